Context: an optimization exercise on an open-source flow, tuned for small area and a short achievable clock period. The choices shown serve that exercise and are no tape-out recipe. The RTL was checked by simulation tests, not by an equivalence proof against the original design. The runs stand in the order in which they began. Some may have run side by side, so a run need not build on the results above it, and the first need not be the original design. Some runs may be left out. An edit can pass the tests and still lose a function that they never use.

==> flow/design.v <==
module Master #(parameter DATA = 32, ADDR = 32)(
    input  wire             pclk,
    input  wire             presetn,
    input  wire             pready,     
    input  wire [DATA-1:0]  prdata,     
    input  wire             transfer,
    input  wire             rw,         
    input  wire [ADDR-1:0]  addr_in,
    input  wire [DATA-1:0]  data_in,
    output reg  [ADDR-1:0]  paddr,
    output reg              pwrite,
    output reg  [DATA-1:0]  pwdata,
    output reg              psel,
    output reg              penable
);
    parameter IDLE   = 2'b00,
              SETUP  = 2'b01, 
              ACCESS = 2'b10;
    reg [1:0] state, next_state;
    always @(*) begin
        case(state)
            IDLE   : next_state = (transfer) ? SETUP : IDLE;
            SETUP  : next_state = ACCESS;
            ACCESS : next_state = (pready&&!transfer)?IDLE:ACCESS;
            default: next_state = IDLE;
        endcase
    end
    always @(posedge pclk or negedge presetn) begin
        if(!presetn)
            state <= IDLE;
        else
            state <= next_state;
    end
    always @(*) begin
        case(state)
            IDLE  : begin 
                paddr   = 0;
                pwdata  = 0;
                pwrite  = 0;
                psel    = 0;
                penable = 0;    end
            SETUP : begin
                psel    = 1;
                penable = 0;
                paddr   = addr_in;
                pwdata  = data_in;
                pwrite  = rw;
            end
            ACCESS: begin
                psel    = 1;
                penable = 1;
                paddr   = addr_in;
                pwdata  = data_in;
                pwrite  = rw;
            end
            default: begin
                paddr   = 0;
                pwdata  = 0;
                pwrite  = 0;
                psel    = 0;
                penable = 0;
            end
        endcase
    end
endmodule
module Slave #(parameter DATA = 32, ADDR =32)(
    input wire             pclk,
    input wire             presetn,
    input wire [ADDR-1:0]  paddr,
    input wire             pwrite,
    input wire [DATA-1:0]  pwdata,
    input wire             psel,
    input wire             penable,
    output reg [DATA-1:0]  prdata,
    output reg             pready
);
    reg [DATA-1:0] mem [0:127];
  always @(posedge pclk or negedge presetn) begin
    if(!presetn) begin
        pready <= 0;
        prdata <= 0;
    end else begin
        if(psel && penable) begin
            pready <= 1;
            if(pwrite)
                mem[paddr[6:0]] <= pwdata;  
            else
                prdata <= mem[paddr[6:0]]; 
        end else begin
            pready <= 0;
        end
    end
end
endmodule
module Top #(parameter DATA = 32, ADDR = 32)(
    input  wire             pclk,
    input  wire             presetn,
    input  wire             transfer,
    input  wire             rw, 
    input  wire [ADDR-1:0]  addr_in,
    input  wire [DATA-1:0]  data_in,
    output wire [DATA-1:0]  prdata
);
    wire [ADDR-1:0] paddr;
    wire            pwrite;
    wire [DATA-1:0] pwdata;
    wire            psel;
    wire            penable;
    wire            pready;
    Master #(.DATA(DATA), .ADDR(ADDR)) master_inst (
        .pclk   (pclk),
        .presetn(presetn),
        .pready (pready),
        .prdata (prdata),
      .transfer(transfer),
        .rw     (rw),
        .addr_in(addr_in),
        .data_in(data_in),
        .paddr  (paddr),
        .pwrite (pwrite),
        .pwdata (pwdata),
        .psel   (psel),
        .penable(penable)
    );
    Slave #(.DATA(DATA), .ADDR(ADDR)) slave_inst (
        .pclk   (pclk),
        .presetn(presetn),
        .paddr  (paddr),
        .pwrite (pwrite),
        .pwdata (pwdata),
        .psel   (psel),
        .penable(penable),
        .prdata (prdata),
        .pready (pready)
    );
endmodule
==> flow/run.sh <==
#!/bin/bash
# synth_recipe.tcl (not shown) runs the flow's synth.tcl, then flattens the netlist and writes it again
# the make line also repeats each setting of config.mk as NAME=value (left out here)
make -C /OpenROAD-flow-scripts/flow DESIGN_CONFIG=/design/flow/config.mk WORK_HOME=/design/flow/orfs CLKGATE_MAP_FILE= SYNTH_SCRIPT=/design/flow/synth_recipe.tcl finish
==> flow/config.mk <==
export PLATFORM = sky130hd
export DESIGN_NAME = Top
export DESIGN_NICKNAME = Top
export VERILOG_FILES = /design/flow/design.v
export SDC_FILE = /design/flow/constraint.sdc
export NUM_CORES = 4
export LEC_CHECK = 0
export CAP_MARGIN = 20
export CELL_PAD_IN_SITES_DETAIL_PLACEMENT = 1
export CELL_PAD_IN_SITES_GLOBAL_PLACEMENT = 1
export CORE_MARGIN = 2
export CORE_UTILIZATION = 30
export PLACE_DENSITY = 0.4
export SLEW_MARGIN = 20
==> flow/constraint.sdc <==
create_clock -name core_clock -period 9.0 [get_ports {pclk}]
set_input_delay 1.8000 -clock core_clock [delete_from_list [all_inputs] [get_ports {pclk}]]
set_output_delay 1.8000 -clock core_clock [all_outputs]
set_load 0.01 [all_outputs]
==> summary.md, run 1 <==
| Metric | Value |
|---|---|
| Outcome | timing/DRC/antenna clean |
| Worst endpoint data arrival time | between 7 and 8 ns |
| Multi-input gate area | 27400 sq um |
| Clock H-tree levels | 5 |
| Ordered cell list for the critical path | buf_4 -> buf_4 -> or4b_2 -> nor2_4 -> a2111oi_1 -> o2111ai_1 -> or4_1 -> nor4_2 -> a31oi_1 |
| Main area contributors after synthesis | sky130_fd_sc_hd__edfxtp_1, sky130_fd_sc_hd__a22oi_1, sky130_fd_sc_hd__a22o_1 |
| Height of the chip | between 700 and 800 microns |
| GP Congestion | 0.891 |
| Area of the core | 505000 sq um |
| Pre-CTS setup slack | 1.93 ns |
| Count of final hold-check violations | 0 |
| Largest net degree at the start of global routing | 90 |
| Initial core utilization | 30.1% |
| Worst path setup slack after routing | around 2.6 ns |
| Layout Area Growth over Synthesis | 18.4% |
| Total of flip-flops plus latches after synthesis | about 4100 |
| Kind of start point of the critical path | input pin |
| Die X | 715 microns |
| Dominant synthesized flop cell | sky130_fd_sc_hd__edfxtp_1 |
| Worst-case hold slack | 0.518 ns |
| CTS Buffer Depth | 4 |
| Clock Skews | ~0.096 ns |
| Post-CTS Setup Repair Bufs | 0 |
| Post-synth net total | between 8000 and 9000 |
| Leading cell types by count after synthesis | sky130_fd_sc_hd__edfxtp_1, sky130_fd_sc_hd__a22oi_1, sky130_fd_sc_hd__clkbuf_1 |
| Total overflow reported by the global router | 0 |
| I/O pins | 100 |
| Tot GR Track Use | 29.5% |
| Post-layout min period | between 6 and 7 ns |
| Number of gates resized after CTS | 0 |
| Critical path required time | 9.90 ns |
| Area share of the largest cell type after synthesis | 81.0% |
| Final routed wirelength across all metal layers | 773000 microns |
| Cell chosen for the clock root | sky130_fd_sc_hd__clkbuf_16 |
| Highest clock frequency the design can meet | 157 MHz |
| Cell Area, Synth | 152000 sq um |
| RSZ-0062 raised after global routing | no |
| Clock tree from TritonCTS | built |
| Net count of the finished layout | 8995 |
| Tightest Hold Check Type | reg -> reg |
| Most common cell on crit path | sky130_fd_sc_hd__buf_4 |
| Number of slew-limit violations in the final report | 0 |
| Area of the die | 512000 sq um |
| Post-synth ARST share | 0.847% |
| Transition time at the pin with the least slew margin | 1.37 ns |
| Post-synth EDFFs | 4096 |
| Cell with the most instances after synthesis | sky130_fd_sc_hd__edfxtp_1 |
| Buffers on Ports | between 70 and 80 |
| Largest driver fanout on the critical path | 32 |
| Skew-Pair Late Insertion Delay | 1.12 ns |
| Total number of placement rows | between 200 and 300 |
| Filler cell count in the final layout | 49634 |
| Detailed placement HPWL | 492000 microns |
| Cell type with the largest total area after synthesis | sky130_fd_sc_hd__edfxtp_1 |
| Residual antenna-violating net count after detailed routing | 0 |
| Clock transition at the register clock pins on the worst setup and hold paths after CTS | roughly 0.06 ns |
| # setup viols final | 0 |
| Seq/Total Area, Yosys | roughly four fifths |
| # Max-Cap Violations | 0 |
| Number of antenna violations at the first check in global routing | 118 |
| DRC violation total after the first TritonRoute iteration | between 15000 and 20000 |
| Final-layout setup total negative slack | 0 ns |
| Mean instance size in the synthesized netlist | 18.1 sq um |
| Total CTS buffers | 467 |
| Average detailed-routed wire length per instance | 48.0 microns |
| First drt pass iteration count | 9 |
| Part of the cycle the worst path needs | 70.9% |
| DR DRC count | 0 |
| Number of library cell types mapped by synthesis | 71 |
| Synth warn | 3 |
| Synthesized instance count | ~8400 |
| Worst path slowest cell | sky130_fd_sc_hd__a2111oi_1 |
| Headroom to the max-slew limit | 8.97% |
| Sink Count | 4131 |
| CTS hold repair buffers | 0 |
| Number of global-route vias before repair | 94205 |
| Fraction of final layout cells sized beyond drive strength 1 | 16.7% |
| Critical path start-end classification | in -> reg |
| Via Count | 96882 |
| Crit path largest cell delay | roughly 1.2 ns |
| Wire length of the first global-routing pass | 986000 microns |
| Post-detailed-route via-to-cell ratio | roughly 6 |
| Area taken by flip-flops and latches | 124000 sq um |
| Kind of capture point of the worst setup path | register |
area by class of cell:
class                           count  share of cell area [%]
Clock buffer                      610                    6.90
Sequential cell                  4131                    68.9
Tap cell                         6706                    4.67
Clock inverter                    252                    1.05
Multi-Input combinational cell   3657                    15.3
Timing Repair Buffer              662                    3.08
Antenna cell                       75                   0.104
Inverter                            5                  0.0104
cell families after synthesis:
group | count (synthesis) | synth area share, %
adders and majority gates | 3 | 0.0247
buffers and inverters | 578 | 1.63
DFF | 4131 | 81.6
muxes | 48 | 0.327
AOI/OAI and AO/OA | 2440 | 12.2
and+or+nand+nor | 1166 | 4.24
path summary, 6_finish.rpt:
| check | start | to | slack [ns] | depth (start not counted) |
|---|---|---|---|---|
| max | addr_in[4] | slave_inst.prdata[22]$_DFFE_PN0P_ | 2.61 | 9 |
| min | slave_inst.mem[0][29]$_DFFE_PP_ | slave_inst.prdata[29]$_DFFE_PN0P_ | 0.52 | 2 |
| max reg2reg | master_inst.state[0]$_DFF_PN0_ | slave_inst.prdata[9]$_DFFE_PN0P_ | 2.98 | 13 |
| min reg2reg | slave_inst.mem[0][29]$_DFFE_PP_ | slave_inst.prdata[29]$_DFFE_PN0P_ | 0.52 | 2 |
| max in group asynchronous | presetn | slave_inst.prdata[5]$_DFFE_PN0P_ | 7.00 | 3 |
| min in group asynchronous | presetn | slave_inst.pready$_DFF_PN0_ | 0.77 | 1 |
per-stage QoR:
stage	area, sq um	std cells	utilization [%]
floorplan	152000	8366	-
detailed placement	165000	15161	32.7
finish	180000	16098	35.6
global placement	165000	15155	32.7
global route	180000	16039	35.6
CTS	179000	16023	35.6
state kept, by name (all words and copies together) (netlist names):
| signal | cells |
|---|---|
| slave_inst.mem | 4096 |
| slave_inst.prdata | 32 |
| master_inst.state | 2 |
| slave_inst.pready | 1 |
worst max-delay path, delay by kind of cell:
family                 cells  cell delay (ns)
AND/OR/NAND/NOR            4             2.81
buffers and inverters      2             0.84
AO/OA/AOI/OAI              3             1.60
metal layers:
| metal | global-route usage, % | routed length (microns) | vias up |
|---|---|---|---|
| met5 | 0 | 182 | - |
| met4 | 12.8 | 39400 | 20 |
| met3 | 5.73 | 65800 | 1208 |
| met2 | 46.5 | 352000 | 5446 |
| met1 | 39.7 | 316000 | 53421 |
| li1 | - | - | 36787 |
cells in the final DEF (no fill, tap or decap), drive strengths merged, types with 75 or more instances in the layout:
| master | instances |
|---|---|
| a221oi | 128 |
| nor2 | 161 |
| nor3 | 165 |
| and3 | 93 |
| nand4 | 139 |
| clkinv | 221 |
| clkbuf | 610 |
| buf | 595 |
| nand2 | 191 |
| a22oi | 1231 |
| a222oi | 101 |
| nand3 | 137 |
| o22ai | 212 |
| a22o | 300 |
| edfxtp | 4096 |
| diode | 75 |
| a21oi | 164 |
Power of run 1 is not shown: the default activity estimate is doubtful for this run.
==> run 2, diff against run 1 <==
==> flow/design.v (replaced) <==
module Master (
    input  wire pclk,
    input  wire presetn,
    input  wire transfer,
    output wire acc
);
    reg [1:0] st;
    always @(posedge pclk or negedge presetn) begin
        if (!presetn)
            st <= 2'b00;
        else case (st)
            2'b00:   st <= {1'b0, transfer};           
            2'b01:   st <= 2'b10;                      
            2'b10:   st <= 2'b11;                      
            default: st <= transfer ? 2'b11 : 2'b00;   
        endcase
    end
    assign acc = st[1];
endmodule
module Slave (
    input  wire        pclk,
    input  wire        presetn,
    input  wire        acc,
    input  wire        rw,
    input  wire [6:0]  addr,
    input  wire [31:0] wdata,
    output reg  [31:0] prdata
);
    reg [31:0] mem [0:127];
    wire [7:0]  plo = 8'b1 << addr[2:0];
    wire [15:0] phi = 16'b1 << addr[6:3];
    wire        wr  = acc & rw;
    wire [127:0] sel;
    genvar i, b, g;
    generate
        for (i = 0; i < 128; i = i + 1) begin : g_word
            assign sel[i] = plo[i % 8] & phi[i / 8];
            always @(posedge pclk)
                if (wr && sel[i])
                    mem[i] <= wdata;
        end
    endgenerate
    wire [31:0] rd;
    generate
        for (b = 0; b < 32; b = b + 1) begin : g_bit
            wire [42:0] y;
            for (g = 0; g < 42; g = g + 1) begin : g_aoi
                AOI222 u (.a0(mem[3*g][b]), .s0(sel[3*g]),
                          .a1(mem[3*g+1][b]), .s1(sel[3*g+1]),
                          .a2(mem[3*g+2][b]), .s2(sel[3*g+2]), .y(y[g]));
            end
            AOI22 u_last (.a0(mem[126][b]), .s0(sel[126]),
                          .a1(mem[127][b]), .s1(sel[127]), .y(y[42]));
            wire [10:0] z;
            for (g = 0; g < 10; g = g + 1) begin : g_nand
                NAND4 u (.a(y[4*g]), .b(y[4*g+1]), .c(y[4*g+2]), .d(y[4*g+3]), .y(z[g]));
            end
            NAND3 u_n3 (.a(y[40]), .b(y[41]), .c(y[42]), .y(z[10]));
            wire [2:0] w;
            NOR4 u_o0 (.a(z[0]), .b(z[1]), .c(z[2]),  .d(z[3]), .y(w[0]));
            NOR4 u_o1 (.a(z[4]), .b(z[5]), .c(z[6]),  .d(z[7]), .y(w[1]));
            NOR3 u_o2 (.a(z[8]), .b(z[9]), .c(z[10]), .y(w[2]));
            NAND3 u_f (.a(w[0]), .b(w[1]), .c(w[2]), .y(rd[b]));
        end
    endgenerate
    always @(posedge pclk or negedge presetn) begin
        if (!presetn)
            prdata <= 32'b0;
        else if (acc && !rw)
            prdata <= rd;
    end
endmodule
module AOI222 (input wire a0, s0, a1, s1, a2, s2, output wire y);
    assign y = ~((a0 & s0) | (a1 & s1) | (a2 & s2));
endmodule
module AOI22 (input wire a0, s0, a1, s1, output wire y);
    assign y = ~((a0 & s0) | (a1 & s1));
endmodule
module NAND4 (input wire a, b, c, d, output wire y);
    assign y = ~(a & b & c & d);
endmodule
module NAND3 (input wire a, b, c, output wire y);
    assign y = ~(a & b & c);
endmodule
module NOR4 (input wire a, b, c, d, output wire y);
    assign y = ~(a | b | c | d);
endmodule
module NOR3 (input wire a, b, c, output wire y);
    assign y = ~(a | b | c);
endmodule
module Top #(parameter DATA = 32, ADDR = 32)(
    input  wire             pclk,
    input  wire             presetn,
    input  wire             transfer,
    input  wire             rw,
    input  wire [ADDR-1:0]  addr_in,
    input  wire [DATA-1:0]  data_in,
    output wire [DATA-1:0]  prdata
);
    wire acc;
    Master master_inst (
        .pclk    (pclk),
        .presetn (presetn),
        .transfer(transfer),
        .acc     (acc)
    );
    Slave slave_inst (
        .pclk   (pclk),
        .presetn(presetn),
        .acc    (acc),
        .rw     (rw),
        .addr   (addr_in[6:0]),
        .wdata  (data_in),
        .prdata (prdata)
    );
endmodule
--- a/flow/config.mk
+++ b/flow/config.mk
@@ -9,6 +9,9 @@
 export CELL_PAD_IN_SITES_DETAIL_PLACEMENT = 1
 export CELL_PAD_IN_SITES_GLOBAL_PLACEMENT = 1
 export CORE_MARGIN = 2
-export CORE_UTILIZATION = 30
-export PLACE_DENSITY = 0.4
+export CORE_UTILIZATION = 50
+export PLACE_DENSITY = 0.6
+export SETUP_SLACK_MARGIN = 5
 export SLEW_MARGIN = 20
+export SYNTH_HIERARCHICAL = 1
+export SYNTH_MINIMUM_KEEP_SIZE = 0
==> run 2 against run 1 <==
Against the previous run: synthesized cell count is 24% lower; flip-flop and latch count is 1 lower; first-iteration DRC count is 8.1% higher; largest cell class unchanged; highest routed layer is now met4.
==> summary.md, run 2 <==
| Metric | Value |
|---|---|
| Ordered cell list for the critical path | clkbuf_16 -> nand3b_1 -> buf_4 -> buf_12 -> nor2_4 -> buf_6 -> a222oi_1 -> nand4_1 -> nor4_4 -> nand3_2 -> mux2_4 |
| Mean instance size in the synthesized netlist | 22.4 sq um |
| Number of library cell types mapped by synthesis | 31 |
| Detailed placement HPWL | 259000 microns |
| Net count of the finished layout | 7568 |
| Area of the die | 291000 sq um |
| Highest clock frequency the design can meet | 225 MHz |
| # setup viols final | 0 |
| Clock tree from TritonCTS | built |
| Cell chosen for the clock root | sky130_fd_sc_hd__clkbuf_16 |
| First drt pass iteration count | 13 |
| Clock H-tree levels | 5 |
| Sink Count | approximately 4100 |
| Post-synth EDFFs | just over 4000 |
| Kind of capture point of the worst setup path | register |
| Cell with the most instances after synthesis | sky130_fd_sc_hd__edfxtp_1 |
| Post-Place Cell Area | approximately 150000 sq um |
| Post-synth net total | 6460 |
| Total overflow reported by the global router | 0 |
| Area share of the largest cell type after synthesis | 85.8% |
| CTS Buffer Depth | 4 |
| Buffers on Ports | between 70 and 80 |
| Area of the core | around 290000 sq um |
| Leading cell types in the layout, fill and taps excluded | sky130_fd_sc_hd__edfxtp_1, sky130_fd_sc_hd__a222oi_1, sky130_fd_sc_hd__buf_4 |
| GP Congestion | 0.815 |
| Part of the cycle the worst path needs | 49.5% |
| Height of the chip | 539 microns |
| Cell Area, Synth | 143000 sq um |
| Worst-case hold slack | 0.507 ns |
| RSZ-0062 raised after global routing | yes |
| Total CTS buffers | 419 |
| Headroom to the max-slew limit | 18.7% |
| Average detailed-routed wire length per instance | 42.0 microns |
| Post-layout min period | 4.45 ns |
| Worst endpoint data arrival time | 5.31 ns |
| Number of global-route vias before repair | between 80000 and 90000 |
| Crit path largest cell delay | 1.01 ns |
| Core utilization of the finished layout | 60.5% |
| Synth warn | 10 |
| Via Count | 82768 |
| Die X | between 500 and 600 microns |
| Layout Area Growth over Synthesis | 20.4% |
| Wire length of the first global-routing pass | 658000 microns |
| I/O pins | 100 |
| Largest driver fanout on the critical path | 18 |
| Number of antenna violations at the first check in global routing | 19 |
| Tot GR Track Use | about a third |
| Initial core utilization | about half |
| Seq/Total Area, Yosys | 86.4% |
| Skew-Pair Late Insertion Delay | 1.01 ns |
| Tightest Hold Check Type | reg -> reg |
| Post-detailed-route via-to-cell ratio | 7.12 |
| Final-layout setup total negative slack | 0 ns |
| Leading cell types by count after synthesis | sky130_fd_sc_hd__edfxtp_1, sky130_fd_sc_hd__a222oi_1, sky130_fd_sc_hd__nand4_1 |
| Clock Skews | 0.0569 ns |
| Main area contributors after synthesis | sky130_fd_sc_hd__edfxtp_1, sky130_fd_sc_hd__a222oi_1, sky130_fd_sc_hd__nand4_1 |
| Clock transition at the register clock pins on the worst setup and hold paths after CTS | 0.06 ns |
| Number of slew-limit violations in the final report | 0 |
| DRC violation total after the first TritonRoute iteration | roughly 17000 |
| Fraction of final layout cells sized beyond drive strength 1 | 22.7% |
| Residual antenna-violating net count after detailed routing | 0 |
| Kind of start point of the critical path | input pin |
| # Max-Cap Violations | 0 |
| Final design area excluding fillers | 173000 sq um |
| Transition time at the pin with the least slew margin | 1.22 ns |
| Dominant synthesized flop cell | sky130_fd_sc_hd__edfxtp_1 |
| DR DRC count | 0 |
| Count of final hold-check violations | 0 |
| Outcome | timing/DRC/antenna clean |
| Worst path slowest cell | sky130_fd_sc_hd__nor4_4 |
| Flip-flop count of the largest register, all copies and words added | ~4100 |
| Cell type with the largest total area after synthesis | sky130_fd_sc_hd__edfxtp_1 |
| Commonest non-fill, non-tap cell in the layout | sky130_fd_sc_hd__edfxtp_1 |
| Final routed wirelength across all metal layers | 488000 microns |
| Critical path required time | 9.86 ns |
| Total number of placement rows | approximately 200 |
| Largest net degree at the start of global routing | 87 |
| Critical path start-end classification | in -> reg |
| Total of flip-flops plus latches after synthesis | approximately 4100 |
| Synthesized instance count | approximately 6400 |
| Post-synth ARST share | 0.823% |
[run 2: cells by family (layout without fill, tap and decap cells)]
| kind of cell | count (synthesis) | after routing | synth area share, % |
|---|---|---|---|
| compound gates | 1378 | 1378 | 9.68 |
| fa+ha+maj | 2 | 2 | 0.0175 |
| buf+inv | 79 | 1519 | 0.242 |
| flops | 4130 | 4130 | 86.4 |
| mux | 32 | 32 | 0.251 |
| other cells | 0 | 13 | 0 |
| simple gates | 769 | 784 | 3.39 |
[run 2: timing repair]
item,4_1_cts,5_1_grt
pin swaps,193,147
hold buffers,0,0
setup endpoints to repair,1985,366
cloned,24,16
buffers inserted,170,120
gates resized for setup,344,79
[run 2: layout make-up]
cell class              count  area (sq um)
diodes                     13          32.5
clock buffers             524         11100
clock inverters           244          2550
fillers                 23315        113000
inverters                   3          11.3
multi-input cells        2196         22400
flip-flops and latches   4130        124000
well taps                3762          4710
repair buffers            748          7870
[run 2: critical path, delay by kind of cell]
family	cells	cell delay [ns]
simple gates	5	2.07
buf+inv	4	0.70
mux	1	0.32
compound gates	1	0.37
[run 2: path summary, 6_finish.rpt]
path | startpoint | end | slack, ns | depth (start not counted)
worst min register to register | slave_inst.prdata[7]$_DFFE_PN0P_ | slave_inst.prdata[7]$_DFFE_PN0P_ | 0.51 | 1
worst min-delay path | slave_inst.prdata[7]$_DFFE_PN0P_ | slave_inst.prdata[7]$_DFFE_PN0P_ | 0.51 | 1
min in group asynchronous | presetn | slave_inst.prdata[10]$_DFFE_PN0P_ | 1.00 | 1
max in group asynchronous | presetn | slave_inst.prdata[30]$_DFFE_PN0P_ | 7.31 | 1
worst max register to register | slave_inst.mem[30][16]$_DFFE_PP_ | slave_inst.prdata[16]$_DFFE_PN0P_ | 5.93 | 5
worst max-delay path | addr_in[0] | slave_inst.prdata[14]$_DFFE_PN0P_ | 4.55 | 11
[run 2: routing by layer]
| layer | routed length (microns) | global-route usage, % | vias to the layer above |
|---|---|---|---|
| met1 | 185000 | 45.8 | 44338 |
| met5 | 0 | 0 | - |
| met3 | 51600 | 5.46 | 646 |
| li1 | - | - | 32592 |
| met2 | 229000 | 50.7 | 5192 |
| met4 | 22300 | 13.6 | 0 |
[run 2: per-module statistics from Yosys (local to each module, per instance), a selection]
| module | flip-flops and latches | cells inside | cell area (sq um) | times used |
|---|---|---|---|---|
| AOI22 | 0 | 1 | 12.5 | 32 |
| AOI222 | 0 | 1 | 10.0 | 1344 |
| Master | 2 | 11 | 115 | 1 |
| NAND3 | 0 | 1 | 5.00 | 64 |
| NAND4 | 0 | 1 | 6.26 | 320 |
| NOR3 | 0 | 1 | 10.0 | 32 |
| NOR4 | 0 | 1 | 12.5 | 64 |
| Slave | 4128 | 4523 | 126000 | 1 |
[run 2: per-stage QoR]
step	worst slack, ns	std cells
2_1_floorplan	4.04	6390
3_3_place_gp	1.70	10507
3_5_place_dp	1.67	10508
4_1_cts	4.73	11470
5_1_grt	4.60	11609
6_report	4.55	11620
Power of run 2 is not shown: the default activity estimate is doubtful for this run.
==> run 3, diff against run 2 <==
--- a/flow/design.v
+++ b/flow/design.v
@@ -27,30 +27,34 @@
     output reg  [31:0] prdata
 );
     reg [31:0] mem [0:127];
+    wire wr = acc & rw;
+    wire rd = acc & ~rw;
     wire [7:0]  plo = 8'b1 << addr[2:0];
     wire [15:0] phi = 16'b1 << addr[6:3];
-    wire        wr  = acc & rw;
-    wire [127:0] sel;
+    wire [15:0] phw = phi & {16{wr}};
+    wire [15:0] phr = phi & {16{rd}};
+    wire [127:0] rsel;
     genvar i, b, g;
     generate
         for (i = 0; i < 128; i = i + 1) begin : g_word
-            assign sel[i] = plo[i % 8] & phi[i / 8];
+            assign rsel[i] = plo[i % 8] & phr[i / 8];
             always @(posedge pclk)
-                if (wr && sel[i])
+                if (plo[i % 8] && phw[i / 8])
                     mem[i] <= wdata;
         end
     endgenerate
-    wire [31:0] rd;
+    wire [31:0] nxt;
     generate
         for (b = 0; b < 32; b = b + 1) begin : g_bit
             wire [42:0] y;
             for (g = 0; g < 42; g = g + 1) begin : g_aoi
-                AOI222 u (.a0(mem[3*g][b]), .s0(sel[3*g]),
-                          .a1(mem[3*g+1][b]), .s1(sel[3*g+1]),
-                          .a2(mem[3*g+2][b]), .s2(sel[3*g+2]), .y(y[g]));
+                AOI222 u (.a0(mem[3*g][b]), .s0(rsel[3*g]),
+                          .a1(mem[3*g+1][b]), .s1(rsel[3*g+1]),
+                          .a2(mem[3*g+2][b]), .s2(rsel[3*g+2]), .y(y[g]));
             end
-            AOI22 u_last (.a0(mem[126][b]), .s0(sel[126]),
-                          .a1(mem[127][b]), .s1(sel[127]), .y(y[42]));
+            AOI222 u_last (.a0(mem[126][b]), .s0(rsel[126]),
+                           .a1(mem[127][b]), .s1(rsel[127]),
+                           .a2(prdata[b]), .s2(~rd), .y(y[42]));
             wire [10:0] z;
             for (g = 0; g < 10; g = g + 1) begin : g_nand
                 NAND4 u (.a(y[4*g]), .b(y[4*g+1]), .c(y[4*g+2]), .d(y[4*g+3]), .y(z[g]));
@@ -60,21 +64,18 @@
             NOR4 u_o0 (.a(z[0]), .b(z[1]), .c(z[2]),  .d(z[3]), .y(w[0]));
             NOR4 u_o1 (.a(z[4]), .b(z[5]), .c(z[6]),  .d(z[7]), .y(w[1]));
             NOR3 u_o2 (.a(z[8]), .b(z[9]), .c(z[10]), .y(w[2]));
-            NAND3 u_f (.a(w[0]), .b(w[1]), .c(w[2]), .y(rd[b]));
+            NAND3 u_f (.a(w[0]), .b(w[1]), .c(w[2]), .y(nxt[b]));
         end
     endgenerate
     always @(posedge pclk or negedge presetn) begin
         if (!presetn)
             prdata <= 32'b0;
-        else if (acc && !rw)
-            prdata <= rd;
+        else
+            prdata <= nxt;
     end
 endmodule
 module AOI222 (input wire a0, s0, a1, s1, a2, s2, output wire y);
     assign y = ~((a0 & s0) | (a1 & s1) | (a2 & s2));
-endmodule
-module AOI22 (input wire a0, s0, a1, s1, output wire y);
-    assign y = ~((a0 & s0) | (a1 & s1));
 endmodule
 module NAND4 (input wire a, b, c, d, output wire y);
     assign y = ~(a & b & c & d);
--- a/flow/config.mk
+++ b/flow/config.mk
@@ -10,6 +10,8 @@
 export CELL_PAD_IN_SITES_GLOBAL_PLACEMENT = 1
 export CORE_MARGIN = 2
 export CORE_UTILIZATION = 50
+export CTS_CLUSTER_DIAMETER = 100
+export CTS_CLUSTER_SIZE = 25
 export PLACE_DENSITY = 0.6
 export SETUP_SLACK_MARGIN = 5
 export SLEW_MARGIN = 20
==> run 3 against run 2 <==
Against the previous run: critical path type unchanged; largest cell class unchanged; non-clock buffer count fell by 186; fmax up 6.9%; synthesized area decreased by 0.14%; count of clock-buffer cells in the layout fell by 285; register-to-register slack got worse by 0.74 ns; still clean on timing, DRC and antenna; synthesized cell count decreased by 0.55%.
==> summary.md, run 3 <==
| Metric | Value |
|---|---|
| Outcome | timing/DRC/antenna clean |
| Number of library cell types mapped by synthesis | 27 |
| Total overflow reported by the global router | 0 |
| Fraction of final layout cells sized beyond drive strength 1 | 15.6% |
| Cell chosen for the clock root | sky130_fd_sc_hd__clkbuf_16 |
| Buffers on Ports | 74 |
| Count of final hold-check violations | 0 |
| Area of the die | 291000 sq um |
| R2r startpoint | master_inst.st[1]$_DFF_PN0_ |
| Layout Area Growth over Synthesis | 12.4% |
| I/O pins | 100 |
| Cell Area, Synth | 143000 sq um |
| Filler cell count in the final layout | 23768 |
| Average detailed-routed wire length per instance | roughly 43 microns |
| Critical path required time | just under 10 ns |
| Largest driver fanout on the critical path | 32 |
| Die X | 539 microns |
| Post-synth net total | 6425 |
| Sink Count | just over 4000 |
| Worst path slowest cell | sky130_fd_sc_hd__nor4_4 |
| GP Congestion | 0.814 |
| CTS Buffer Depth | 4 |
| Seq/Total Area, Yosys | roughly 87% |
| Clock H-tree levels | 4 |
| Detailed placement HPWL | ~250000 microns |
| First drt pass iteration count | 14 |
| Clock Skews | approximately 0.062 ns |
| Final design area excluding fillers | 161000 sq um |
| # setup viols final | 0 |
| Clock transition at the register clock pins on the worst setup and hold paths after CTS | 0.11 ns |
| Net count of the finished layout | between 7000 and 8000 |
| Cell with the most instances after synthesis | sky130_fd_sc_hd__edfxtp_1 |
| Area share of the largest cell type after synthesis | 85.9% |
| # Max-Cap Violations | 0 |
| Total of flip-flops plus latches after synthesis | 4130 |
| Initial core utilization | roughly half |
| Post-detailed-route via-to-cell ratio | between 7 and 8 |
| Crit path largest cell delay | 0.79 ns |
| Cell type with the largest total area after synthesis | sky130_fd_sc_hd__edfxtp_1 |
| Dominant synthesized flop cell | sky130_fd_sc_hd__edfxtp_1 |
| Via Count | 79528 |
| Skew-Pair Late Insertion Delay | slightly above 0.9 ns |
| Residual antenna-violating net count after detailed routing | 0 |
| Total number of placement rows | roughly 200 |
| Start point of the worst hold path | master_inst.st[0]$_DFF_PN0_ |
| Clock tree from TritonCTS | built |
| Number of global-route vias before repair | between 70000 and 80000 |
| Multi-input gate area | 21500 sq um |
| Commonest non-fill, non-tap cell in the layout | sky130_fd_sc_hd__edfxtp_1 |
| Worst endpoint data arrival time | 4.93 ns |
| Kind of start point of the critical path | input pin |
| Ordered cell list for the critical path | buf_6 -> nand4bb_4 -> buf_12 -> buf_12 -> buf_4 -> nor3_2 -> buf_6 -> a222oi_1 -> nand4_1 -> nor4_4 -> nand3_1 |
| Total CTS buffers | 187 |
| Number of antenna violations at the first check in global routing | 25 |
| Post-synth EDFFs | 4096 |
| Headroom to the max-slew limit | 22.3% |
| Main area contributors after synthesis | sky130_fd_sc_hd__edfxtp_1, sky130_fd_sc_hd__a222oi_1, sky130_fd_sc_hd__nand4_1 |
| Critical path start-end classification | in -> reg |
| DR DRC count | 0 |
| Leading cell types by count after synthesis | sky130_fd_sc_hd__edfxtp_1, sky130_fd_sc_hd__a222oi_1, sky130_fd_sc_hd__nand4_1 |
| Area of the core | ~280000 sq um |
| Part of the cycle the worst path needs | between 40% and 50% |
| Largest net degree at the start of global routing | 90 |
| Tightest Hold Check Type | reg -> reg |
| Crit. Startpoint | rw |
| Tot GR Track Use | 31.1% |
| Flip-flop count of the largest register, all copies and words added | around 4100 |
| Number of slew-limit violations in the final report | 0 |
| Post-synth ARST share | 0.823% |
| Height of the chip | 539 microns |
| Final-layout setup total negative slack | 0 ns |
| Post-layout min period | 4.16 ns |
| Post-Place Cell Area | around 150000 sq um |
| Highest clock frequency the design can meet | 240 MHz |
| Kind of capture point of the worst setup path | register |
| Mean instance size in the synthesized netlist | 22.5 sq um |
| Leading cell types in the layout, fill and taps excluded | sky130_fd_sc_hd__edfxtp_1, sky130_fd_sc_hd__a222oi_1, sky130_fd_sc_hd__buf_4 |
| Transition time at the pin with the least slew margin | between 1 and 1.5 ns |
| Synthesized instance count | approximately 6400 |
| Synth warn | 10 |
| Final routed wirelength across all metal layers | around 460000 microns |
| RSZ-0062 raised after global routing | yes |
| Wire length of the first global-routing pass | ~630000 microns |
| Area taken by flip-flops and latches | between 100000 and 150000 sq um |
| DRC violation total after the first TritonRoute iteration | about 17000 |
run 3: cell types whose count changed after synthesis, sizes merged, moves of 3 or more:
cell,previous run,this run
nor2,128,0
nor3,160,288
a222oi,1344,1376
a22oi,32,0
mux2,32,0
clkbuf,45,53
nand4bb,6,3
or4b,4,1
run 3: final timing paths:
check,cells after the start,endpoint,slack (ns)
setup / recovery,11,slave_inst.prdata[19]$_DFF_PN0_,4.84
hold / removal,1,master_inst.st[0]$_DFF_PN0_,0.53
setup reg to reg,10,slave_inst.prdata[19]$_DFF_PN0_,5.19
hold reg to reg,1,master_inst.st[0]$_DFF_PN0_,0.53
max in group asynchronous,2,slave_inst.prdata[0]$_DFF_PN0_,7.46
min in group asynchronous,2,slave_inst.prdata[31]$_DFF_PN0_,1.00
run 3: Yosys stat by module (local to each module, per instance), excerpt:
module | cells inside | flops+latches | area (sq um) | times used
AOI222 | 1 | 0 | 10.0 | 1376
NAND3 | 1 | 0 | 5.00 | 64
Master | 11 | 2 | 115 | 1
Slave | 4488 | 4128 | 126000 | 1
NOR4 | 1 | 0 | 12.5 | 64
NAND4 | 1 | 0 | 6.26 | 320
run 3: layer usage:
layer | up-vias | part of all wire, % | GRT usage, % | wire [microns]
li1 | 31379 | - | - | -
met1 | 43026 | 39 | 44.1 | 180000
met2 | 4611 | 47 | 49.1 | 218000
met3 | 508 | 10 | 5.40 | 47100
met4 | 4 | 3.9 | 10.9 | 18200
met5 | - | 0.054 | 0 | 249
run 3: logic make-up (layout without fill, tap and decap cells):
group	after synthesis	after routing	share of synthesized area (%)
AO/OA/AOI/OAI	1378	1378	9.64
adder cells (fa/ha/maj)	2	2	0.0175
buffers and inverters	86	812	0.275
flip-flops	4130	4130	86.5
other	0	18	0
AND/OR/NAND/NOR	759	764	3.53
run 3: worst max-delay path, delay by kind of cell:
family / cells / cell delay [ns]
buffers and inverters: 5 / 0.84
and+or+nand+nor: 5 / 1.70
AOI/OAI and AO/OA: 1 / 0.52
run 3: timing repair:
item	4_1_cts	5_1_grt
gates cloned	13	8
hold buffers	0	0
endpoints found under the hold margin	0	0
resized for setup	225	87
pin swaps	69	48
setup buffers	75	47
setup endpoints to repair	329	28
run 3: layout make-up:
| cell class | count | area share (%) |
|---|---|---|
| well taps | 3762 | 2.93 |
| clock buffers | 239 | 3.06 |
| multi-input cells | 2144 | 13.4 |
| diodes | 18 | 0.0280 |
| inverters | 3 | 0.00700 |
| clock inverters | 8 | 0.0591 |
| repair buffers | 562 | 3.53 |
| flip-flops and latches | 4130 | 77.0 |
run 3: per-stage QoR:
step / worst slack, ns / cells / util (%) / hold slack (ns)
after CTS: 4.92 / 10790 / 56.1 / 0.533
after global placement: 2.48 / 10454 / 53.6 / 0.502
after floorplan: 4.03 / 6355 / - / 0.487
after global routing: 4.93 / 10851 / 56.4 / 0.546
final: 4.84 / 10866 / 56.4 / 0.525
after detailed placement: 2.33 / 10455 / 53.7 / 0.517
Power of run 3 is not shown: the default activity estimate is doubtful for this run.
==> run 4, diff against run 3 <==
--- a/flow/config.mk
+++ b/flow/config.mk
@@ -9,10 +9,10 @@
 export CELL_PAD_IN_SITES_DETAIL_PLACEMENT = 1
 export CELL_PAD_IN_SITES_GLOBAL_PLACEMENT = 1
 export CORE_MARGIN = 2
-export CORE_UTILIZATION = 50
+export CORE_UTILIZATION = 60
 export CTS_CLUSTER_DIAMETER = 100
 export CTS_CLUSTER_SIZE = 25
-export PLACE_DENSITY = 0.6
+export PLACE_DENSITY = 0.7
 export SETUP_SLACK_MARGIN = 5
 export SLEW_MARGIN = 20
 export SYNTH_HIERARCHICAL = 1
==> run 4 against run 3 <==
Against the previous run: still clean; via count increased by 2.7%; wire length fell by 1.1%; non-clock buffer count up 26; synthesized cell count stayed put; register-to-register slack worse by 0.15 ns; fmax shrank 0.29%; die area shrank 17%; design area is 0.35% lower; critical path depth decreased by 1; utilization up 11 points; count of clock-buffer cells in the layout decreased by 17; critical path type unchanged; critical endpoint is now slave_inst.prdata[3]$_DFF_PN0_; highest routed layer unchanged.
==> summary.md, run 4 <==
| Metric | Value |
|---|---|
| Sink Count | 4130 |
| Synth warn | 10 |
| Area taken by flip-flops and latches | ~120000 sq um |
| Transition time at the pin with the least slew margin | 1.16 ns |
| Internal reg-to-reg setup slack | 5.04 ns |
| Buffers on Ports | 74 |
| Largest driver fanout on the critical path | 15 |
| Total CTS buffers | between 150 and 200 |
| Post-detailed-route via-to-cell ratio | ~8.0 |
| Number of global-route vias before repair | 79599 |
| Critical path required time | 9.73 ns |
| Die X | 492 microns |
| Total overflow reported by the global router | 0 |
| CTS Buffer Depth | 3 |
| Leading cell types by count after synthesis | sky130_fd_sc_hd__edfxtp_1, sky130_fd_sc_hd__a222oi_1, sky130_fd_sc_hd__nand4_1 |
| Highest clock frequency the design can meet | roughly 240 MHz |
| Headroom to the max-slew limit | 22.5% |
| I/O pins | 100 |
| Cell with the most instances after synthesis | sky130_fd_sc_hd__edfxtp_1 |
| Dominant synthesized flop cell | sky130_fd_sc_hd__edfxtp_1 |
| Kind of capture point of the worst setup path | register |
| Post-synth ARST share | 0.823% |
| Average detailed-routed wire length per instance | 44.7 microns |
| Clock H-tree levels | 4 |
| Clock transition at the register clock pins on the worst setup and hold paths after CTS | 0.10 ns |
| Clock Skews | about 0.047 ns |
| Area share of the largest cell type after synthesis | between 80 and 90% |
| Total of flip-flops plus latches after synthesis | approximately 4100 |
| Height of the chip | 492 microns |
| Critical path start-end classification | in -> reg |
| Multi-input gate area | 21600 sq um |
| Mean instance size in the synthesized netlist | about 23 sq um |
| Skew-Pair Late Insertion Delay | 0.91 ns |
| Flip-flop count of the largest register, all copies and words added | 4096 |
| Outcome | timing/DRC/antenna clean |
| Area of the die | 242000 sq um |
| Total number of placement rows | 179 |
| Net count of the finished layout | 7118 |
| Cell chosen for the clock root | sky130_fd_sc_hd__clkbuf_16 |
| Residual antenna-violating net count after detailed routing | 0 |
| Tot GR Track Use | between 30% and 40% |
| Cell Area, Synth | 143000 sq um |
| Via Count | 81664 |
| Largest net degree at the start of global routing | 101 |
| Post-synth EDFFs | 4096 |
| GP Congestion | 0.820 |
| Worst path setup slack after routing | 4.82 ns |
| Number of slew-limit violations in the final report | 0 |
| Synthesized instance count | 6355 |
| Layout Area Growth over Synthesis | 12.0% |
| Initial core utilization | 60.2% |
| CTS hold repair buffers | 0 |
| Post-synth net total | about 6400 |
| DR DRC count | 0 |
| Detailed placement HPWL | 246000 microns |
| Part of the cycle the worst path needs | 46.4% |
| Area of the core | 238000 sq um |
| Leading cell types in the layout, fill and taps excluded | sky130_fd_sc_hd__edfxtp_1, sky130_fd_sc_hd__a222oi_1, sky130_fd_sc_hd__buf_4 |
| Cell type with the largest total area after synthesis | sky130_fd_sc_hd__edfxtp_1 |
| Kind of start point of the critical path | input pin |
| Commonest non-fill, non-tap cell in the layout | sky130_fd_sc_hd__edfxtp_1 |
| # Max-Cap Violations | 0 |
| Seq/Total Area, Yosys | between 80% and 90% |
| Fraction of final layout cells sized beyond drive strength 1 | 15.7% |
| Final-layout setup total negative slack | 0 ns |
| Final design area excluding fillers | between 150000 and 200000 sq um |
| RSZ-0062 raised after global routing | yes |
| Post-Place Cell Area | 152000 sq um |
| Post-layout min period | 4.18 ns |
| Worst endpoint data arrival time | 4.90 ns |
| Clock tree from TritonCTS | built |
| Worst-case hold slack | 0.596 ns |
| Main area contributors after synthesis | sky130_fd_sc_hd__edfxtp_1, sky130_fd_sc_hd__a222oi_1, sky130_fd_sc_hd__nand4_1 |
| First drt pass iteration count | 15 |
| Tightest Hold Check Type | reg -> reg |
| Wire length of the first global-routing pass | 619000 microns |
| # setup viols final | 0 |
| Pre-CTS setup slack | 2.39 ns |
| DRC violation total after the first TritonRoute iteration | ~19000 |
| Number of antenna violations at the first check in global routing | 18 |
| Number of library cell types mapped by synthesis | 27 |
| Filler cell count in the final layout | 18265 |
| Count of final hold-check violations | 0 |
| Final routed wirelength across all metal layers | 459000 microns |
[run 4: cell count changes in the layout (fill, tap and decap cells not counted), sizes merged]
cell      previous run  this run
clkinv               4         1
inv                  4         5
nand3               66        65
bufbuf               5         3
nand2b               3         2
buf                515       538
clkbuf             248       236
bufinv               1         0
clkinvlp             2         1
diode               18        14
[run 4: layer usage]
metal | up-vias | wire length [microns] | track usage (%)
met3 | 798 | 58800 | 7.35
met2 | 6430 | 219000 | 57.8
li1 | 31355 | - | -
met1 | 43073 | 160000 | 51.0
met4 | 8 | 20900 | 14.8
met5 | - | 40 | 0
[run 4: area by class of cell]
| class | count | area share (%) |
|---|---|---|
| antenna | 14 | 0.0219 |
| clock buffer | 222 | 3.01 |
| clock inverter | 4 | 0.0304 |
| inverter | 3 | 0.00703 |
| multi-input combinational | 2142 | 13.5 |
| sequential | 4130 | 77.3 |
| tap | 3167 | 2.47 |
| timing repair buffer | 588 | 3.71 |
[run 4: stage by stage]
stage / utilization [%] / instances
final: 67.4 / 10270
after global routing: 67.4 / 10257
after CTS: 66.7 / 10149
after floorplan: - / 6355
after global placement: 64.0 / 9847
after detailed placement: 64.0 / 9848
[run 4: worst max-delay path, cell delays in order]
cell                        delay, ns
sky130_fd_sc_hd__buf_6           0.16
sky130_fd_sc_hd__nand2b_4        0.26
sky130_fd_sc_hd__buf_12          0.21
sky130_fd_sc_hd__nor3_4          0.10
sky130_fd_sc_hd__clkbuf_16       0.19
sky130_fd_sc_hd__buf_6           0.16
sky130_fd_sc_hd__a222oi_1        0.43
sky130_fd_sc_hd__nand4_1         0.62
sky130_fd_sc_hd__nor4_4          0.79
sky130_fd_sc_hd__nand3_1         0.14
[run 4: final timing paths]
path	startpoint	endpoint	cells after the start
min in group asynchronous	presetn	slave_inst.prdata[28]$_DFF_PN0_	1
min	master_inst.st[0]$_DFF_PN0_	master_inst.st[0]$_DFF_PN0_	1
max	addr_in[4]	slave_inst.prdata[3]$_DFF_PN0_	10
max reg2reg	master_inst.st[1]$_DFF_PN0_	slave_inst.prdata[25]$_DFF_PN0_	11
min reg2reg	master_inst.st[0]$_DFF_PN0_	master_inst.st[0]$_DFF_PN0_	1
max in group asynchronous	presetn	slave_inst.prdata[17]$_DFF_PN0_	1
[run 4: what timing repair did]
action,CTS,global route
gates resized for setup,189,129
gates cloned,8,14
pin swaps,55,73
endpoints found under the setup margin,315,28
setup buffers,67,92
[run 4: cells by family after synthesis]
group | synth area share [%]
flops | 86.5
fa+ha+maj | 0.0175
buf+inv | 0.275
simple gates | 3.53
compound gates | 9.64
[run 4: modules after synthesis (local to each module, per instance), excerpt]
module / area, sq um / times used
NOR3: 10.0 / 32
Master: 115 / 1
Slave: 126000 / 1
NAND3: 5.00 / 64
NAND4: 6.26 / 320
AOI222: 10.0 / 1376
NOR4: 12.5 / 64
Power of run 4 is not shown: the default activity estimate is doubtful for this run.
==> run 5, diff against run 4 <==
--- a/flow/design.v
+++ b/flow/design.v
@@ -56,15 +56,15 @@
                            .a1(mem[127][b]), .s1(rsel[127]),
                            .a2(prdata[b]), .s2(~rd), .y(y[42]));
             wire [10:0] z;
-            for (g = 0; g < 10; g = g + 1) begin : g_nand
-                NAND4 u (.a(y[4*g]), .b(y[4*g+1]), .c(y[4*g+2]), .d(y[4*g+3]), .y(z[g]));
+            for (g = 0; g < 10; g = g + 1) begin : g_and
+                AND4 u (.a(y[4*g]), .b(y[4*g+1]), .c(y[4*g+2]), .d(y[4*g+3]), .y(z[g]));
             end
-            NAND3 u_n3 (.a(y[40]), .b(y[41]), .c(y[42]), .y(z[10]));
+            AND3 u_a3 (.a(y[40]), .b(y[41]), .c(y[42]), .y(z[10]));
             wire [2:0] w;
-            NOR4 u_o0 (.a(z[0]), .b(z[1]), .c(z[2]),  .d(z[3]), .y(w[0]));
-            NOR4 u_o1 (.a(z[4]), .b(z[5]), .c(z[6]),  .d(z[7]), .y(w[1]));
-            NOR3 u_o2 (.a(z[8]), .b(z[9]), .c(z[10]), .y(w[2]));
-            NAND3 u_f (.a(w[0]), .b(w[1]), .c(w[2]), .y(nxt[b]));
+            NAND4 u_n0 (.a(z[0]), .b(z[1]), .c(z[2]),  .d(z[3]), .y(w[0]));
+            NAND4 u_n1 (.a(z[4]), .b(z[5]), .c(z[6]),  .d(z[7]), .y(w[1]));
+            NAND3 u_n2 (.a(z[8]), .b(z[9]), .c(z[10]), .y(w[2]));
+            OR3 u_f (.a(w[0]), .b(w[1]), .c(w[2]), .y(nxt[b]));
         end
     endgenerate
     always @(posedge pclk or negedge presetn) begin
@@ -77,17 +77,20 @@
 module AOI222 (input wire a0, s0, a1, s1, a2, s2, output wire y);
     assign y = ~((a0 & s0) | (a1 & s1) | (a2 & s2));
 endmodule
+module AND4 (input wire a, b, c, d, output wire y);
+    assign y = a & b & c & d;
+endmodule
+module AND3 (input wire a, b, c, output wire y);
+    assign y = a & b & c;
+endmodule
 module NAND4 (input wire a, b, c, d, output wire y);
     assign y = ~(a & b & c & d);
 endmodule
 module NAND3 (input wire a, b, c, output wire y);
     assign y = ~(a & b & c);
 endmodule
-module NOR4 (input wire a, b, c, d, output wire y);
-    assign y = ~(a | b | c | d);
-endmodule
-module NOR3 (input wire a, b, c, output wire y);
-    assign y = ~(a | b | c);
+module OR3 (input wire a, b, c, output wire y);
+    assign y = a | b | c;
 endmodule
 module Top #(parameter DATA = 32, ADDR = 32)(
     input  wire             pclk,
==> flow/flow/run.sh (new file) <==
#!/bin/bash
set -euo pipefail
bash standard.sh \
  SETUP_SLACK_MARGIN=6 \
  "BUFFER_PORTS_ARGS=-buffer_cell sky130_fd_sc_hd__buf_4" \
  finish > flow_make.log 2>&1
==> flow/standard.sh (new file) <==
#!/bin/bash
# synth_recipe.tcl (not shown) runs the flow's synth.tcl, then flattens the netlist and writes it again
# the make line also repeats each setting of config.mk as NAME=value (left out here)
make -C /OpenROAD-flow-scripts/flow DESIGN_CONFIG=/design/flow/config.mk WORK_HOME=/design/flow/orfs CLKGATE_MAP_FILE= SYNTH_SCRIPT=/design/flow/synth_recipe.tcl "${@:-finish}"
--- a/flow/config.mk
+++ b/flow/config.mk
@@ -13,7 +13,6 @@
 export CTS_CLUSTER_DIAMETER = 100
 export CTS_CLUSTER_SIZE = 25
 export PLACE_DENSITY = 0.7
-export SETUP_SLACK_MARGIN = 5
 export SLEW_MARGIN = 20
 export SYNTH_HIERARCHICAL = 1
 export SYNTH_MINIMUM_KEEP_SIZE = 0
removed: flow/run.sh
==> run 5 against run 4 <==
Against the previous run: synthesized area increased by 0.22%; flip-flop and latch count unchanged; register-to-register slack got worse by 0.07 ns; wire length increased by 6.4%; synthesized cell count unchanged; setup slack got worse by 0.29 ns; utilization increased by 1.7 points.
==> summary.md, run 5 <==
| Metric | Value |
|---|---|
| Outcome | timing/DRC/antenna clean |
| Area of the die | 243000 sq um |
| Net count of the finished layout | 7227 |
| Seq/Total Area, Yosys | between 80% and 90% |
| Area of the core | between 200000 and 250000 sq um |
| Main area contributors after synthesis | sky130_fd_sc_hd__edfxtp_1, sky130_fd_sc_hd__a222oi_1, sky130_fd_sc_hd__and4_1 |
| DRC violation total after the first TritonRoute iteration | 21009 |
| R2r startpoint | master_inst.st[1]$_DFF_PN0_ |
| Largest net degree at the start of global routing | 101 |
| Buffers on Ports | 74 |
| Die X | 493 microns |
| I/O pins | 100 |
| Fraction of final layout cells sized beyond drive strength 1 | 18.7% |
| Number of slew-limit violations in the final report | 0 |
| Total overflow reported by the global router | 0 |
| Post-Place Cell Area | 153000 sq um |
| Worst-case hold path end point | master_inst.st[0]$_DFF_PN0_ |
| Post-detailed-route via-to-cell ratio | 8.03 |
| Average detailed-routed wire length per instance | 46.8 microns |
| Post-synth ARST share | 0.823% |
| Number of library cell types mapped by synthesis | 28 |
| Cell type with the largest total area after synthesis | sky130_fd_sc_hd__edfxtp_1 |
| Tightest Hold Check Type | reg -> reg |
| Kind of start point of the critical path | input pin |
| Crit path largest cell delay | approximately 0.8 ns |
| Sink Count | between 4000 and 5000 |
| Number of antenna violations at the first check in global routing | 50 |
| Post-layout min period | around 4.5 ns |
| DR DRC count | 0 |
| Post-synth EDFFs | 4096 |
| Critical path start-end classification | in -> reg |
| Transition time at the pin with the least slew margin | 1.22 ns |
| Clock tree from TritonCTS | built |
| # Max-Cap Violations | 0 |
| Total CTS buffers | 183 |
| Final-layout setup total negative slack | 0 ns |
| Synth warn | 10 |
| GP Congestion | 0.817 |
| Highest clock frequency the design can meet | 224 MHz |
| Cell Area, Synth | between 100000 and 150000 sq um |
| Detailed placement HPWL | 245000 microns |
| Cell depth of the worst hold path | 1 |
| Layout Area Growth over Synthesis | 14.6% |
| Tot GR Track Use | 39.1% |
| Synthesized instance count | 6355 |
| Post-synth net total | 6425 |
| Start point of the worst hold path | master_inst.st[0]$_DFF_PN0_ |
| Critical path required time | 9.80 ns |
| Clock Skews | 0.0506 ns |
| Total number of placement rows | approximately 180 |
| Number of global-route vias before repair | 81078 |
| Endpoint of the worst register-to-register path | slave_inst.prdata[11]$_DFF_PN0_ |
| Pre-CTS setup slack | 3.06 ns |
| Worst path setup slack after routing | between 4 and 5 ns |
| Initial core utilization | 60.3% |
| Cell chosen for the clock root | sky130_fd_sc_hd__clkbuf_16 |
| Clock transition at the register clock pins on the worst setup and hold paths after CTS | approximately 0.12 ns |
| Dominant synthesized flop cell | sky130_fd_sc_hd__edfxtp_1 |
| Internal reg-to-reg setup slack | 4.97 ns |
| Ordered cell list for the critical path | buf_12 -> or3b_4 -> buf_12 -> buf_16 -> buf_6 -> buf_12 -> nor3_4 -> clkbuf_16 -> a222oi_1 -> and4_1 -> nand4_1 -> or3_1 |
| Clock H-tree levels | 4 |
| Residual antenna-violating net count after detailed routing | 0 |
| Filler cell count in the final layout | about 18000 |
| Part of the cycle the worst path needs | 49.6% |
| Commonest non-fill, non-tap cell in the layout | sky130_fd_sc_hd__edfxtp_1 |
| Kind of capture point of the worst setup path | register |
| Mean instance size in the synthesized netlist | 22.6 sq um |
| Worst path slowest cell | sky130_fd_sc_hd__nand4_1 |
| Skew-Pair Late Insertion Delay | approximately 0.91 ns |
| Via Count | 83868 |
| Count of final hold-check violations | 0 |
| DP Cell Count | 9832 |
| Cell with the most instances after synthesis | sky130_fd_sc_hd__edfxtp_1 |
| Final design area excluding fillers | 164000 sq um |
| Most common cell on crit path | sky130_fd_sc_hd__buf_12 |
| Area share of the largest cell type after synthesis | a little under nine tenths |
| Final routed wirelength across all metal layers | 489000 microns |
| Leading cell types by count after synthesis | sky130_fd_sc_hd__edfxtp_1, sky130_fd_sc_hd__a222oi_1, sky130_fd_sc_hd__and4_1 |
| Number of standard cells in the final layout excluding fillers | 10438 |
| Largest driver fanout on the critical path | 8 |
| RSZ-0062 raised after global routing | yes |
| Total of flip-flops plus latches after synthesis | 4130 |
| Count of cells along the worst register-to-register path | 14 |
| CTS Buffer Depth | 3 |
| Wire length of the first global-routing pass | 655000 microns |
| # setup viols final | 0 |
| Leading cell types in the layout, fill and taps excluded | sky130_fd_sc_hd__edfxtp_1, sky130_fd_sc_hd__a222oi_1, sky130_fd_sc_hd__buf_4 |
| Headroom to the max-slew limit | 18.5% |
| First drt pass iteration count | 13 |
| Flip-flop count of the largest register, all copies and words added | 4096 |
| Height of the chip | between 400 and 500 microns |
| Worst endpoint data arrival time | 5.26 ns |
==> run 5: changes by cell type after synthesis, sizes merged <==
| cell | before | now |
|---|---|---|
| nand3 | 65 | 33 |
| nor3 | 288 | 256 |
| and4 | 0 | 320 |
| nand4 | 321 | 65 |
| or3 | 1 | 33 |
| and3 | 0 | 32 |
| nor4 | 64 | 0 |
==> run 5: modules after synthesis, one instance, submodules excluded, excerpt <==
module	copies in the design	cell area, sq um
Master	1	115
OR3	32	6.26
NAND3	32	5.00
NAND4	64	6.26
AOI222	1376	10.0
AND4	320	8.76
Slave	1	126000
AND3	32	6.26
==> run 5: area by class of cell <==
class | instances | area [sq um] | share of cell area [%]
well taps | 3167 | 3960 | 2.41
diodes | 59 | 148 | 0.0898
clock buffers | 230 | 4900 | 2.98
flip-flops and latches | 4130 | 124000 | 75.3
repair buffers | 696 | 8990 | 5.47
multi-input cells | 2143 | 22400 | 13.6
inverters | 3 | 11.3 | 0.00685
clock inverters | 10 | 118 | 0.0715
==> run 5: kinds of logic (layout without fill, tap and decap cells) <==
family / after synthesis / after routing / synth area share [%]
flops: 4130 / 4130 / 86.3
compound gates: 1378 / 1378 / 9.61
simple gates: 759 / 763 / 3.75
buf+inv: 86 / 939 / 0.274
fa+ha+maj: 2 / 2 / 0.0174
other cells: 0 / 59 / 0
==> run 5: metal layers <==
layer  share of wire, %  global-route usage, %  up-vias
met5              0.039                      0        -
met4                5.8                   19.8       28
met3                 14                   8.55     1001
met2                 46                   60.1     7347
met1                 34                   53.7    43771
li1                   -                      -    31721
==> run 5: timing repair <==
| action | 4_1_cts | 5_1_grt |
|---|---|---|
| hold endpoints to repair | 0 | 0 |
| hold buffers | 0 | 0 |
| setup buffers | 181 | 67 |
| gates resized for setup | 600 | 201 |
| cloned | 51 | 8 |
| pin swaps | 222 | 124 |
| setup endpoints to repair | 3001 | 1889 |
==> run 5: how the worst max path moves through the flow <==
stage	end	slack, ns	depth (start not counted)	from
finish	slave_inst.prdata[11]$_DFF_PN0_	4.53	12	addr_in[0]
global route	slave_inst.prdata[5]$_DFF_PN0_	4.70	10	addr_in[1]
CTS	slave_inst.prdata[27]$_DFF_PN0_	5.18	11	addr_in[2]
detailed placement	slave_inst.prdata[22]$_DFF_PN0_	3.06	9	addr_in[4]
global placement	slave_inst.prdata[19]$_DFF_PN0_	3.16	9	addr_in[1]
floorplan	slave_inst.prdata[0]$_DFF_PN0_	5.05	8	addr_in[5]
==> run 5: critical path: cells and delay by family <==
kind | cells | cell delay, ns
AND/OR/NAND/NOR | 5 | 2.17
buffers and inverters | 6 | 0.84
AO/OA/AOI/OAI | 1 | 0.40
==> run 5: metrics by stage <==
step	util, %	hold WS (ns)
finish	69.1	0.551
CTS	68.5	0.554
global placement	64.3	0.501
detailed placement	64.3	0.534
global route	69.1	0.579
floorplan	-	0.487
Power of run 5 is not shown: the default activity estimate is doubtful for this run.
==> run 6, diff against run 5 <==
--- a/flow/design.v
+++ b/flow/design.v
@@ -61,10 +61,10 @@
             end
             AND3 u_a3 (.a(y[40]), .b(y[41]), .c(y[42]), .y(z[10]));
             wire [2:0] w;
-            NAND4 u_n0 (.a(z[0]), .b(z[1]), .c(z[2]),  .d(z[3]), .y(w[0]));
-            NAND4 u_n1 (.a(z[4]), .b(z[5]), .c(z[6]),  .d(z[7]), .y(w[1]));
-            NAND3 u_n2 (.a(z[8]), .b(z[9]), .c(z[10]), .y(w[2]));
-            OR3 u_f (.a(w[0]), .b(w[1]), .c(w[2]), .y(nxt[b]));
+            AND4 u_w0 (.a(z[0]), .b(z[1]), .c(z[2]),  .d(z[3]), .y(w[0]));
+            AND4 u_w1 (.a(z[4]), .b(z[5]), .c(z[6]),  .d(z[7]), .y(w[1]));
+            AND3 u_w2 (.a(z[8]), .b(z[9]), .c(z[10]), .y(w[2]));
+            NAND3 u_f (.a(w[0]), .b(w[1]), .c(w[2]), .y(nxt[b]));
         end
     endgenerate
     always @(posedge pclk or negedge presetn) begin
@@ -83,14 +83,8 @@
 module AND3 (input wire a, b, c, output wire y);
     assign y = a & b & c;
 endmodule
-module NAND4 (input wire a, b, c, d, output wire y);
-    assign y = ~(a & b & c & d);
-endmodule
 module NAND3 (input wire a, b, c, output wire y);
     assign y = ~(a & b & c);
-endmodule
-module OR3 (input wire a, b, c, output wire y);
-    assign y = a | b | c;
 endmodule
 module Top #(parameter DATA = 32, ADDR = 32)(
     input  wire             pclk,
==> run 6 against run 5 <==
Against the previous run: global-route usage increased by 0.93 points; flip-flop and latch count stayed put; cell count is 0.31% higher; die area increased by 0.11%; synthesized area up 0.11%; synthesized cell count is the same; highest routed layer unchanged.
==> summary.md, run 6 <==
| Metric | Value |
|---|---|
| Final-layout setup total negative slack | 0 ns |
| Post-synth ARST share | 0.823% |
| Worst path setup slack after routing | 5.28 ns |
| Flip-flop count of the largest register, all copies and words added | 4096 |
| Tightest Hold Check Type | reg -> reg |
| Area share of the largest cell type after synthesis | 85.7% |
| Pre-CTS setup slack | 3.17 ns |
| Headroom to the max-slew limit | between 20% and 30% |
| Post-synth net total | 6425 |
| Clock H-tree levels | 4 |
| Post-synth EDFFs | 4096 |
| Main area contributors after synthesis | sky130_fd_sc_hd__edfxtp_1, sky130_fd_sc_hd__a222oi_1, sky130_fd_sc_hd__and4_1 |
| Cell type with the largest total area after synthesis | sky130_fd_sc_hd__edfxtp_1 |
| Total overflow reported by the global router | 0 |
| Outcome | timing/DRC/antenna clean |
| Critical path start-end classification | in -> reg |
| Detail Route met2 WL | about 230000 microns |
| CTS Buffer Depth | 3 |
| Layout Area Growth over Synthesis | 15.8% |
| Area of the core | 238000 sq um |
| Mean instance size in the synthesized netlist | 22.6 sq um |
| Die X | 493 microns |
| Total number of placement rows | about 180 |
| Clock Skews | 0.0342 ns |
| Number of global-route vias before repair | between 80000 and 90000 |
| Leading cell types in the layout, fill and taps excluded | sky130_fd_sc_hd__edfxtp_1, sky130_fd_sc_hd__a222oi_1, sky130_fd_sc_hd__buf_4 |
| Part of the cycle the worst path needs | around two fifths |
| Post-Place Cell Area | approximately 150000 sq um |
| Leading cell types by count after synthesis | sky130_fd_sc_hd__edfxtp_1, sky130_fd_sc_hd__a222oi_1, sky130_fd_sc_hd__and4_1 |
| Highest clock frequency the design can meet | 269 MHz |
| Via Count | 84702 |
| Area of the die | 243000 sq um |
| Clock transition at the register clock pins on the worst setup and hold paths after CTS | roughly 0.090 ns |
| Final routed wirelength across all metal layers | 500000 microns |
| Skew-Pair Late Insertion Delay | 0.88 ns |
| Number of antenna violations at the first check in global routing | 31 |
| CTS hold repair buffers | 0 |
| Kind of capture point of the worst setup path | register |
| Fraction of final layout cells sized beyond drive strength 1 | 20.7% |
| First drt pass iteration count | 22 |
| Critical path required time | 9.75 ns |
| Post-layout min period | 3.72 ns |
| Number of slew-limit violations in the final report | 0 |
| Cell with the most instances after synthesis | sky130_fd_sc_hd__edfxtp_1 |
| GP Congestion | slightly above 0.8 |
| Total of flip-flops plus latches after synthesis | 4130 |
| Detailed placement HPWL | 246000 microns |
| Count of final hold-check violations | 0 |
| Cell Area, Synth | 144000 sq um |
| # Max-Cap Violations | 0 |
| Synthesized instance count | 6355 |
| Net count of the finished layout | 7296 |
| DR DRC count | 0 |
| Initial core utilization | 60.4% |
| Cell depth of the worst hold path | 1 |
| Largest net degree at the start of global routing | 87 |
| Height of the chip | 493 microns |
| Post-detailed-route via-to-cell ratio | 8.09 |
| Cell chosen for the clock root | sky130_fd_sc_hd__clkbuf_16 |
| Final design area excluding fillers | around 170000 sq um |
| Largest driver fanout on the critical path | 10 |
| Dominant synthesized flop cell | sky130_fd_sc_hd__edfxtp_1 |
| Number of library cell types mapped by synthesis | 28 |
| Total CTS buffers | 183 |
| Buffers on Ports | 74 |
| Wl on met1 | 165000 microns |
| Average detailed-routed wire length per instance | 47.7 microns |
| # setup viols final | 0 |
| Transition time at the pin with the least slew margin | between 1 and 1.5 ns |
| Seq/Total Area, Yosys | 86.3% |
| Filler cell count in the final layout | 17938 |
| RSZ-0062 raised after global routing | yes |
| I/O pins | 100 |
| Count of cells along the worst register-to-register path | 13 |
| Met3 routed wirelength | ~67000 microns |
| Commonest non-fill, non-tap cell in the layout | sky130_fd_sc_hd__edfxtp_1 |
| Sink Count | between 4000 and 5000 |
| Residual antenna-violating net count after detailed routing | 0 |
| Kind of start point of the critical path | input pin |
| Wire length of the first global-routing pass | 669000 microns |
| Worst endpoint data arrival time | 4.47 ns |
| Tot GR Track Use | about two fifths |
| Clock tree from TritonCTS | built |
| Top Layer Used | met5 |
| Synth warn | 10 |
| DRC violation total after the first TritonRoute iteration | 21266 |
==> run 6: kinds of logic after synthesis <==
group	after synthesis	synth area share (%)
adder cells (fa/ha/maj)	2	0.0174
buffers and inverters	86	0.274
AND/OR/NAND/NOR	759	3.85
flip-flops	4130	86.3
AO/OA/AOI/OAI	1378	9.60
==> run 6: area by class of cell <==
type / instances / area [sq um] / area share [%]
flip-flops and latches: 4130 / 124000 / 74.5
multi-input cells: 2144 / 22900 / 13.8
repair buffers: 764 / 10500 / 6.29
clock buffers: 238 / 4960 / 2.98
well taps: 3167 / 3960 / 2.38
clock inverters: 8 / 108 / 0.0647
diodes: 16 / 40.0 / 0.0241
inverters: 3 / 11.3 / 0.00677
==> run 6: metrics by stage <==
stage,std cells,hold WS (ns),utilization (%)
global placement,9826,0.502,64.3
CTS,10370,0.563,69.3
global route,10456,0.578,69.9
floorplan,6355,0.487,-
detailed placement,9826,0.547,64.3
finish,10470,0.561,69.9
==> run 6: worst paths after layout <==
path	start	slack, ns	to
setup / recovery	addr_in[0]	5.28	slave_inst.prdata[7]$_DFF_PN0_
hold / removal	master_inst.st[0]$_DFF_PN0_	0.56	master_inst.st[0]$_DFF_PN0_
setup reg to reg	master_inst.st[1]$_DFF_PN0_	5.68	slave_inst.prdata[7]$_DFF_PN0_
hold reg to reg	master_inst.st[0]$_DFF_PN0_	0.56	master_inst.st[0]$_DFF_PN0_
max in group asynchronous	presetn	7.55	slave_inst.prdata[7]$_DFF_PN0_
min in group asynchronous	presetn	0.92	slave_inst.prdata[20]$_DFF_PN0_
==> run 6: per-module statistics from Yosys, one instance, submodules excluded, excerpt <==
module	copies in the design	cells inside	area [sq um]	flops+latches
NAND3	32	1	5.00	0
AND4	384	1	8.76	0
AND3	64	1	6.26	0
AOI222	1376	1	10.0	0
Master	1	11	115	2
Slave	1	4488	126000	4128
==> run 6: what timing repair did <==
item | 4_1_cts | 5_1_grt
buffers inserted | 232 | 64
resized for setup | 847 | 149
pin swaps | 178 | 104
cloned | 66 | 20
endpoints found under the setup margin | 3335 | 2200
==> run 6: per-layer routing <==
metal	up-vias	global-route usage, %
li1	31811	-
met1	44114	53.9
met2	7595	62.8
met3	1162	7.98
met4	20	21.1
met5	-	0
==> run 6: worst max-delay path: stages <==
cell	delay, ns
sky130_fd_sc_hd__buf_12	0.13
sky130_fd_sc_hd__or3b_4	0.37
sky130_fd_sc_hd__buf_12	0.28
sky130_fd_sc_hd__nor3_4	0.10
sky130_fd_sc_hd__buf_12	0.16
sky130_fd_sc_hd__buf_8	0.12
sky130_fd_sc_hd__buf_16	0.15
sky130_fd_sc_hd__a222oi_1	0.49
sky130_fd_sc_hd__and4_4	0.37
sky130_fd_sc_hd__and4_4	0.35
sky130_fd_sc_hd__nand3_2	0.12
Power of run 6 is not shown: the default activity estimate is doubtful for this run.
==> run 7, diff against run 6 <==
--- a/flow/design.v
+++ b/flow/design.v
@@ -31,15 +31,14 @@
     wire rd = acc & ~rw;
     wire [7:0]  plo = 8'b1 << addr[2:0];
     wire [15:0] phi = 16'b1 << addr[6:3];
-    wire [15:0] phw = phi & {16{wr}};
-    wire [15:0] phr = phi & {16{rd}};
-    wire [127:0] rsel;
+    wire [127:0] rsel, wsel;
     genvar i, b, g;
     generate
         for (i = 0; i < 128; i = i + 1) begin : g_word
-            assign rsel[i] = plo[i % 8] & phr[i / 8];
+            AND3 u_r (.a(plo[i % 8]), .b(phi[i / 8]), .c(rd), .y(rsel[i]));
+            AND3 u_w (.a(plo[i % 8]), .b(phi[i / 8]), .c(wr), .y(wsel[i]));
             always @(posedge pclk)
-                if (plo[i % 8] && phw[i / 8])
+                if (wsel[i])
                     mem[i] <= wdata;
         end
     endgenerate
==> flow/config.mk (replaced) <==
export PLATFORM = sky130hd
export DESIGN_NAME = Top
export DESIGN_NICKNAME = Top
export VERILOG_FILES = /design/flow/design.v
export SDC_FILE = /design/flow/constraint.sdc
export NUM_CORES = 4
export LEC_CHECK = 0
export CAP_MARGIN = 20
export CELL_PAD_IN_SITES_DETAIL_PLACEMENT = 0
export CELL_PAD_IN_SITES_GLOBAL_PLACEMENT = 0
export CORE_MARGIN = 2
export CORE_UTILIZATION = 66
export CTS_CLUSTER_DIAMETER = 100
export CTS_CLUSTER_SIZE = 25
export PLACE_DENSITY = 0.75
export SLEW_MARGIN = 20
export SYNTH_HIERARCHICAL = 1
export SYNTH_MINIMUM_KEEP_SIZE = 0
==> run 7 against run 6 <==
Against the previous run: register-to-register slack about the same; fmax decreased by 0.91%; cell count decreased by 8.2%; non-clock buffer count decreased by 621; synthesized cell count decreased by 1.1%; sequential share of layout area increased by 5.0 points.
==> summary.md, run 7 <==
| Metric | Value |
|---|---|
| Tot GR Track Use | approximately 37% |
| I/O pins | 100 |
| Filler cell count in the final layout | about 12000 |
| Residual antenna-violating net count after detailed routing | 0 |
| Sink Count | 4130 |
| Cell chosen for the clock root | sky130_fd_sc_hd__clkbuf_16 |
| Wire length of the first global-routing pass | 568000 microns |
| Post-synth EDFFs | slightly above 4000 |
| RSZ-0062 raised after global routing | yes |
| First drt pass iteration count | 14 |
| Commonest non-fill, non-tap cell in the layout | sky130_fd_sc_hd__edfxtp_1 |
| Fraction of final layout cells sized beyond drive strength 1 | 12.3% |
| Dominant synthesized flop cell | sky130_fd_sc_hd__edfxtp_1 |
| Proportion of synthesized area in mux cells | 0% |
| Critical path start-end classification | in -> reg |
| Clock transition at the register clock pins on the worst setup and hold paths after CTS | 0.10 ns |
| Tightest Hold Check Type | reg -> reg |
| Die X | 470 microns |
| Worst path setup slack after routing | 5.25 ns |
| Seq/Total Area, Yosys | around 86% |
| # Max-Cap Violations | 0 |
| DR DRC count | 0 |
| Clock tree from TritonCTS | built |
| Synth warn | 10 |
| Net count of the finished layout | 6762 |
| Detailed placement HPWL | 211000 microns |
| Cell with the most instances after synthesis | sky130_fd_sc_hd__edfxtp_1 |
| Mean instance size in the synthesized netlist | 22.9 sq um |
| Clock H-tree levels | 4 |
| Leading cell types by count after synthesis | sky130_fd_sc_hd__edfxtp_1, sky130_fd_sc_hd__a222oi_1, sky130_fd_sc_hd__and4_1 |
| Worst path slowest cell | sky130_fd_sc_hd__and3_2 |
| CTS Buffer Depth | 3 |
| Post-layout min period | ~3.8 ns |
| Average detailed-routed wire length per instance | 44.0 microns |
| Worst-case hold slack | ~0.56 ns |
| Final-layout setup total negative slack | 0 ns |
| Cell depth of the worst hold path | 1 |
| Number of library cell types mapped by synthesis | 24 |
| Total overflow reported by the global router | 0 |
| Count of cells along the worst register-to-register path | 7 |
| Height of the chip | ~470 microns |
| Post-synth ARST share | 0.823% |
| Number of slew-limit violations in the final report | 0 |
| Post-synth net total | ~6400 |
| GP Congestion | about 0.85 |
| Transition time at the pin with the least slew margin | 1.18 ns |
| Crit path largest cell delay | 0.52 ns |
| Most common cell on crit path | sky130_fd_sc_hd__and4_1 |
| DRC violation total after the first TritonRoute iteration | around 22000 |
| Area of the core | ~220000 sq um |
| Total of flip-flops plus latches after synthesis | slightly above 4000 |
| Number of antenna violations at the first check in global routing | 44 |
| Area share of the largest cell type after synthesis | 85.7% |
| Number of global-route vias before repair | 74651 |
| Synthesized instance count | 6282 |
| Outcome | timing/DRC/antenna clean |
| Kind of start point of the critical path | input pin |
| Headroom to the max-slew limit | 21.4% |
| Cell type with the largest total area after synthesis | sky130_fd_sc_hd__edfxtp_1 |
| Largest driver fanout on the critical path | 40 |
| Xor-xnor portion of the synthesized cell area | 0% |
| Ordered cell list for the critical path | buf_4 -> and3b_2 -> buf_6 -> and3_2 -> a222oi_1 -> and4_1 -> and4_1 -> nand3_1 |
| CTS hold repair buffers | 0 |
| Main area contributors after synthesis | sky130_fd_sc_hd__edfxtp_1, sky130_fd_sc_hd__a222oi_1, sky130_fd_sc_hd__and4_1 |
| Basic-gate share of the synthesized area counting and, or, nand and nor cells | 4.07% |
| Flip-flop count of the largest register, all copies and words added | 4096 |
| Highest clock frequency the design can meet | 266 MHz |
| Cell Area, Synth | approximately 140000 sq um |
| Initial core utilization | between 60% and 70% |
| Total CTS buffers | 183 |
| Post-detailed-route via-to-cell ratio | 8.44 |
| Combinational family with the most area after synthesis | compound AO/OA/AOI/OAI gates |
| Skew-Pair Late Insertion Delay | just over 0.9 ns |
| Part of the cycle the worst path needs | 41.7% |
| Buffers on Ports | 74 |
| Multi-input gate area | 22000 sq um |
| Count of final hold-check violations | 0 |
| Kind of capture point of the worst setup path | register |
| Largest net degree at the start of global routing | 110 |
| Internal reg-to-reg setup slack | 5.68 ns |
| Area of the die | between 200000 and 250000 sq um |
| Final routed wirelength across all metal layers | 423000 microns |
| Worst endpoint data arrival time | 4.52 ns |
| Critical path required time | 9.77 ns |
| Via Count | approximately 80000 |
| Layout Area Growth over Synthesis | 8.52% |
| Compound-cell area share of the yosys netlist | 9.61% |
| Adder-cell share of the synthesized area | 0.0174% |
| Leading cell types in the layout, fill and taps excluded | sky130_fd_sc_hd__edfxtp_1, sky130_fd_sc_hd__a222oi_1, sky130_fd_sc_hd__and3_4 |
| Clock Skews | slightly below 0.04 ns |
| Total number of placement rows | roughly 170 |
| # setup viols final | 0 |
| Pre-CTS setup slack | about 3.7 ns |
| Area taken by flip-flops and latches | roughly 120000 sq um |
-- run 7: stage by stage --
step                utilization (%)  cells  cell area (sq um)
finish                         71.9   9613             156000
global route                   71.9   9589             156000
CTS                            71.7   9552             155000
detailed placement             68.7   9252             149000
global placement               68.7   9252             149000
floorplan                         -   6282             144000
-- run 7: logic make-up (layout without fill, tap and decap cells) --
kind of cell,after synthesis,count (layout)
compound gates,1378,1378
flops,4130,4130
simple gates,765,851
buf+inv,7,369
fa+ha+maj,2,2
other cells,0,29
-- run 7: final timing paths --
kind,startpoint,to
max in group asynchronous,presetn,slave_inst.prdata[22]$_DFF_PN0_
max,addr_in[2],slave_inst.prdata[1]$_DFF_PN0_
min in group asynchronous,presetn,master_inst.st[0]$_DFF_PN0_
min reg2reg,master_inst.st[0]$_DFF_PN0_,master_inst.st[0]$_DFF_PN0_
min,master_inst.st[0]$_DFF_PN0_,master_inst.st[0]$_DFF_PN0_
max reg2reg,master_inst.st[1]$_DFF_PN0_,slave_inst.prdata[5]$_DFF_PN0_
-- run 7: area by class of cell --
| cell class | count | area share, % |
|---|---|---|
| Antenna cell | 29 | 0.0466 |
| Tap cell | 2854 | 2.29 |
| Clock buffer | 214 | 3.08 |
| Inverter | 3 | 0.00723 |
| Timing Repair Buffer | 143 | 0.854 |
| Sequential cell | 4130 | 79.5 |
| Multi-Input combinational cell | 2231 | 14.1 |
| Clock inverter | 9 | 0.0795 |
-- run 7: per-module statistics from Yosys, one instance, submodules excluded, a selection --
module	times used	flip-flops and latches
AOI222	1376	0
Slave	1	4128
NAND3	32	0
AND3	320	0
AND4	384	0
Master	1	2
-- run 7: routing by layer --
layer | up-vias | GRT usage (%) | routed length [microns]
li1 | 30853 | - | -
met1 | 40824 | 51.1 | 136000
met2 | 8308 | 54.9 | 191000
met3 | 1115 | 10.9 | 72500
met4 | 36 | 17.0 | 23100
met5 | - | 0 | 262
-- run 7: critical path: cells and delay by family --
| family | cells | cell delay, ns |
|---|---|---|
| buffers and inverters | 2 | 0.46 |
| AO/OA/AOI/OAI | 1 | 0.48 |
| AND/OR/NAND/NOR | 5 | 1.71 |
-- run 7: repair_timing --
item                        CTS  global route
resized for setup           330            45
cloned                       55            32
buffers inserted             22             0
pin swaps                    53            30
setup endpoints to repair  3488          3233
Power of run 7 is not shown: the default activity estimate is doubtful for this run.
==> run 8, diff against run 7 <==
--- a/flow/design.v
+++ b/flow/design.v
@@ -31,11 +31,12 @@
     wire rd = acc & ~rw;
     wire [7:0]  plo = 8'b1 << addr[2:0];
     wire [15:0] phi = 16'b1 << addr[6:3];
-    wire [127:0] rsel, wsel;
+    wire [127:0] rsel, rsel_h, wsel;
     genvar i, b, g;
     generate
         for (i = 0; i < 128; i = i + 1) begin : g_word
             AND3 u_r (.a(plo[i % 8]), .b(phi[i / 8]), .c(rd), .y(rsel[i]));
+            AND3 u_rh (.a(plo[i % 8]), .b(phi[i / 8]), .c(rd), .y(rsel_h[i]));
             AND3 u_w (.a(plo[i % 8]), .b(phi[i / 8]), .c(wr), .y(wsel[i]));
             always @(posedge pclk)
                 if (wsel[i])
@@ -46,13 +47,14 @@
     generate
         for (b = 0; b < 32; b = b + 1) begin : g_bit
             wire [42:0] y;
+            wire [127:0] rs = (b < 16) ? rsel : rsel_h;
             for (g = 0; g < 42; g = g + 1) begin : g_aoi
-                AOI222 u (.a0(mem[3*g][b]), .s0(rsel[3*g]),
-                          .a1(mem[3*g+1][b]), .s1(rsel[3*g+1]),
-                          .a2(mem[3*g+2][b]), .s2(rsel[3*g+2]), .y(y[g]));
+                AOI222 u (.a0(mem[3*g][b]), .s0(rs[3*g]),
+                          .a1(mem[3*g+1][b]), .s1(rs[3*g+1]),
+                          .a2(mem[3*g+2][b]), .s2(rs[3*g+2]), .y(y[g]));
             end
-            AOI222 u_last (.a0(mem[126][b]), .s0(rsel[126]),
-                           .a1(mem[127][b]), .s1(rsel[127]),
+            AOI222 u_last (.a0(mem[126][b]), .s0(rs[126]),
+                           .a1(mem[127][b]), .s1(rs[127]),
                            .a2(prdata[b]), .s2(~rd), .y(y[42]));
             wire [10:0] z;
             for (g = 0; g < 10; g = g + 1) begin : g_and
==> run 8 against run 7 <==
Against the previous run: still clean on timing, DRC and antenna; via count is 5.3% higher; worst hold slack worse by 0.027 ns; critical path depth is 2 higher; synthesized area is 0.56% higher; critical path type unchanged; critical endpoint is now slave_inst.prdata[10]$_DFF_PN0_.
==> summary.md, run 8 <==
| Metric | Value |
|---|---|
| Cell type with the largest total area after synthesis | sky130_fd_sc_hd__edfxtp_1 |
| Die X | between 400 and 500 microns |
| Net count of the finished layout | 7211 |
| Clock transition at the register clock pins on the worst setup and hold paths after CTS | 0.09 ns |
| Number of antenna violations at the first check in global routing | 43 |
| Average detailed-routed wire length per instance | 44.6 microns |
| Via Count | 85443 |
| Part of the cycle the worst path needs | approximately two fifths |
| Tightest Hold Check Type | reg -> reg |
| Post-synth EDFFs | 4096 |
| Critical path required time | 9.77 ns |
| First drt pass iteration count | 20 |
| Post-synth ARST share | 0.823% |
| RSZ-0062 raised after global routing | yes |
| Multi-input gate area | 24300 sq um |
| Synthesized instance count | 6410 |
| Height of the chip | 472 microns |
| Commonest non-fill, non-tap cell in the layout | sky130_fd_sc_hd__edfxtp_1 |
| Area taken by flip-flops and latches | about 120000 sq um |
| Total CTS buffers | 183 |
| Buffers on Ports | between 70 and 80 |
| Cell chosen for the clock root | sky130_fd_sc_hd__clkbuf_16 |
| Final routed wirelength across all metal layers | around 450000 microns |
| Sink Count | 4130 |
| Initial core utilization | 66.4% |
| Area of the core | between 200000 and 250000 sq um |
| Largest net degree at the start of global routing | approximately 120 |
| Skew-Pair Late Insertion Delay | 0.89 ns |
| Number of library cell types mapped by synthesis | 24 |
| Cell Area, Synth | 144000 sq um |
| Leading cell types by count after synthesis | sky130_fd_sc_hd__edfxtp_1, sky130_fd_sc_hd__a222oi_1, sky130_fd_sc_hd__and3_1 |
| Post-layout min period | 3.54 ns |
| Residual antenna-violating net count after detailed routing | 0 |
| Total overflow reported by the global router | 0 |
| Post-synth net total | approximately 6500 |
| GP Congestion | 0.848 |
| Wire length of the first global-routing pass | 602000 microns |
| Leading cell types in the layout, fill and taps excluded | sky130_fd_sc_hd__edfxtp_1, sky130_fd_sc_hd__a222oi_1, sky130_fd_sc_hd__and3_4 |
| Area share of the largest cell type after synthesis | 85.2% |
| Total of flip-flops plus latches after synthesis | 4130 |
| Clock tree from TritonCTS | built |
| # setup viols final | 0 |
| Seq/Total Area, Yosys | 85.8% |
| Synth warn | 10 |
| Tot GR Track Use | 39.1% |
| I/O pins | 100 |
| CTS Buffer Depth | 3 |
| Cell with the most instances after synthesis | sky130_fd_sc_hd__edfxtp_1 |
| Kind of start point of the critical path | input pin |
| Headroom to the max-slew limit | 23.1% |
| Kind of capture point of the worst setup path | register |
| Fraction of final layout cells sized beyond drive strength 1 | 19.9% |
| DR DRC count | 0 |
| Count of final hold-check violations | 0 |
| Transition time at the pin with the least slew margin | roughly 1.2 ns |
| Total number of placement rows | 171 |
| Dominant synthesized flop cell | sky130_fd_sc_hd__edfxtp_1 |
| Filler cell count in the final layout | 11417 |
| CTS hold repair buffers | 0 |
| Detailed placement HPWL | 222000 microns |
| Outcome | timing/DRC/antenna clean |
| # Max-Cap Violations | 0 |
| Final-layout setup total negative slack | 0 ns |
| Layout Area Growth over Synthesis | 12.3% |
| DRC violation total after the first TritonRoute iteration | about 24000 |
| Mean instance size in the synthesized netlist | 22.5 sq um |
| Area of the die | 222000 sq um |
| Highest clock frequency the design can meet | approximately 280 MHz |
| Flip-flop count of the largest register, all copies and words added | 4096 |
| Post-detailed-route via-to-cell ratio | ~8.5 |
| Critical path start-end classification | in -> reg |
| Number of global-route vias before repair | a little under 80000 |
| Clock Skews | around 0.064 ns |
| Number of slew-limit violations in the final report | 0 |
| Worst endpoint data arrival time | 4.31 ns |
| Largest driver fanout on the critical path | 8 |
| Clock H-tree levels | 4 |
| Main area contributors after synthesis | sky130_fd_sc_hd__edfxtp_1, sky130_fd_sc_hd__a222oi_1, sky130_fd_sc_hd__and4_1 |
## run 8: area by class of cell
type / count / share of cell area (%)
multi-input combinational: 2400 / 15.0
inverter: 3 / 0.00694
clock buffer: 240 / 3.06
tap: 2854 / 2.20
sequential: 4130 / 76.4
clock inverter: 10 / 0.0725
timing repair buffer: 423 / 3.26
antenna: 38 / 0.0586
## run 8: final timing paths
path | endpoint | start | cells past startpoint | slack, ns
worst max-delay path | slave_inst.prdata[10]$_DFF_PN0_ | rw | 10 | 5.46
worst min-delay path | master_inst.st[0]$_DFF_PN0_ | master_inst.st[0]$_DFF_PN0_ | 1 | 0.53
worst max register to register | slave_inst.prdata[10]$_DFF_PN0_ | master_inst.st[1]$_DFF_PN0_ | 9 | 5.72
worst min register to register | master_inst.st[0]$_DFF_PN0_ | master_inst.st[0]$_DFF_PN0_ | 1 | 0.53
max in group asynchronous | slave_inst.prdata[2]$_DFF_PN0_ | presetn | 1 | 7.53
min in group asynchronous | slave_inst.prdata[27]$_DFF_PN0_ | presetn | 1 | 0.93
## run 8: logic make-up (layout without fill, tap and decap cells)
group / Yosys count / in the layout / share of synthesized area [%]
buffers and inverters: 7 / 676 / 0.0390
other: 0 / 38 / 0
DFF: 4130 / 4130 / 85.8
and+or+nand+nor: 893 / 1020 / 4.60
adders and majority gates: 2 / 2 / 0.0173
AOI/OAI and AO/OA: 1378 / 1378 / 9.55
## run 8: critical path, cell delays in order
cell and delay [ns]:
sky130_fd_sc_hd__buf_12 0.09, sky130_fd_sc_hd__nor2b_4 0.05, sky130_fd_sc_hd__buf_12 0.16, sky130_fd_sc_hd__buf_16 0.18, sky130_fd_sc_hd__buf_16 0.18, sky130_fd_sc_hd__and3_4 0.21
sky130_fd_sc_hd__a222oi_1 0.84, sky130_fd_sc_hd__and4_1 0.40, sky130_fd_sc_hd__and4_4 0.28, sky130_fd_sc_hd__nand3_2 0.09
## run 8: per-layer routing
metal  share of wire, %  vias up  global-route usage [%]
met1                 31    42721                    52.6
met5              0.062        -                  0.0433
met2                 44     9042                    56.8
li1                   -    32194                       -
met3                 18     1458                    14.5
met4                6.6       28                    19.8
## run 8: what timing repair did
item	in CTS	in global routing
gates resized for setup	910	106
gates cloned	149	21
setup buffers	191	64
endpoints found under the setup margin	4000	2375
pin swaps	310	135
## run 8: per-stage QoR
step	instances	worst slack [ns]	utilization, %	cell area, sq um	hold WS (ns)
floorplan	6410	4.23	-	145000	0.486
global placement	9384	3.80	68.9	150000	0.504
detailed placement	9384	3.75	68.9	150000	0.510
CTS	9974	5.61	74.0	161000	0.528
global route	10062	5.55	74.6	162000	0.564
finish	10098	5.46	74.6	162000	0.531
## run 8: per-module statistics from Yosys, one instance, submodules excluded, a selection
module,cells inside,flops+latches,copies in the design
Master,11,2,1
Slave,4159,4128,1
NAND3,1,0,32
AOI222,1,0,1376
AND3,1,0,448
AND4,1,0,384
Power of run 8 is not shown: the default activity estimate is doubtful for this run.
==> run 9, diff against run 8 <==
--- a/flow/design.v
+++ b/flow/design.v
@@ -29,15 +29,17 @@
     reg [31:0] mem [0:127];
     wire wr = acc & rw;
     wire rd = acc & ~rw;
-    wire [7:0]  plo = 8'b1 << addr[2:0];
-    wire [15:0] phi = 16'b1 << addr[6:3];
+    wire [7:0]  plo, plo_w;
+    wire [15:0] phi, phi_w;
+    PREDEC u_pr (.addr(addr), .lo(plo),   .hi(phi));
+    PREDEC u_pw (.addr(addr), .lo(plo_w), .hi(phi_w));
     wire [127:0] rsel, rsel_h, wsel;
     genvar i, b, g;
     generate
         for (i = 0; i < 128; i = i + 1) begin : g_word
             AND3 u_r (.a(plo[i % 8]), .b(phi[i / 8]), .c(rd), .y(rsel[i]));
             AND3 u_rh (.a(plo[i % 8]), .b(phi[i / 8]), .c(rd), .y(rsel_h[i]));
-            AND3 u_w (.a(plo[i % 8]), .b(phi[i / 8]), .c(wr), .y(wsel[i]));
+            AND3 u_w (.a(plo_w[i % 8]), .b(phi_w[i / 8]), .c(wr), .y(wsel[i]));
             always @(posedge pclk)
                 if (wsel[i])
                     mem[i] <= wdata;
@@ -87,6 +89,10 @@
 module NAND3 (input wire a, b, c, output wire y);
     assign y = ~(a & b & c);
 endmodule
+module PREDEC (input wire [6:0] addr, output wire [7:0] lo, output wire [15:0] hi);
+    assign lo = 8'b1 << addr[2:0];
+    assign hi = 16'b1 << addr[6:3];
+endmodule
 module Top #(parameter DATA = 32, ADDR = 32)(
     input  wire             pclk,
     input  wire             presetn,
==> run 9 against run 8 <==
Against the previous run: wire length shrank 5.9%; non-clock buffer count is 52 lower; worst hold slack better by 0.011 ns; synthesized area grew 0.24%; sequential share of layout area up 0.62 points; design area is 0.81% lower; still clean; global-route usage shrank 2.7 points; synthesized cell count increased by 0.44%.
==> summary.md, run 9 <==
| Metric | Value |
|---|---|
| Outcome | timing/DRC/antenna clean |
| I/O pins | 100 |
| Total number of placement rows | 171 |
| Critical path start-end classification | in -> reg |
| Crit. Startpoint | addr_in[0] |
| Flip-flop count of the largest register, all copies and words added | 4096 |
| Pre-CTS setup slack | 3.53 ns |
| Number of global-route vias before repair | roughly 76000 |
| First drt pass iteration count | 17 |
| CTS hold repair buffers | 0 |
| Synthesized instance count | 6438 |
| Kind of start point of the critical path | input pin |
| Worst endpoint data arrival time | 4.18 ns |
| Area share of the largest cell type after synthesis | 85.0% |
| Cell Area, Synth | 145000 sq um |
| DRC violation total after the first TritonRoute iteration | 20387 |
| Final-layout setup total negative slack | 0 ns |
| Average detailed-routed wire length per instance | 42.4 microns |
| Number of slew-limit violations in the final report | 0 |
| Post-synth net total | 6508 |
| Main area contributors after synthesis | sky130_fd_sc_hd__edfxtp_1, sky130_fd_sc_hd__a222oi_1, sky130_fd_sc_hd__and4_1 |
| Number of antenna violations at the first check in global routing | 27 |
| Transition time at the pin with the least slew margin | 1.09 ns |
| Wire length of the first global-routing pass | 567000 microns |
| CTS Buffer Depth | 3 |
| Start point of the worst hold path | master_inst.st[0]$_DFF_PN0_ |
| Net count of the finished layout | 7126 |
| Layout Area Growth over Synthesis | 11.2% |
| GP Congestion | 0.888 |
| Sink Count | 4130 |
| Clock Skews | approximately 0.043 ns |
| # Max-Cap Violations | 0 |
| Commonest non-fill, non-tap cell in the layout | sky130_fd_sc_hd__edfxtp_1 |
| Residual antenna-violating net count after detailed routing | 0 |
| Tightest Hold Check Type | reg -> reg |
| Count of cells along the worst register-to-register path | 3 |
| Largest driver fanout on the critical path | 32 |
| Number of library cell types mapped by synthesis | 24 |
| Leading cell types in the layout, fill and taps excluded | sky130_fd_sc_hd__edfxtp_1, sky130_fd_sc_hd__a222oi_1, sky130_fd_sc_hd__and3_4 |
| Area of the die | approximately 220000 sq um |
| Clock transition at the register clock pins on the worst setup and hold paths after CTS | approximately 0.1 ns |
| Post-synth ARST share | less than 1% |
| Cell chosen for the clock root | sky130_fd_sc_hd__clkbuf_16 |
| Leading cell types by count after synthesis | sky130_fd_sc_hd__edfxtp_1, sky130_fd_sc_hd__a222oi_1, sky130_fd_sc_hd__and3_1 |
| Cell type with the largest total area after synthesis | sky130_fd_sc_hd__edfxtp_1 |
| Clock H-tree levels | 4 |
| DR DRC count | 0 |
| Worst-case hold slack | 0.542 ns |
| Synth warn | 10 |
| Worst path setup slack after routing | 5.33 ns |
| Dominant synthesized flop cell | sky130_fd_sc_hd__edfxtp_1 |
| Buffers on Ports | 74 |
| Total of flip-flops plus latches after synthesis | between 4000 and 5000 |
| Kind of capture point of the worst setup path | register |
| Clock tree from TritonCTS | built |
| Critical path required time | 9.51 ns |
| Via Count | 82199 |
| Cell with the most instances after synthesis | sky130_fd_sc_hd__edfxtp_1 |
| Total CTS buffers | 183 |
| Final routed wirelength across all metal layers | ~420000 microns |
| Post-synth EDFFs | 4096 |
| Tot GR Track Use | 36.4% |
| R2r startpoint | master_inst.st[1]$_DFF_PN0_ |
| Cell depth of the worst hold path | 1 |
| Height of the chip | 472 microns |
| Core utilization of the finished layout | 73.9% |
| Die X | 472 microns |
| Total overflow reported by the global router | 0 |
| Internal reg-to-reg setup slack | ~5.6 ns |
| Area of the core | between 200000 and 250000 sq um |
| Detailed placement HPWL | 224000 microns |
| Post-detailed-route via-to-cell ratio | 8.23 |
| Count of final hold-check violations | 0 |
| Highest clock frequency the design can meet | roughly 270 MHz |
| Headroom to the max-slew limit | 27.1% |
| Fraction of final layout cells sized beyond drive strength 1 | 18.2% |
| Largest net degree at the start of global routing | 130 |
| Seq/Total Area, Yosys | between 80% and 90% |
| RSZ-0062 raised after global routing | yes |
| Skew-Pair Late Insertion Delay | 0.90 ns |
| Mean instance size in the synthesized netlist | 22.5 sq um |
| Part of the cycle the worst path needs | between 40% and 50% |
| Post-layout min period | roughly 3.7 ns |
| # setup viols final | 0 |
| Initial core utilization | between 60% and 70% |
-- run 9: cell families (layout without fill, tap and decap cells) --
| logic type | after synthesis | in the layout | synth area share, % |
|---|---|---|---|
| flops | 4130 | 4130 | 85.6 |
| compound gates | 1378 | 1378 | 9.53 |
| other cells | 0 | 16 | 0 |
| simple gates | 917 | 987 | 4.80 |
| buf+inv | 11 | 621 | 0.0700 |
| fa+ha+maj | 2 | 2 | 0.0173 |
-- run 9: through the flow --
| stage | cells | cell area (sq um) |
|---|---|---|
| 6_report | 9988 | 161000 |
| 3_3_place_gp | 9410 | 150000 |
| 2_1_floorplan | 6438 | 145000 |
| 5_1_grt | 9977 | 161000 |
| 4_1_cts | 9867 | 159000 |
| 3_5_place_dp | 9410 | 150000 |
-- run 9: cell type report --
class | instances | area [sq um]
inverter | 3 | 11.3
sequential | 4130 | 124000
fill | 11626 | 56700
tap | 2854 | 3570
multi-input combinational | 2367 | 23800
antenna | 16 | 40.0
clock inverter | 12 | 163
timing repair buffer | 371 | 4610
clock buffer | 235 | 4840
-- run 9: what timing repair did --
action                     4_1_cts  5_1_grt
resized for setup              805      133
gates cloned                    64       38
setup buffers                  146       66
setup endpoints to repair     4160     4032
pin swaps                      241      139
-- run 9: modules after synthesis, one instance, submodules excluded, a selection --
| module | times used | cells |
|---|---|---|
| AOI222 | 1376 | 1 |
| PREDEC | 2 | 28 |
| Master | 1 | 11 |
| AND3 | 448 | 1 |
| NAND3 | 32 | 1 |
| AND4 | 384 | 1 |
| Slave | 1 | 4131 |
-- run 9: per-layer routing --
layer  up-vias  track usage, %  wire length, microns
met4        16            20.6                 29500
met2      7867            54.6                192000
met1     41173            48.7                135000
met3      1225            10.4                 67300
li1      31918               -                     -
met5         -               0                   120
-- run 9: worst max-delay path, stage by stage --
cell	delay (ns)
sky130_fd_sc_hd__bufbuf_16	0.25
sky130_fd_sc_hd__and3b_1	0.61
sky130_fd_sc_hd__buf_4	0.56
sky130_fd_sc_hd__and3_2	0.91
-- run 9: path summary, 6_finish.rpt --
path,end
worst max-delay path,slave_inst.mem[125][27]$_DFFE_PP_
worst min-delay path,master_inst.st[0]$_DFF_PN0_
worst max register to register,slave_inst.mem[43][20]$_DFFE_PP_
worst min register to register,master_inst.st[0]$_DFF_PN0_
max in group asynchronous,slave_inst.prdata[25]$_DFF_PN0_
min in group asynchronous,master_inst.st[1]$_DFF_PN0_
Power of run 9 is not shown: the default activity estimate is doubtful for this run.

separate check: timing with driven ports:
The results above use ideal ports. As a check the final layouts listed here were re-extracted and re-timed, cells and wires unchanged.
Step 1: set_driving_cell puts a clkbuf_16 on pclk and a buf_2 on each other input, an assumption about the parent block.
Step 2 times the ports against the registers' clock, not the clock port: input delays grow and output delays shrink by t, the midpoint of the rising clock arrivals with the driver on.
Three values: ideal, step 1, step 2; two values: the first two.
run	shift t [ns]	setup WS [ns]	latest minus earliest clock arrival (ns)
run 1	1.188	2.615 / 2.690 / 1.501	0.124 / 0.123
run 2	1.058	4.549 / 4.390 / 3.331	0.075 / 0.075
run 3	1.000	4.837 / 4.723 / 3.722	0.066 / 0.067
run 4	0.990	4.825 / 4.719 / 3.729	0.056 / 0.055
run 5	0.997	4.535 / 4.574 / 3.577	0.054 / 0.054
run 6	0.986	5.280 / 5.261 / 4.275	0.050 / 0.049
run 7	0.978	5.246 / 5.181 / 4.204	0.043 / 0.043
run 8	0.964	5.456 / 5.332 / 4.369	0.069 / 0.069
run 9	0.976	5.328 / 5.113 / 4.136	0.047 / 0.047
After both steps every run listed still meets setup and hold. For run 2, which loses most, drivers alone change the setup slack by -0.159 ns; drivers and shift together by -1.218 ns.
